This design comes from an exercise in tuning for small area on the open sky130 flow, not from production work. The RTL was checked by simulation tests, not by an equivalence proof against the original design. Order is by start time. A run may have started before the one above it ended, and the first run may already hold edits. Not every run is shown, and edits may drop behaviour that the tests do not exercise. The clock cells of run 9 come from the design's own scripts or RTL, not from TritonCTS. The clock input has no modelled driver; a real chip could not lean on it and would need a root buffer or a full tree. Power figures rest on the tool's default switching activity, not on a simulated workload.

### flow/design.v
`timescale 1ns / 1ps
module clk_manager(
			input clk_i,
			input rst_i,
			output reg clk_o,
			output tick_o
    );
parameter DIVIDED_BY =200;
	reg [31:0] count;
	assign tick_o = (count > DIVIDED_BY) && !clk_o;
	always@(posedge (clk_i)) begin
		if(!rst_i) begin
			clk_o<=1'b0;
			count<=32'b0;
		end
		else begin
			if(count<=DIVIDED_BY) begin
				count<=count+32'b1;
			end else begin
				clk_o<=!clk_o;
				count<=32'b0;
			end
		end
	end
endmodule
`timescale 1ns / 1ps
module quadenc(
			input clk_in,
			input en_in,
			input rst_in,
			input a_in,
			input b_in,
			input c_in,
			output cw_out,
			output acw_out
    );
	reg [7:0] a_buff,b_buff;
	reg a_valid,b_valid;
	reg [1:0] a_reg,b_reg;
	always@(posedge (clk_in)) begin
		if(!rst_in) begin
			a_buff<=8'd0;
			b_buff<=8'd0;
			a_valid<=1'b0;
			b_valid<=1'b0;
		end
		else if(en_in) begin
			a_buff[7:1]<=a_buff[6:0];
			a_buff[0]<=a_in;
			b_buff[7:1]<=b_buff[6:0];
			b_buff[0]<=b_in;
			if(a_buff==8'b11111111) begin
				a_valid<=1;
			end
			else begin
				if(a_buff==8'b00000000) begin
					a_valid<=0;
				end
			end
			if(b_buff==8'b11111111) begin
				b_valid<=1;
			end
			else begin
				if(b_buff==8'b00000000) begin
					b_valid<=0;
				end
			end
		end
	end
	always@(posedge (clk_in)) begin
		if(!rst_in) begin
			a_reg<=2'd0;
			b_reg<=2'd0;
		end
		else if(en_in) begin
			a_reg[1]<=a_reg[0];
			a_reg[0]<=a_valid;
			b_reg[1]<=b_reg[0];
			b_reg[0]<=b_valid;
		end
	end
	assign  cw_out = (a_reg==2'b00)&&(b_reg==2'b01);
	assign acw_out = (a_reg==2'b01)&&(b_reg==2'b00);
endmodule
`timescale 1ns / 1ps
module game_engine(
		input clk_in,
		input rst_in,
		input cw_in,
		input acw_in,
		output [127:0] line1_out,
		output [127:0] line2_out
    );
	parameter VEL_DIV = 6000000;
	reg clk_vel;
	reg [32:0] count_vel;
	wire vel_tick;
	reg [7:0] line1_buff [15:0];
	reg [7:0] line2_buff [15:0];
	wire [7:0] env1_arr [15:0];
	wire [7:0] env2_arr [15:0];
	reg [1:0] cw_buff,acw_buff;
	reg [4:0]load_count ;
	reg [7:0]car_left;
	reg [7:0] car_right;
	reg [7:0] line1_mix [15:0];
	reg [7:0] line2_mix [15:0];
	reg game_over;
	wire [7:0] msg_game_over[15:0];
	assign msg_game_over[15] = " ";
	assign msg_game_over[14] = " ";
	assign msg_game_over[13] = "G";
	assign msg_game_over[12] = "a";
	assign msg_game_over[11] = "m";
	assign msg_game_over[10] = "e";
	assign msg_game_over[9] =  " ";
	assign msg_game_over[8] = " ";
	assign msg_game_over[7] = "O";
	assign msg_game_over[6] = "v";
	assign msg_game_over[5] = "e";
	assign msg_game_over[4] = "r";
	assign msg_game_over[3] = " ";
	assign msg_game_over[2] = " ";
	assign msg_game_over[1] = " ";
	assign msg_game_over[0] = " ";
	assign env1_arr[15] = " ";
	assign env1_arr[14] = " ";
	assign env1_arr[13] = ">";
	assign env1_arr[12] = " ";
	assign env1_arr[11] = " ";
	assign env1_arr[10] = " ";
	assign env1_arr[9] = " ";
	assign env1_arr[8] = " ";
	assign env1_arr[7] = " ";
	assign env1_arr[6] = " ";
	assign env1_arr[5] = " ";
	assign env1_arr[4] = ">";
	assign env1_arr[3] = " ";
	assign env1_arr[2] = " ";
	assign env1_arr[1] = " ";
	assign env1_arr[0] = " ";
	assign env2_arr[15] = " ";
	assign env2_arr[14] = " ";
	assign env2_arr[13] = " ";
	assign env2_arr[12] = " ";
	assign env2_arr[11] = " ";
	assign env2_arr[10] = " ";
	assign env2_arr[9] = ">";
	assign env2_arr[8] = " ";
	assign env2_arr[7] = " ";
	assign env2_arr[6] = " ";
	assign env2_arr[5] = " ";
	assign env2_arr[4] = " ";
	assign env2_arr[3] = " ";
	assign env2_arr[2] = " ";
	assign env2_arr[1] = ">";
	assign env2_arr[0] = " ";
	always@(posedge clk_in) begin
		if(!rst_in) begin
			cw_buff<=2'b0;
			acw_buff<=2'b0;
			car_left<=8'h20;
			car_right<=8'h60;
		end else begin
			cw_buff[0]<=cw_buff[1];
			cw_buff[1]<=cw_in;
			acw_buff[0]<=acw_buff[1];
			acw_buff[1]<=acw_in;
			if(acw_buff==2'b01) begin
				car_left<=" ";
				car_right<="<";
			end else begin
				if(cw_buff==2'b01) begin
					car_left<="<";
					car_right<=" ";
				end
			end
		end
	end
	always@(posedge clk_in) begin
		if(!rst_in) begin
			game_over<=0;
		end else begin
			if((line2_buff[0]==">" && car_right=="<")|(line1_buff[0]==">" && car_left=="<")) begin
				game_over<=1'b1;
			end
		end
	end
	genvar b;
	generate
	for(b=15;b>0;b=b-1) begin : GameMix
		always@(posedge clk_in) begin
			if(!rst_in) begin
				line1_mix[b]<=0;
				line2_mix[b]<=0;
			end else begin
				if(!game_over) begin
					line1_mix[b]<=line1_buff[b];
					line2_mix[b]<=line2_buff[b];
				end else begin
					line1_mix[b]<=msg_game_over[b];
					line2_mix[b]<=msg_game_over[b];
				end
			end
		end
	end
	endgenerate
		always@(posedge clk_in) begin
			if(!rst_in) begin
				line1_mix[0]<=0;
				line2_mix[0]<=0;
			end else begin
				if(!game_over) begin
					line1_mix[0]<=car_left;
					line2_mix[0]<=car_right;
				end else begin
					line1_mix[0]<=msg_game_over[0];
					line2_mix[0]<=msg_game_over[0];
				end
			end
		end
	always @(posedge clk_in) begin
		if(!rst_in) begin
			clk_vel<=0;
			count_vel<=0;
		end else begin
			if(count_vel<=VEL_DIV) begin
				count_vel<=count_vel+1;
			end
			else begin
				clk_vel<=!clk_vel;
				count_vel<=0;
			end
		end
	end
	assign vel_tick = (count_vel > VEL_DIV) && !clk_vel;
	genvar c;
	generate
	for (c=15;c>0;c=c-1) begin : GameMem
		always @(posedge clk_in) begin
			if(!rst_in) begin
				line1_buff[c-1]<=0;
				line2_buff[c-1]<=0;
			end
			else if(vel_tick) begin
				line1_buff[c-1]<=line1_buff[c];
				line2_buff[c-1]<=line2_buff[c];
			end
		end
	end
	endgenerate
	always@(posedge clk_in) begin
		if(!rst_in) begin
			load_count<=0;
			line1_buff[15]<=0;
			line2_buff[15]<=0;
		end else if(vel_tick) begin		
			if(load_count<5'd16) begin
				line1_buff[15]<=env1_arr[load_count];
				line2_buff[15]<=env2_arr[load_count];
				load_count<=load_count+1;
			end else begin
				line1_buff[15]<=line1_buff[0];
				line2_buff[15]<=line2_buff[0];
			end
		end
	end
		assign line1_out[7:0]=line1_mix[0];
		assign line1_out[15:8]=line1_mix[1];
		assign line1_out[23:16]=line1_mix[2];
		assign line1_out[31:24]=line1_mix[3];
		assign line1_out[39:32]=line1_mix[4];
		assign line1_out[47:40]=line1_mix[5];
		assign line1_out[55:48]=line1_mix[6];
		assign line1_out[63:56]=line1_mix[7];
		assign line1_out[71:64]=line1_mix[8];
		assign line1_out[79:72]=line1_mix[9];
		assign line1_out[87:80]=line1_mix[10];
		assign line1_out[95:88]=line1_mix[11];
		assign line1_out[103:96]=line1_mix[12];
		assign line1_out[111:104]=line1_mix[13];
		assign line1_out[119:112]=line1_mix[14];
		assign line1_out[127:120]=line1_mix[15];
		assign line2_out[7:0]=line2_mix[0];
		assign line2_out[15:8]=line2_mix[1];
		assign line2_out[23:16]=line2_mix[2];
		assign line2_out[31:24]=line2_mix[3];
		assign line2_out[39:32]=line2_mix[4];
		assign line2_out[47:40]=line2_mix[5];
		assign line2_out[55:48]=line2_mix[6];
		assign line2_out[63:56]=line2_mix[7];
		assign line2_out[71:64]=line2_mix[8];
		assign line2_out[79:72]=line2_mix[9];
		assign line2_out[87:80]=line2_mix[10];
		assign line2_out[95:88]=line2_mix[11];
		assign line2_out[103:96]=line2_mix[12];
		assign line2_out[111:104]=line2_mix[13];
		assign line2_out[119:112]=line2_mix[14];
		assign line2_out[127:120]=line2_mix[15];
endmodule
`timescale 1ns / 1ps
module quad_game_top(
			input clk_in,
			input rst_in,
			input a_in,
			input b_in,
			output [127:0] line1_out,
			output [127:0] line2_out
    );
wire rst;
wire enc_tick;
wire cw, acw;
assign rst = !rst_in;
		clk_manager #(.DIVIDED_BY (3)) clkdiv (
				.clk_i(clk_in),
				.rst_i(rst),
				.clk_o(),
				.tick_o(enc_tick)
				);
		quadenc qenc (
				.clk_in(clk_in),
				.en_in(enc_tick),
				.rst_in(rst),
				.a_in(a_in),
				.b_in(b_in),
				.c_in(1'b0),
				.cw_out(cw),
				.acw_out(acw)
		);
game_engine #(.VEL_DIV (250)) gameEngine(
		.clk_in(clk_in),
		.rst_in(rst),
		.cw_in(cw),
		.acw_in(acw),
		.line1_out(line1_out),
		.line2_out(line2_out)
    );
endmodule
### flow/run.sh
#!/bin/bash
# synth_recipe.tcl (not shown) runs the flow's synth.tcl, then flattens the netlist and writes it again
# the make line also repeats each setting of config.mk as NAME=value (left out here)
make -C /OpenROAD-flow-scripts/flow DESIGN_CONFIG=/design/flow/config.mk WORK_HOME=/design/flow/orfs CLKGATE_MAP_FILE= SYNTH_SCRIPT=/design/flow/synth_recipe.tcl finish
### flow/config.mk
export PLATFORM = sky130hd
export DESIGN_NAME = quad_game_top
export DESIGN_NICKNAME = quad_game_top
export VERILOG_FILES = /design/flow/design.v
export SDC_FILE = /design/flow/constraint.sdc
export NUM_CORES = 4
export LEC_CHECK = 0
export CAP_MARGIN = 20
export CORE_MARGIN = 2
export CORE_UTILIZATION = 40
export SLEW_MARGIN = 20
### flow/constraint.sdc
create_clock -name core_clock -period 10.0 [get_ports {clk_in}]
set_input_delay 2.0000 -clock core_clock [delete_from_list [all_inputs] [get_ports {clk_in}]]
set_output_delay 2.0000 -clock core_clock [all_outputs]
set_load 0.01 [all_outputs]
==> impl_metrics.prom, run 1 <==
# TYPE chip_impl_metric gauge
chip_impl_info{name="synth_area_leader_cell",value="sky130_fd_sc_hd__dfxtp_1"} 1
chip_impl_metric{name="globalplace.congestion",unit=""} 0.779
chip_impl_info{name="criticalPathCategory",value="in2reg"} 1
chip_impl_metric{name="timing.final.setup_violations",unit=""} 0
chip_impl_info{name="cp-start-kind",value="input port"} 1
chip_impl_metric{name="syn_inst",unit=""} 2006
chip_impl_metric{name="synthDistinctLibCells",unit=""} 43
chip_impl_metric{name="cts_setup_buffers",unit=""} 0
chip_impl_metric{name="post-synth-top-area-fraction",unit="%"} 64.3
chip_impl_metric{name="p_per_area",unit="nW/um^2"} 204
chip_impl_metric{name="share_of_the_core_filled_with_cells",unit="%"} 51.0
chip_impl_metric{name="cts_htree_levels",unit=""} 2
chip_impl_metric{name="port_buffers",unit=""} 252
chip_impl_metric{name="drc",unit=""} 0
chip_impl_metric{name="grt_max_degree",unit=""} 255
chip_impl_info{name="tritoncts_clock_tree",value="done"} 1
chip_impl_metric{name="post_route_hold_slack",unit="ns"} 0.426
chip_impl_info{name="hold_end",value="clkdiv.count[0]$_SDFF_PP0_"} 1
chip_impl_metric{name="final_cell_area",unit="sq um"} 23700
chip_impl_info{name="worstSetupStartpoint",value="rst_in"} 1
chip_impl_metric{name="setup_tns",unit="ns"} 0
chip_impl_metric{name="syn_avg_cell_area",unit="sq um"} 9.35
chip_impl_metric{name="detailedRoute.firstIterationViolations",unit=""} 923
chip_impl_metric{name="fillers",unit=""} 4329
chip_impl_metric{name="clock_latency_late_sink",unit="ns"} 0.63
chip_impl_metric{name="fraction_of_layout_instances_using_a_drive_strength_above_1",unit="%"} 4.98
chip_impl_metric{name="power_leakage",unit="nW"} 8.57
chip_impl_metric{name="routed_wire_length_per_instance",unit="microns"} 15.1
chip_impl_metric{name="max_cap_violations",unit=""} 0
chip_impl_metric{name="post_drt_via_cell_ratio",unit=""} 4.65
chip_impl_metric{name="wl",unit="microns"} 43800
chip_impl_metric{name="power.switching_fraction",unit="%"} 21.5
chip_impl_metric{name="cts-buffers-inserted",unit=""} 60
chip_impl_metric{name="switchingPower",unit="mW"} 1.04
chip_impl_metric{name="hold_viol_final",unit=""} 0
chip_impl_metric{name="seq_area",unit="sq um"} 12100
chip_impl_metric{name="maxSlewViolCount",unit=""} 0
chip_impl_metric{name="via_count_of_the_first_global_routing_pass",unit=""} 12800
chip_impl_metric{name="reg2regPathDepth",unit=""} 8
chip_impl_metric{name="numPlacedInstances",unit=""} 2791
chip_impl_metric{name="floorplan.core_area",unit="sq um"} 46500
chip_impl_metric{name="cts_repair_resize_count",unit=""} 0
chip_impl_metric{name="count_of_standard_cell_rows",unit=""} 79
chip_impl_info{name="gr-max-usage-layer",value="met2"} 1
chip_impl_metric{name="finalNetCount",unit=""} 2258
chip_impl_metric{name="mappedNetlistArea",unit="sq um"} 18800
chip_impl_metric{name="die_width",unit="microns"} 221
chip_impl_metric{name="cts_clock_pin_slew_for_the_worst_setup_and_hold_paths",unit="ns"} 0.06
chip_impl_metric{name="gr-usage-all-layers",unit="%"} 17.7
chip_impl_metric{name="drt.antenna.violating_nets",unit=""} 0
chip_impl_metric{name="clock-sinks",unit=""} 602
chip_impl_metric{name="min_period",unit="ns"} 3.85
chip_impl_info{name="synth_top_cells_by_area",value="sky130_fd_sc_hd__dfxtp_1 (64%), sky130_fd_sc_hd__nand2_1 (9.9%), sky130_fd_sc_hd__a21oi_1 (6.7%), sky130_fd_sc_hd__and2_1 (5.2%), sky130_fd_sc_hd__nor2_1 (4.1%)"} 1
chip_impl_metric{name="global_route.usage.met1",unit="%"} 25.1
chip_impl_metric{name="number_of_antenna_violations_at_the_first_check_in_global_routing",unit=""} 0
chip_impl_metric{name="final_period_util",unit="%"} 38.5
chip_impl_metric{name="max-clock-path-buffers",unit=""} 3
chip_impl_metric{name="hold_depth",unit=""} 1
chip_impl_metric{name="die_height",unit="microns"} 221
chip_impl_info{name="most_used_flip_flop_cell_after_synthesis",value="sky130_fd_sc_hd__dfxtp_1"} 1
chip_impl_metric{name="layout_skew",unit="ns"} 0.0343
chip_impl_metric{name="critPathMaxFanout",unit=""} 118
chip_impl_metric{name="yosys_warnings",unit=""} 7
chip_impl_metric{name="power.ir.vdd_worst",unit="V"} 0.000114
chip_impl_info{name="worst_hold_startpoint",value="clkdiv.count[0]$_SDFF_PP0_"} 1
chip_impl_metric{name="initial_utilization",unit="%"} 40.4
chip_impl_metric{name="share_of_total_power_in_the_clock_network",unit="%"} 46.2
chip_impl_metric{name="cp_data_required_time",unit="ns"} 10.54
chip_impl_metric{name="comb_power_share",unit="%"} 3.1
chip_impl_metric{name="synth.yosys.seq_area_share",unit="%"} 64.3
chip_impl_metric{name="ys_async_sr_fraction",unit="%"} 0
chip_impl_info{name="grt_setup_unrepaired",value="false"} 1
chip_impl_metric{name="power_frac_seq",unit="%"} 50.7
chip_impl_metric{name="multi_input_comb_area",unit="sq um"} 6190
chip_impl_metric{name="first_pass_grt_wire_length",unit="microns"} 68400
chip_impl_info{name="worst_hold_path_type",value="reg2reg"} 1
chip_impl_metric{name="grt_use_met2",unit="%"} 27.1
chip_impl_metric{name="max-slew-margin-rel",unit="%"} 34.1
chip_impl_metric{name="reg2reg_setup_slack",unit="ns"} 7.06
chip_impl_metric{name="dpl_cell_area",unit="sq um"} 21700
chip_impl_metric{name="p_int",unit="mW"} 3.79
chip_impl_metric{name="ys_seq_elements",unit=""} 602
chip_impl_metric{name="final_cell_count_no_fill",unit=""} 2899
chip_impl_metric{name="worst-slew-pin-transition",unit="ns"} 0.989
chip_impl_metric{name="grt.overflow.total",unit=""} 0
chip_impl_metric{name="worstPathArrival",unit="ns"} 4.39
chip_impl_info{name="crit-reg2reg-capture",value="gameEngine.line2_buff[5][0]$_SDFFE_PP0P_"} 1
chip_impl_metric{name="design.portCount",unit=""} 260
chip_impl_info{name="root_buffer",value="sky130_fd_sc_hd__clkbuf_16"} 1
chip_impl_metric{name="die_outline_area",unit="sq um"} 48600
chip_impl_metric{name="via_count",unit=""} 13500
chip_impl_info{name="rr_startpoint",value="gameEngine.count_vel[0]$_SDFF_PP0_"} 1
chip_impl_info{name="final_cell_mix",value="sky130_fd_sc_hd__dfxtp_1 (601), sky130_fd_sc_hd__nand2_1 (496), sky130_fd_sc_hd__a21oi_1 (252)"} 1
chip_impl_info{name="final_common_cell",value="sky130_fd_sc_hd__dfxtp_1"} 1
chip_impl_metric{name="grt.met3_usage",unit="%"} 3.93
chip_impl_info{name="reg.largest.list",value="gameEngine.line1_buff x128, gameEngine.line2_buff x128"} 1
chip_impl_info{name="status",value="finished clean"} 1
chip_impl_metric{name="synth_edf_count",unit=""} 0
chip_impl_metric{name="area_growth_syn_to_layout",unit="%"} 26.3
chip_impl_info{name="setup.worst_path.end_class",value="register"} 1
chip_impl_metric{name="cts_hold_buffers",unit=""} 0
chip_impl_metric{name="max_freq",unit="MHz"} 260
chip_impl_metric{name="total_iterations_of_the_first_detailed_routing_run",unit=""} 5
chip_impl_metric{name="detailedPlacementHpwl",unit="microns"} 27500
[worst max-delay path: stages]
cell                     delay (ns)
sky130_fd_sc_hd__buf_8         0.23
sky130_fd_sc_hd__nor2_4        0.61
sky130_fd_sc_hd__buf_4         0.46
sky130_fd_sc_hd__buf_4         0.67
sky130_fd_sc_hd__and2_1        0.23
[per-stage QoR]
step | power [mW] | setup WS [ns]
after global placement | 2.65 | 5.65
after CTS | 4.88 | 6.21
after floorplan | 2.61 | 6.99
after detailed placement | 2.65 | 5.56
after global routing | 5.00 | 6.03
final | 4.83 | 6.15
[cell families after synthesis]
group           count (synthesis)  share of synthesized area (%)
simple gates                  932                           21.6
flops                         602                           64.3
fa+ha+maj                       7                          0.467
other cells                     1                         0.0200
xor+xnor                        9                          0.420
compound gates                278                           7.99
mux                            22                           1.17
buf+inv                       155                           4.04
[how the worst max path moves through the flow]
stage                                                         to  slack, ns  depth (start not counted)
final                     gameEngine.line1_mix[13][3]$_SDFF_PP0_       6.15                          5
after global routing      gameEngine.line1_mix[14][3]$_SDFF_PP0_       6.03                          5
after CTS                  gameEngine.line2_mix[9][2]$_SDFF_PP0_       6.21                          5
after detailed placement   gameEngine.line2_mix[9][2]$_SDFF_PP0_       5.56                          5
after global placement     gameEngine.line1_mix[9][0]$_SDFF_PP0_       5.65                          5
after floorplan           gameEngine.line1_mix[15][5]$_SDFF_PP0_       6.99                          4
[cell usage after synthesis (6+ instances only)]
cell                       instances
sky130_fd_sc_hd__nor4_1           18
sky130_fd_sc_hd__a211oi_1          6
sky130_fd_sc_hd__buf_2            36
sky130_fd_sc_hd__ha_1              7
sky130_fd_sc_hd__inv_1            12
sky130_fd_sc_hd__nand3_1          11
sky130_fd_sc_hd__buf_4            13
sky130_fd_sc_hd__buf_1             6
sky130_fd_sc_hd__nor3_1           19
sky130_fd_sc_hd__nand4_1          10
sky130_fd_sc_hd__a21oi_1         252
sky130_fd_sc_hd__buf_6            11
sky130_fd_sc_hd__and2_1          156
sky130_fd_sc_hd__mux2i_1          22
sky130_fd_sc_hd__nor2_1          204
sky130_fd_sc_hd__nand2_1         496
sky130_fd_sc_hd__dfxtp_1         602
sky130_fd_sc_hd__clkbuf_1         77
[power groups by stage]
stage,combinational [mW],clock [mW],sequential (mW)
floorplan,0.112,0,2.50
global placement,0.146,0,2.50
detailed placement,0.148,0,2.50
CTS,0.149,2.28,2.45
global route,0.166,2.39,2.45
finish,0.149,2.23,2.45
[per-layer routing]
metal | share of wire [%] | vias to the layer above
li1 | - | 6817
met1 | 47 | 6278
met2 | 45 | 336
met3 | 6.1 | 63
met4 | 1.8 | 0
met5 | 0 | -
[final cells by class]
cell class | instances | share of cell area, %
clock inverters | 18 | 0.882
multi-input cells | 1309 | 26.1
flip-flops and latches | 602 | 50.9
repair buffers | 262 | 11.2
inverters | 12 | 0.190
diodes | 1 | 0.0106
well taps | 607 | 3.21
clock buffers | 88 | 7.47
==> run 2: changes to the inputs <==
==> flow/design.v (replaced) <==
`timescale 1ns / 1ps
module clk_manager(
			input clk_i,
			input rst_i,           
			output tick_o,         
			output car_o,          
			output step_o,         
			output clr_o           
    );
	reg [2:0] c8;
	reg [2:0] c5;
	reg [5:0] c63;
	always @(posedge clk_i) begin
		if (rst_i) begin
			c8  <= 3'd0;
			c5  <= 3'b000;
			c63 <= 6'b000001;
		end else begin
			c8  <= {c8[2] ^ (c8[1] & c8[0]), c8[1] ^ c8[0], !c8[0]};
			c5  <= {c5[1], c5[0], !(c5[2] & (c5[1] | c5[0]))};
			c63 <= {c63[4:0], c63[5] ^ c63[4]};
		end
	end
	assign tick_o = !c8[0] &&  c5[1] && !c5[0];             
	assign car_o  =  c8[0] && !c5[2] &&  c5[1];             
	assign step_o = c8[2] && !c8[1] && !c8[0] && (c63 == 6'b000001);
	assign clr_o  = !c5[2] && !c5[0];                       
endmodule
`timescale 1ns / 1ps
module quadenc(
			input clk_in,
			input en_in,
			input rst_in,          
			input a_in,
			input b_in,
			output mv_cw_o,
			output mv_acw_o
    );
	reg a_s, b_s;              
	reg [2:0] a_r, b_r;        
	reg a_v, b_v;              
	reg a_u, b_u;              
	reg [1:0] mv;              
	wire a_same = (a_in == a_s);
	wire b_same = (b_in == b_s);
	wire a_sat = &a_r;
	wire b_sat = &b_r;
	wire a_f = a_r[0] ? (a_r[1] | a_r[2]) : !a_r[2];
	wire b_f = b_r[0] ? (b_r[1] | b_r[2]) : !b_r[2];
	wire [2:0] a_rn = a_same ? {a_r[1:0], a_f} : 3'b110;
	wire [2:0] b_rn = b_same ? {b_r[1:0], b_f} : 3'b110;
	always @(posedge clk_in) begin
		if (rst_in) begin
			a_s <= 1'b0; b_s <= 1'b0;
			a_r <= 3'd7; b_r <= 3'd7;
			a_v <= 1'b0; b_v <= 1'b0;
			a_u <= 1'b0; b_u <= 1'b0;
		end else if (en_in) begin
			a_s <= a_in;
			b_s <= b_in;
			a_r <= a_rn;
			b_r <= b_rn;
			if (a_sat) a_v <= a_s;
			if (b_sat) b_v <= b_s;
			a_u <= a_v;
			b_u <= b_v;
		end
	end
	always @(posedge clk_in) begin
		if (en_in) begin
			mv[1] <= !mv[1] && !mv[0] && (a_u ^ b_u);
			mv[0] <= a_u | ((mv[1] | mv[0]) && b_u);
		end
	end
	assign mv_cw_o  = mv[1] & !mv[0];
	assign mv_acw_o = mv[1] &  mv[0];
endmodule
`timescale 1ns / 1ps
module game_engine(
		input clk_in,
		input rst_in,          
		input step_in,         
		input car_in,          
		input mv_cw_in,
		input mv_acw_in,
		input clr_in,          
		output [127:0] line1_out,
		output [127:0] line2_out
    );
	localparam [127:0] MSG  = "  Game  Over    ";
	localparam [15:0] ENV1 = 16'b0010_0000_0001_0000;  
	localparam [15:0] ENV2 = 16'b0000_0010_0000_0010;  
	reg [3:0] q;               
	reg loaded;                
	reg [1:0] st;              
	wire over = st[1] & st[0];
	wire [3:0] dlo = {q[1] & q[0], q[1] & !q[0], !q[1] & q[0], !q[1] & !q[0]};
	wire [3:0] dhi = {4{!over}} & {q[3] & q[2], q[3] & !q[2], !q[3] & q[2], !q[3] & !q[2]};
	wire [3:0] dhl = {4{loaded}} & dhi;
	wire [15:0] m, ml;         
	genvar j;
	generate
	for (j = 0; j < 16; j = j + 1) begin : dec
		assign m[j]  = dlo[j % 4] & dhi[j / 4];
		assign ml[j] = dlo[j % 4] & dhl[j / 4];
	end
	endgenerate
	wire hit1 = ml[4] | ml[13];
	wire hit2 = ml[1] | ml[9];
	always @(posedge clk_in) begin
		if (rst_in) begin
			q <= 4'd0;
			loaded <= 1'b0;
			st <= 2'd0;
		end else begin
			if (step_in) begin
				q <= {q[3] ^ (q[2] & q[1] & q[0]), q[2] ^ (q[1] & q[0]), q[1] ^ q[0], !q[0]};
				loaded <= loaded | (&q);
			end
			if ((st == 2'd1 && hit1) || (st == 2'd2 && hit2)) st <= 2'd3;
			else if (!over && car_in) begin
				if (mv_acw_in) st <= 2'd2;
				else if (mv_cw_in) st <= 2'd1;
			end
		end
	end
	wire [15:1] ge;
	assign ge[8]  = q[3];
	assign ge[4]  = q[3] | q[2];
	assign ge[12] = q[3] & q[2];
	assign ge[2]  = ge[4] | q[1];
	assign ge[6]  = q[3] | (q[2] & q[1]);
	assign ge[10] = q[3] & (q[2] | q[1]);
	assign ge[14] = ge[12] & q[1];
	assign ge[1]  = ge[2] | q[0];
	assign ge[3]  = ge[4] | (q[1] & q[0]);
	assign ge[5]  = q[3] | (q[2] & (q[1] | q[0]));
	assign ge[7]  = q[3] | (q[2] & q[1] & q[0]);
	assign ge[9]  = q[3] & (q[2] | q[1] | q[0]);
	assign ge[11] = q[3] & (q[2] | (q[1] & q[0]));
	assign ge[13] = ge[12] & (q[1] | q[0]);
	assign ge[15] = ge[14] & q[0];
	genvar i;
	generate
	for (i = 1; i < 16; i = i + 1) begin : pos
		wire g1 = (i > 4  ? m[(20 - i) % 16] : ml[(20 - i) % 16]) |
		          (i > 13 ? m[(29 - i) % 16] : ml[(29 - i) % 16]);
		wire g2 = (i > 1  ? m[(17 - i) % 16] : ml[(17 - i) % 16]) |
		          (i > 9  ? m[(25 - i) % 16] : ml[(25 - i) % 16]);
		wire vis = loaded | ge[16 - i];
		wire b5 = MSG[8*i+5] ? (over | vis) : (!over & vis);
		wire [7:0] msg = MSG[8*i+7:8*i];
		assign line1_out[8*i+7:8*i] = {1'b0, msg[6] & over, b5,
		                               msg[4] ? (over | g1) : g1, msg[3] ? (over | g1) : g1,
		                               msg[2] ? (over | g1) : g1, msg[1] ? (over | g1) : g1,
		                               msg[0] & over};
		assign line2_out[8*i+7:8*i] = {1'b0, msg[6] & over, b5,
		                               msg[4] ? (over | g2) : g2, msg[3] ? (over | g2) : g2,
		                               msg[2] ? (over | g2) : g2, msg[1] ? (over | g2) : g2,
		                               msg[0] & over};
	end
	endgenerate
	assign line1_out[7:0] = clr_in ? 8'h00 : (st == 2'd1) ? "<" : " ";
	assign line2_out[7:0] = clr_in ? 8'h00 : (st == 2'd2) ? "<" : (st == 2'd0) ? 8'h60 : " ";
endmodule
`timescale 1ns / 1ps
module quad_game_top(
			input clk_in,
			input rst_in,
			input a_in,
			input b_in,
			output [127:0] line1_out,
			output [127:0] line2_out
    );
wire enc_tick, car_slot, step, clr;
wire mv_cw, mv_acw;
		clk_manager clkdiv (
				.clk_i(clk_in),
				.rst_i(rst_in),
				.tick_o(enc_tick),
				.car_o(car_slot),
				.step_o(step),
				.clr_o(clr)
				);
		quadenc qenc (
				.clk_in(clk_in),
				.en_in(enc_tick),
				.rst_in(rst_in),
				.a_in(a_in),
				.b_in(b_in),
				.mv_cw_o(mv_cw),
				.mv_acw_o(mv_acw)
		);
game_engine gameEngine(
		.clk_in(clk_in),
		.rst_in(rst_in),
		.step_in(step),
		.car_in(car_slot),
		.mv_cw_in(mv_cw),
		.mv_acw_in(mv_acw),
		.clr_in(clr),
		.line1_out(line1_out),
		.line2_out(line2_out)
    );
endmodule
==> flow/flow/run.sh (new file) <==
#!/bin/bash
# Own layout flow: the standard synthesis and layout, except that every
# port buffer is a buf_1 and each output port that carries a constant gets
# a buf_1 of its own too, fed from shared tie cells (see const_ports.tcl).
set -euo pipefail
W=$(pwd)
bash standard.sh synth > "$W/synth.log" 2>&1
bash standard.sh SKIP_REPAIR_TIE_FANOUT=1 \
  "PRE_GLOBAL_PLACE_TCL=$W/flow/const_ports.tcl" \
  "BUFFER_PORTS_ARGS=-buffer_cell sky130_fd_sc_hd__buf_1" \
  finish > "$W/layout.log" 2>&1
==> flow/flow/const_ports.tcl (new file) <==
# PRE_GLOBAL_PLACE hook (tie fanout repair in floorplan is skipped).
# The standard global placement removes synthesis buffers and then gives
# every non-constant port a buffer; ports that carry a constant keep one
# tie cell each there. Here those ports get a buf_1 of their own instead,
# fed from shared tie cells, so that no tie cell is left with only a
# dangling output.
remove_buffers
set db [ord::get_db]
set block [ord::get_db_block]
set buf_master [$db findMaster sky130_fd_sc_hd__buf_1]
set tie_name sky130_fd_sc_hd__conb_1
set n 0
set new_bufs {}
foreach inst [$block getInsts] {
  if { [[$inst getMaster] getName] ne $tie_name } { continue }
  foreach iterm [$inst getITerms] {
    if { ![$iterm isOutputSignal] } { continue }
    set net [$iterm getNet]
    if { $net == "NULL" } { continue }
    foreach bterm [$net getBTerms] {
      if { [$bterm getIoType] ne "OUTPUT" } { continue }
      set buf [odb::dbInst_create $block $buf_master "const_port_buf_$n"]
      set onet [odb::dbNet_create $block "const_port_net_$n"]
      $bterm disconnect
      $bterm connect $onet
      [$buf findITerm A] connect $net
      [$buf findITerm X] connect $onet
      lappend new_bufs $buf
      incr n
    }
  }
}
puts "const_ports: buffered $n constant output ports"
# power and ground pins of the new cells, by the platform's global connection rules
add_global_connection -net {VDD} -inst_pattern {.*} -pin_pattern {^VDD$} -power
add_global_connection -net {VDD} -inst_pattern {.*} -pin_pattern {^VDDPE$}
add_global_connection -net {VDD} -inst_pattern {.*} -pin_pattern {^VDDCE$}
add_global_connection -net {VDD} -inst_pattern {.*} -pin_pattern {VPWR}
add_global_connection -net {VDD} -inst_pattern {.*} -pin_pattern {VPB}
add_global_connection -net {VSS} -inst_pattern {.*} -pin_pattern {^VSS$} -ground
add_global_connection -net {VSS} -inst_pattern {.*} -pin_pattern {^VSSE$}
add_global_connection -net {VSS} -inst_pattern {.*} -pin_pattern {VGND}
add_global_connection -net {VSS} -inst_pattern {.*} -pin_pattern {VNB}
global_connect
# keep them through the buffer removal of global placement
foreach buf $new_bufs { $buf setDoNotTouch 1 }
set lib [get_name [get_property [lindex [get_lib_cell $tie_name] 0] library]]
foreach port {LO HI} {
  repair_tie_fanout -max_fanout 12 $lib/$tie_name/$port
}
==> flow/standard.sh (new file) <==
#!/bin/bash
# synth_recipe.tcl (not shown) runs the flow's synth.tcl, then flattens the netlist and writes it again
# the make line also repeats each setting of config.mk as NAME=value (left out here)
make -C /OpenROAD-flow-scripts/flow DESIGN_CONFIG=/design/flow/config.mk WORK_HOME=/design/flow/orfs CLKGATE_MAP_FILE= SYNTH_SCRIPT=/design/flow/synth_recipe.tcl "${@:-finish}"
removed: flow/run.sh
==> run 2 against run 1 <==
Against the previous run: fmax decreased by 18%; synthesized area decreased by 80%; first-iteration DRC count decreased by 90%; utilization decreased by 17 points.
==> impl_metrics.prom, run 2 <==
# TYPE chip_impl_metric gauge
chip_impl_metric{name="die_height",unit="microns"} 101
chip_impl_metric{name="first_pass_grt_wire_length",unit="microns"} 10700
chip_impl_metric{name="clock-sinks",unit=""} 33
chip_impl_metric{name="final_cell_area",unit="sq um"} 3080
chip_impl_metric{name="syn_inst",unit=""} 498
chip_impl_metric{name="initial_utilization",unit="%"} 40.9
chip_impl_info{name="cp-start-kind",value="register"} 1
chip_impl_metric{name="p_int",unit="mW"} 0.195
chip_impl_metric{name="p_per_area",unit="nW/um^2"} 87.7
chip_impl_metric{name="via_count",unit=""} 2799
chip_impl_metric{name="switchingPower",unit="mW"} 0.0755
chip_impl_metric{name="synth_edf_count",unit=""} 2
chip_impl_metric{name="total_iterations_of_the_first_detailed_routing_run",unit=""} 4
chip_impl_info{name="final_common_cell",value="sky130_fd_sc_hd__buf_1"} 1
chip_impl_metric{name="cts_repair_resize_count",unit=""} 0
chip_impl_info{name="largest_family_of_logic_cells_by_synthesized_area",value="buffers and inverters"} 1
chip_impl_metric{name="layout_skew",unit="ns"} 0.00225
chip_impl_metric{name="max-slew-margin-rel",unit="%"} 36.0
chip_impl_metric{name="multi_input_comb_area",unit="sq um"} 1130
chip_impl_metric{name="max_cap_violations",unit=""} 0
chip_impl_info{name="most_used_flip_flop_cell_after_synthesis",value="sky130_fd_sc_hd__dfxtp_1"} 1
chip_impl_metric{name="grt.overflow.total",unit=""} 0
chip_impl_metric{name="timing.critical_path.slowest_cell_delay",unit="ns"} 0.56
chip_impl_metric{name="power.switching_fraction",unit="%"} 27.9
chip_impl_metric{name="fillers",unit=""} 1014
chip_impl_metric{name="port_buffers",unit=""} 190
chip_impl_metric{name="synth-adder-area-share",unit="%"} 2.67
chip_impl_metric{name="synth.yosys.seq_area_share",unit="%"} 18.2
chip_impl_info{name="reg.largest.list",value="clkdiv.c63 x6, gameEngine.q x4"} 1
chip_impl_metric{name="final_period_util",unit="%"} 47.1
chip_impl_metric{name="yosys_warnings",unit=""} 3
chip_impl_metric{name="largest_register_ffs",unit=""} 6
chip_impl_metric{name="critPathMaxFanout",unit=""} 34
chip_impl_metric{name="cts_clock_pin_slew_for_the_worst_setup_and_hold_paths",unit="ns"} 0.07
chip_impl_metric{name="synth_simple_gate_area_share",unit="%"} 14.8
chip_impl_info{name="setup.worst_path.end_class",value="output pin"} 1
chip_impl_metric{name="cts_setup_buffers",unit=""} 0
chip_impl_metric{name="ys_seq_elements",unit=""} 33
chip_impl_info{name="status",value="finished clean"} 1
chip_impl_metric{name="cts_hold_buffers",unit=""} 0
chip_impl_metric{name="setup_tns",unit="ns"} 0
chip_impl_metric{name="synth_compound_gate_area_share",unit="%"} 10.4
chip_impl_metric{name="die_outline_area",unit="sq um"} 10100
chip_impl_metric{name="cp_data_required_time",unit="ns"} 8.00
chip_impl_metric{name="gr-usage-all-layers",unit="%"} 13.4
chip_impl_metric{name="globalplace.congestion",unit=""} 0.725
chip_impl_metric{name="drt.antenna.violating_nets",unit=""} 0
chip_impl_metric{name="cts-buffers-inserted",unit=""} 5
chip_impl_info{name="root_buffer",value="sky130_fd_sc_hd__clkbuf_8"} 1
chip_impl_metric{name="cts_htree_levels",unit=""} 2
chip_impl_metric{name="area_growth_syn_to_layout",unit="%"} -17.8
chip_impl_metric{name="detailedRoute.firstIterationViolations",unit=""} 95
chip_impl_metric{name="dpl_cell_area",unit="sq um"} 3000
chip_impl_metric{name="maxSlewViolCount",unit=""} 0
chip_impl_info{name="synthMostInstantiatedCell",value="sky130_fd_sc_hd__buf_4"} 1
chip_impl_metric{name="synth_xor_xnor_area_share",unit="%"} 0.936
chip_impl_info{name="worst_hold_path_type",value="reg2reg"} 1
chip_impl_info{name="tritoncts_clock_tree",value="done"} 1
chip_impl_metric{name="syn_avg_cell_area",unit="sq um"} 7.51
chip_impl_metric{name="grt_max_degree",unit=""} 70
chip_impl_info{name="timing.critical_path.slowest_stage_cell",value="sky130_fd_sc_hd__inv_1"} 1
chip_impl_metric{name="worstPathArrival",unit="ns"} 2.71
chip_impl_metric{name="hold_viol_final",unit=""} 0
chip_impl_metric{name="synthDistinctLibCells",unit=""} 46
chip_impl_metric{name="fraction_of_layout_instances_using_a_drive_strength_above_1",unit="%"} 2.35
chip_impl_metric{name="detailedPlacementHpwl",unit="microns"} 5900
chip_impl_metric{name="comb_power_share",unit="%"} 13.2
chip_impl_metric{name="power_frac_seq",unit="%"} 51.6
chip_impl_metric{name="count_of_standard_cell_rows",unit=""} 35
chip_impl_metric{name="share_of_total_power_in_the_clock_network",unit="%"} 35.2
chip_impl_info{name="final_cell_mix",value="sky130_fd_sc_hd__buf_1 (258), sky130_fd_sc_hd__dfxtp_1 (31), sky130_fd_sc_hd__nor2_1 (30)"} 1
chip_impl_metric{name="drc",unit=""} 0
chip_impl_info{name="synth_top_cells_by_count",value="sky130_fd_sc_hd__buf_4 (239), sky130_fd_sc_hd__dfxtp_1 (31), sky130_fd_sc_hd__nor2_1 (30)"} 1
chip_impl_info{name="top_register",value="clkdiv.c63"} 1
chip_impl_metric{name="mappedNetlistArea",unit="sq um"} 3740
chip_impl_metric{name="die_width",unit="microns"} 101
chip_impl_metric{name="antenna_cells",unit=""} 0
chip_impl_info{name="worstPathCellList",value="nand2_1 > inv_1 > nor2_1 > o21ai_0 > buf_1"} 1
chip_impl_metric{name="timing.final.setup_violations",unit=""} 0
chip_impl_metric{name="seq_area",unit="sq um"} 681
chip_impl_metric{name="numPlacedInstances",unit=""} 613
chip_impl_metric{name="number_of_antenna_violations_at_the_first_check_in_global_routing",unit=""} 0
chip_impl_metric{name="power_leakage",unit="nW"} 1.15
chip_impl_metric{name="ys_async_sr_fraction",unit="%"} 0
chip_impl_metric{name="power.ir.vdd_worst",unit="V"} 0.0000690
chip_impl_info{name="synth_area_leader_cell",value="sky130_fd_sc_hd__buf_4"} 1
chip_impl_metric{name="post_drt_via_cell_ratio",unit=""} 4.51
chip_impl_info{name="criticalPathCategory",value="reg2out"} 1
chip_impl_metric{name="design.portCount",unit=""} 260
chip_impl_metric{name="routed_wire_length_per_instance",unit="microns"} 12.5
chip_impl_metric{name="max-clock-path-buffers",unit=""} 2
chip_impl_metric{name="wl",unit="microns"} 7770
chip_impl_metric{name="min_period",unit="ns"} 4.71
chip_impl_metric{name="floorplan.core_area",unit="sq um"} 9150
chip_impl_metric{name="max_freq",unit="MHz"} 212
chip_impl_metric{name="worst-slew-pin-transition",unit="ns"} 0.947
chip_impl_metric{name="clock_latency_late_sink",unit="ns"} 0.29
chip_impl_info{name="synth_top_cells_by_area",value="sky130_fd_sc_hd__buf_4 (48%), sky130_fd_sc_hd__dfxtp_1 (17%), sky130_fd_sc_hd__o21ai_0 (3.5%), sky130_fd_sc_hd__nor2_1 (3.0%), sky130_fd_sc_hd__ha_1 (2.7%)"} 1
chip_impl_metric{name="post-synth-top-area-fraction",unit="%"} 47.9
chip_impl_metric{name="final_cell_count_no_fill",unit=""} 621
chip_impl_metric{name="finalNetCount",unit=""} 521
chip_impl_metric{name="yosys-mux-area-fraction",unit="%"} 1.34
chip_impl_metric{name="via_count_of_the_first_global_routing_pass",unit=""} 2111
chip_impl_info{name="grt_setup_unrepaired",value="false"} 1
run 2: cell count changes after synthesis, sizes merged, moves of 152 or more:
cell,previous run,this run
nor2,204,30
nand2,496,24
dfxtp,602,31
a21oi,252,13
and2,156,4
buf,66,246
run 2: layer usage:
metal  up-vias  track usage (%)  wire length, microns
met2       145             24.5                  3930
li1       1385                -                     -
met1      1259             16.2                  3180
met4         0             4.00                    93
met3        10             2.08                   563
met5         -                0                     0
run 2: stage by stage:
stage          util [%]  hold slack, ns  power [mW]  setup slack (ns)
3_3_place_gp       32.7           0.432       0.176              5.71
2_1_floorplan         -           0.422       0.185              6.31
4_1_cts            33.6           0.450       0.273              5.25
6_report           33.6           0.446       0.270              5.29
5_1_grt            33.6           0.486       0.283              4.97
3_5_place_dp       32.7           0.441       0.177              5.57
run 2: power by group through the flow:
stage | logic (mW) | registers, mW | clock network [mW]
final | 0.0357 | 0.139 | 0.0951
after global routing | 0.0391 | 0.140 | 0.104
after CTS | 0.0351 | 0.139 | 0.0982
after detailed placement | 0.0350 | 0.142 | 0
after global placement | 0.0346 | 0.142 | 0
after floorplan | 0.0439 | 0.141 | 0
run 2: worst max-delay path, delay by kind of cell, from the launching register on:
family	cells	cell delay, ns
simple gates	2	1.02
compound gates	1	0.26
flops	1	0.39
buf+inv	2	0.74
run 2: final cells by class:
| type | count | area share (%) |
|---|---|---|
| Buffer | 69 | 8.41 |
| Multi-Input combinational cell | 192 | 36.8 |
| Clock buffer | 5 | 2.24 |
| Tap cell | 111 | 4.51 |
| Timing Repair Buffer | 191 | 23.5 |
| Clock inverter | 3 | 0.407 |
| Inverter | 17 | 2.07 |
| Sequential cell | 33 | 22.1 |
run 2: worst paths after layout:
| path | start | to | slack, ns | cells after the start |
|---|---|---|---|---|
| max | gameEngine.st[0]$_SDFFE_PP0P_ | line1_out[45] | 5.29 | 5 |
| min | clkdiv.c63[4]$_SDFF_PP0_ | clkdiv.c63[5]$_SDFF_PP0_ | 0.45 | 2 |
| min reg2reg | clkdiv.c63[4]$_SDFF_PP0_ | clkdiv.c63[5]$_SDFF_PP0_ | 0.45 | 2 |
| max reg2reg | clkdiv.c8[0]$_SDFF_PP0_ | qenc.b_r[0]$_SDFFE_PP1P_ | 8.19 | 4 |
run 2: logic make-up after synthesis:
kind of cell,count (synthesis)
xor gates and xnor gates,4
and+or+nand+nor,109
AOI/OAI and AO/OA,65
muxes,5
other,1
adders and majority gates,8
DFF,33
buffers and inverters,273
==> run 3: changes to the inputs <==
==> flow/flow/run.sh (replaced) <==
#!/bin/bash
# Own layout flow.
# Synthesis: the standard synthesis script (synth_recipe.tcl), with two
# changes to the combinational mapping only: no adder extraction
# (ADDER_MAP_FILE empty) and an area-oriented ABC script (abc_area.script).
# Registers, their names and their cells are those of the standard synthesis.
# Layout: the standard layout, except that every port buffer is a buf_1
# and each output port that carries a constant gets a buf_1 of its own too,
# fed from shared tie cells (see const_ports.tcl).
set -euo pipefail
W=$(pwd)
{
  head -n 1 synth_recipe.tcl
  cat <<EOT
set ::env(ADDER_MAP_FILE) ""
proc abc {args} {
  set i [lsearch -exact \$args -script]
  if { \$i >= 0 } { lset args [expr {\$i + 1}] $W/flow/abc_area.script }
  yosys abc {*}\$args
}
EOT
  tail -n +2 synth_recipe.tcl
} > "$W/own_synth.tcl"
bash standard.sh "SYNTH_SCRIPT=$W/own_synth.tcl" synth > "$W/synth.log" 2>&1
bash standard.sh SKIP_REPAIR_TIE_FANOUT=1 \
  "PRE_GLOBAL_PLACE_TCL=$W/flow/const_ports.tcl" \
  "BUFFER_PORTS_ARGS=-buffer_cell sky130_fd_sc_hd__buf_1" \
  finish > "$W/layout.log" 2>&1
==> flow/flow/abc_area.script (new file) <==
strash
dch -f
amap
topo
dnsize
==> run 3 against run 2 <==
Against the previous run: still clean on timing, DRC and antenna; die area down 7.2%; power up 0.84%; non-clock buffer count up 2; synthesized area down 7.5%; synthesized cell count down 7.0%; clock power down 2%; clock skew up 0.0071 ns; via count down 6.1%; cell count down 3.4%; worst hold slack worse by 0.017 ns; utilization up 1.2 points; worst setup slack worse by 0.36 ns; critical path type unchanged; critical endpoint is now line1_out[49].
==> impl_metrics.prom, run 3 <==
# TYPE chip_impl_metric gauge
chip_impl_info{name="status",value="finished clean"} 1
chip_impl_metric{name="first_pass_grt_wire_length",unit="microns"} 10300
chip_impl_metric{name="p_int",unit="mW"} 0.198
chip_impl_metric{name="antenna_cells",unit=""} 0
chip_impl_metric{name="drt.antenna.violating_nets",unit=""} 0
chip_impl_metric{name="worstPathArrival",unit="ns"} 3.06
chip_impl_metric{name="worst-slew-pin-transition",unit="ns"} 0.884
chip_impl_metric{name="cts_hold_buffers",unit=""} 0
chip_impl_metric{name="dpl_cell_area",unit="sq um"} 2810
chip_impl_metric{name="port_buffers",unit=""} 190
chip_impl_info{name="synth_area_leader_cell",value="sky130_fd_sc_hd__buf_4"} 1
chip_impl_info{name="critPathMostFrequentCell",value="sky130_fd_sc_hd__or2_0"} 1
chip_impl_metric{name="finalNetCount",unit=""} 498
chip_impl_metric{name="total_iterations_of_the_first_detailed_routing_run",unit=""} 4
chip_impl_metric{name="cts_repair_resize_count",unit=""} 0
chip_impl_metric{name="largest_register_ffs",unit=""} 6
chip_impl_metric{name="number_of_antenna_violations_at_the_first_check_in_global_routing",unit=""} 0
chip_impl_metric{name="clock-sinks",unit=""} 33
chip_impl_info{name="criticalPathCategory",value="reg2out"} 1
chip_impl_metric{name="timing.final.setup_violations",unit=""} 0
chip_impl_metric{name="die_outline_area",unit="sq um"} 9420
chip_impl_info{name="synthMostInstantiatedCell",value="sky130_fd_sc_hd__buf_4"} 1
chip_impl_metric{name="setup_tns",unit="ns"} 0
chip_impl_info{name="most_used_flip_flop_cell_after_synthesis",value="sky130_fd_sc_hd__dfxtp_1"} 1
chip_impl_info{name="timing.critical_path.slowest_stage_cell",value="sky130_fd_sc_hd__nor2_4"} 1
chip_impl_metric{name="critical_path.n_buffers_inverters",unit=""} 3
chip_impl_metric{name="final_period_util",unit="%"} 50.6
chip_impl_info{name="cp_top_family",value="simple AND/OR/NAND/NOR gates"} 1
chip_impl_metric{name="grt_max_degree",unit=""} 70
chip_impl_metric{name="p_per_area",unit="nW/um^2"} 94.2
chip_impl_metric{name="final_cell_area",unit="sq um"} 2890
chip_impl_info{name="synth_top_cells_by_area",value="sky130_fd_sc_hd__buf_4 (52%), sky130_fd_sc_hd__dfxtp_1 (18%), sky130_fd_sc_hd__o22ai_1 (4.7%), sky130_fd_sc_hd__nor2_1 (4.4%), sky130_fd_sc_hd__clkinv_1 (3.0%)"} 1
chip_impl_metric{name="synthDistinctLibCells",unit=""} 27
chip_impl_metric{name="routed_wire_length_per_instance",unit="microns"} 11.5
chip_impl_metric{name="clock_latency_late_sink",unit="ns"} 0.28
chip_impl_metric{name="synth.yosys.seq_area_share",unit="%"} 19.7
chip_impl_metric{name="gr-usage-all-layers",unit="%"} 13.1
chip_impl_metric{name="ys_seq_elements",unit=""} 33
chip_impl_metric{name="design.portCount",unit=""} 260
chip_impl_info{name="setup.worst_path.end_class",value="output pin"} 1
chip_impl_metric{name="share_of_total_power_in_the_clock_network",unit="%"} 34.4
chip_impl_metric{name="timing.critical_path.slowest_cell_delay",unit="ns"} 0.60
chip_impl_metric{name="cts_setup_buffers",unit=""} 0
chip_impl_metric{name="globalplace.congestion",unit=""} 0.764
chip_impl_metric{name="post-synth-top-area-fraction",unit="%"} 51.6
chip_impl_metric{name="grt.overflow.total",unit=""} 0
chip_impl_metric{name="post_drt_via_cell_ratio",unit=""} 4.38
chip_impl_metric{name="cts_htree_levels",unit=""} 2
chip_impl_info{name="rr_startpoint",value="gameEngine.st[0]$_SDFFE_PP0P_"} 1
chip_impl_metric{name="power_leakage",unit="nW"} 0.927
chip_impl_metric{name="post_route_hold_slack",unit="ns"} 0.428
chip_impl_info{name="tritoncts_clock_tree",value="done"} 1
chip_impl_metric{name="max-clock-path-buffers",unit=""} 2
chip_impl_metric{name="syn_inst",unit=""} 463
chip_impl_metric{name="ys_async_sr_fraction",unit="%"} 0
chip_impl_info{name="worstPathCellList",value="clkinv_1 > nor2_4 > buf_4 > or3_1 > or2_0 > o22ai_1 > or2_0 > buf_1"} 1
chip_impl_metric{name="yosys_warnings",unit=""} 3
chip_impl_info{name="grt_setup_unrepaired",value="false"} 1
chip_impl_metric{name="drc",unit=""} 0
chip_impl_metric{name="synth_edf_count",unit=""} 2
chip_impl_info{name="cp-start-kind",value="register"} 1
chip_impl_info{name="final_common_cell",value="sky130_fd_sc_hd__buf_1"} 1
chip_impl_metric{name="max_cap_violations",unit=""} 0
chip_impl_metric{name="cp_data_required_time",unit="ns"} 8.00
chip_impl_metric{name="syn_avg_cell_area",unit="sq um"} 7.48
chip_impl_metric{name="detailedPlacementHpwl",unit="microns"} 5460
chip_impl_metric{name="hold_viol_final",unit=""} 0
chip_impl_metric{name="die_width",unit="microns"} 97.0
chip_impl_metric{name="critPathMaxFanout",unit=""} 40
chip_impl_metric{name="initial_utilization",unit="%"} 41.7
chip_impl_metric{name="layout_skew",unit="ns"} 0.00934
chip_impl_metric{name="via_count_of_the_first_global_routing_pass",unit=""} 2014
chip_impl_metric{name="finalPower",unit="mW"} 0.272
chip_impl_metric{name="max_freq",unit="MHz"} 197
chip_impl_info{name="worstSetupStartpoint",value="gameEngine.st[0]$_SDFFE_PP0P_"} 1
chip_impl_info{name="top_register",value="clkdiv.c63"} 1
chip_impl_metric{name="cts_clock_pin_slew_for_the_worst_setup_and_hold_paths",unit="ns"} 0.06
chip_impl_info{name="root_buffer",value="sky130_fd_sc_hd__clkbuf_8"} 1
chip_impl_metric{name="power.switching_fraction",unit="%"} 27.2
chip_impl_metric{name="maxSlewViolCount",unit=""} 0
chip_impl_metric{name="wl",unit="microns"} 6900
chip_impl_metric{name="mappedNetlistArea",unit="sq um"} 3460
chip_impl_metric{name="detailedRoute.firstIterationViolations",unit=""} 66
chip_impl_info{name="synth_top_cells_by_count",value="sky130_fd_sc_hd__buf_4 (238), sky130_fd_sc_hd__nor2_1 (41), sky130_fd_sc_hd__dfxtp_1 (31)"} 1
chip_impl_metric{name="switchingPower",unit="mW"} 0.0740
chip_impl_metric{name="floorplan.core_area",unit="sq um"} 8300
chip_impl_info{name="final_cell_mix",value="sky130_fd_sc_hd__buf_1 (259), sky130_fd_sc_hd__nor2_1 (40), sky130_fd_sc_hd__dfxtp_1 (31)"} 1
chip_impl_info{name="reg.largest.list",value="clkdiv.c63 x6, gameEngine.q x4"} 1
chip_impl_info{name="worst_hold_startpoint",value="clkdiv.c63[0]$_SDFF_PP1_"} 1
chip_impl_metric{name="count_of_standard_cell_rows",unit=""} 33
chip_impl_metric{name="max-slew-margin-rel",unit="%"} 41.1
chip_impl_metric{name="cts-buffers-inserted",unit=""} 5
chip_impl_metric{name="via_count",unit=""} 2627
chip_impl_metric{name="comb_power_share",unit="%"} 13.9
chip_impl_metric{name="area_growth_syn_to_layout",unit="%"} -16.5
chip_impl_metric{name="die_height",unit="microns"} 97.0
chip_impl_info{name="worst_hold_path_type",value="reg2reg"} 1
chip_impl_metric{name="power.ir.vdd_worst",unit="V"} 0.0000870
chip_impl_metric{name="power_frac_seq",unit="%"} 51.8
chip_impl_metric{name="min_period",unit="ns"} 5.06
chip_impl_metric{name="fraction_of_layout_instances_using_a_drive_strength_above_1",unit="%"} 2.02
==> run 3: changes by cell type after synthesis, moves of 7 or more <==
cell                       change
sky130_fd_sc_hd__inv_1        -17
sky130_fd_sc_hd__ha_1          -8
sky130_fd_sc_hd__clkbuf_1     -10
sky130_fd_sc_hd__clkinv_1     +28
sky130_fd_sc_hd__nand3_1       -7
sky130_fd_sc_hd__o22ai_1      +24
sky130_fd_sc_hd__or2_0        +16
sky130_fd_sc_hd__nor2_1       +11
sky130_fd_sc_hd__o21ai_0      -10
sky130_fd_sc_hd__nand2_1      -15
==> run 3: path summary, 6_finish.rpt <==
path	endpoint	slack, ns	cells after the start
min	clkdiv.c63[1]$_SDFF_PP0_	0.43	2
min reg2reg	clkdiv.c63[1]$_SDFF_PP0_	0.43	2
max	line1_out[49]	4.94	8
max reg2reg	gameEngine.st[0]$_SDFFE_PP0P_	7.05	10
==> run 3: cell type report <==
| type | instances | area (sq um) |
|---|---|---|
| buffer | 69 | 259 |
| clock buffer | 7 | 76.3 |
| clock inverter | 1 | 5.00 |
| fill | 919 | 5410 |
| inverter | 28 | 105 |
| multi-input combinational | 164 | 897 |
| sequential | 33 | 681 |
| tap | 105 | 131 |
| timing repair buffer | 193 | 736 |
==> run 3: worst register-to-register path: cells and delay by family (launching register included) <==
| kind | cells | cell delay, ns |
|---|---|---|
| simple gates | 6 | 1.66 |
| flops | 1 | 0.39 |
| buf+inv | 2 | 0.51 |
| compound gates | 2 | 0.25 |
==> run 3: cells by family (layout without fill, tap and decap cells) <==
| kind of cell | count (synthesis) | count (layout) | synth area share, % |
|---|---|---|---|
| AO/OA/AOI/OAI | 70 | 70 | 13.0 |
| buffers and inverters | 266 | 298 | 54.6 |
| flip-flops | 33 | 33 | 19.7 |
| other | 1 | 1 | 0.108 |
| AND/OR/NAND/NOR | 93 | 93 | 12.6 |
==> run 3: per-layer routing <==
metal | vias to the layer above | routed length [microns] | GRT usage (%) | part of all wire, %
met4 | 0 | 48 | 3.36 | 0.70
li1 | 1362 | - | - | -
met1 | 1147 | 2730 | 15.4 | 40
met2 | 112 | 3660 | 24.5 | 53
met5 | - | 0 | 0 | 0
met3 | 6 | 463 | 2.17 | 6.7
==> run 3: metrics by stage <==
step                setup slack, ns  util, %  cells
floorplan                      4.60        -    463
CTS                            4.89     34.8    600
global placement               5.35     33.8    592
detailed placement             5.19     33.8    592
global route                   4.62     34.8    600
finish                         4.94     34.8    600
==> run 3: power groups by stage <==
stage	registers, mW	logic (mW)	clock network, mW
6_report	0.141	0.0377	0.0936
5_1_grt	0.142	0.0422	0.104
4_1_cts	0.141	0.0371	0.0965
3_5_place_dp	0.144	0.0370	0
3_3_place_gp	0.144	0.0366	0
2_1_floorplan	0.143	0.0441	0
==> run 4: changes to the inputs <==
--- a/flow/flow/run.sh
+++ b/flow/flow/run.sh
@@ -27,2 +27,3 @@
   "BUFFER_PORTS_ARGS=-buffer_cell sky130_fd_sc_hd__buf_1" \
+  "CTS_ARGS=-sink_clustering_enable -buf_list sky130_fd_sc_hd__clkbuf_4 -root_buf sky130_fd_sc_hd__clkbuf_4 -dont_use_dummy_load -repair_clock_nets" \
   finish > "$W/layout.log" 2>&1
==> run 4 against run 3 <==
Against the previous run: worst hold slack improved by 0.0019 ns; largest cell class unchanged; largest power group unchanged; sequential power about the same; worst setup slack got worse by 0.013 ns; combinational power about the same; first-iteration DRC count up 4.5%; flip-flop and latch count did not move; critical path type unchanged; wire length up 0.13%; critical path depth did not move; clock-buffer cell count down 2; fmax decreased by 0.25%; critical endpoint unchanged; register-to-register slack gained 0.02 ns; still clean.
==> impl_metrics.prom, run 4 <==
# TYPE chip_impl_metric gauge
chip_impl_info{name="status",value="finished clean"} 1
chip_impl_metric{name="cts_clock_pin_slew_for_the_worst_setup_and_hold_paths",unit="ns"} 0.09
chip_impl_info{name="final_cell_mix",value="sky130_fd_sc_hd__buf_1 (259), sky130_fd_sc_hd__nor2_1 (40), sky130_fd_sc_hd__dfxtp_1 (31)"} 1
chip_impl_metric{name="final_cell_count_no_fill",unit=""} 597
chip_impl_info{name="tritoncts_clock_tree",value="done"} 1
chip_impl_metric{name="drc",unit=""} 0
chip_impl_info{name="cp-start-kind",value="register"} 1
chip_impl_info{name="timing.critical_path.slowest_stage_cell",value="sky130_fd_sc_hd__nor2_4"} 1
chip_impl_metric{name="mappedNetlistArea",unit="sq um"} 3460
chip_impl_info{name="setup.worst_path.end_class",value="output pin"} 1
chip_impl_metric{name="critical_path.n_buffers_inverters",unit=""} 3
chip_impl_metric{name="max-clock-path-buffers",unit=""} 2
chip_impl_metric{name="clock_latency_late_sink",unit="ns"} 0.33
chip_impl_metric{name="via_count",unit=""} 2635
chip_impl_metric{name="total_iterations_of_the_first_detailed_routing_run",unit=""} 4
chip_impl_metric{name="syn_inst",unit=""} 463
chip_impl_metric{name="die_width",unit="microns"} 97.0
chip_impl_metric{name="critPathMaxFanout",unit=""} 40
chip_impl_metric{name="post_drt_via_cell_ratio",unit=""} 4.41
chip_impl_metric{name="initial_utilization",unit="%"} 41.7
chip_impl_metric{name="floorplan.core_area",unit="sq um"} 8300
chip_impl_metric{name="cts_repair_resize_count",unit=""} 0
chip_impl_metric{name="numPlacedInstances",unit=""} 592
chip_impl_metric{name="first_pass_grt_wire_length",unit="microns"} 10200
chip_impl_metric{name="yosys_warnings",unit=""} 3
chip_impl_metric{name="cp_data_required_time",unit="ns"} 8.00
chip_impl_metric{name="maxSlewViolCount",unit=""} 0
chip_impl_info{name="most_used_flip_flop_cell_after_synthesis",value="sky130_fd_sc_hd__dfxtp_1"} 1
chip_impl_metric{name="ys_seq_elements",unit=""} 33
chip_impl_metric{name="synthDistinctLibCells",unit=""} 27
chip_impl_metric{name="p_per_area",unit="nW/um^2"} 84.6
chip_impl_metric{name="final_period_util",unit="%"} 50.8
chip_impl_metric{name="max-slew-margin-rel",unit="%"} 42.5
chip_impl_info{name="synth_top_cells_by_area",value="sky130_fd_sc_hd__buf_4 (52%), sky130_fd_sc_hd__dfxtp_1 (18%), sky130_fd_sc_hd__o22ai_1 (4.7%), sky130_fd_sc_hd__nor2_1 (4.4%), sky130_fd_sc_hd__clkinv_1 (3.0%)"} 1
chip_impl_metric{name="area_growth_syn_to_layout",unit="%"} -17.8
chip_impl_metric{name="syn_avg_cell_area",unit="sq um"} 7.48
chip_impl_metric{name="clock-sinks",unit=""} 33
chip_impl_metric{name="synth.yosys.seq_area_share",unit="%"} 19.7
chip_impl_info{name="synth_top_cells_by_count",value="sky130_fd_sc_hd__buf_4 (238), sky130_fd_sc_hd__nor2_1 (41), sky130_fd_sc_hd__dfxtp_1 (31)"} 1
chip_impl_metric{name="fraction_of_layout_instances_using_a_drive_strength_above_1",unit="%"} 1.83
chip_impl_metric{name="max_freq",unit="MHz"} 197
chip_impl_metric{name="worstPathArrival",unit="ns"} 3.08
chip_impl_info{name="criticalPathCategory",value="reg2out"} 1
chip_impl_metric{name="post-synth-top-area-fraction",unit="%"} 51.6
chip_impl_metric{name="timing.final.setup_violations",unit=""} 0
chip_impl_info{name="root_buffer",value="sky130_fd_sc_hd__clkbuf_4"} 1
chip_impl_metric{name="port_buffers",unit=""} 190
chip_impl_info{name="grt_setup_unrepaired",value="false"} 1
chip_impl_metric{name="synth_edf_count",unit=""} 2
chip_impl_info{name="cp_top_family",value="simple AND/OR/NAND/NOR gates"} 1
chip_impl_metric{name="gr-usage-all-layers",unit="%"} 13.0
chip_impl_info{name="final_common_cell",value="sky130_fd_sc_hd__buf_1"} 1
chip_impl_metric{name="count_of_standard_cell_rows",unit=""} 33
chip_impl_metric{name="power.ir.vdd_worst",unit="V"} 0.0000710
chip_impl_metric{name="worst_slack_setup_final",unit="ns"} 4.92
chip_impl_info{name="synth_area_leader_cell",value="sky130_fd_sc_hd__buf_4"} 1
chip_impl_metric{name="routed_wire_length_per_instance",unit="microns"} 11.6
chip_impl_metric{name="number_of_antenna_violations_at_the_first_check_in_global_routing",unit=""} 0
chip_impl_metric{name="globalplace.congestion",unit=""} 0.764
chip_impl_metric{name="cts-buffers-inserted",unit=""} 5
chip_impl_metric{name="cts_setup_buffers",unit=""} 0
chip_impl_metric{name="min_period",unit="ns"} 5.08
chip_impl_metric{name="worst-slew-pin-transition",unit="ns"} 0.863
chip_impl_metric{name="wl",unit="microns"} 6910
chip_impl_info{name="synthMostInstantiatedCell",value="sky130_fd_sc_hd__buf_4"} 1
chip_impl_metric{name="power_leakage",unit="nW"} 0.907
chip_impl_metric{name="timing.critical_path.slowest_cell_delay",unit="ns"} 0.60
chip_impl_metric{name="setup_tns",unit="ns"} 0
chip_impl_metric{name="detailedPlacementHpwl",unit="microns"} 5460
chip_impl_info{name="top_register",value="clkdiv.c63"} 1
chip_impl_metric{name="grt_max_degree",unit=""} 70
chip_impl_metric{name="drt.antenna.violating_nets",unit=""} 0
chip_impl_info{name="reg.largest.list",value="clkdiv.c63 x6, gameEngine.q x4"} 1
chip_impl_metric{name="finalPower",unit="mW"} 0.241
chip_impl_metric{name="finalNetCount",unit=""} 498
chip_impl_metric{name="grt.overflow.total",unit=""} 0
chip_impl_info{name="worst_hold_path_type",value="reg2reg"} 1
chip_impl_metric{name="cts_htree_levels",unit=""} 2
chip_impl_metric{name="antenna_cells",unit=""} 0
chip_impl_info{name="gr-max-usage-layer",value="met2"} 1
chip_impl_metric{name="design.portCount",unit=""} 260
chip_impl_metric{name="grt_use_met2",unit="%"} 24.7
chip_impl_metric{name="max_cap_violations",unit=""} 0
chip_impl_metric{name="via_count_of_the_first_global_routing_pass",unit=""} 2030
chip_impl_metric{name="cts_hold_buffers",unit=""} 0
chip_impl_metric{name="die_outline_area",unit="sq um"} 9420
chip_impl_metric{name="hold_viol_final",unit=""} 0
chip_impl_info{name="worstPathCellList",value="clkinv_1 > nor2_4 > buf_4 > or3_1 > or2_0 > o22ai_1 > or2_0 > buf_1"} 1
chip_impl_metric{name="die_height",unit="microns"} 97.0
chip_impl_metric{name="place_worst_setup_slack",unit="ns"} 5.19
chip_impl_metric{name="grt.met3_usage",unit="%"} 2.60
chip_impl_metric{name="ys_async_sr_fraction",unit="%"} 0
chip_impl_info{name="critPathMostFrequentCell",value="sky130_fd_sc_hd__or2_0"} 1
chip_impl_metric{name="global_route.usage.met1",unit="%"} 15.2
chip_impl_metric{name="largest_register_ffs",unit=""} 6
chip_impl_metric{name="detailedRoute.firstIterationViolations",unit=""} 69
chip_impl_metric{name="layout_skew",unit="ns"} 0.0252
-- run 4: changes by cell type in the layout (fill, tap and decap cells not counted) --
cell	previous run	this run
sky130_fd_sc_hd__clkbuf_1	2	0
sky130_fd_sc_hd__clkbuf_8	5	0
sky130_fd_sc_hd__clkbuf_4	0	5
sky130_fd_sc_hd__clkinv_2	1	0
-- run 4: final cells by class --
type,instances,area [sq um]
buffer,69,259
clock buffer,5,37.5
fill,924,5450
inverter,28,105
multi-input combinational,164,897
sequential,33,681
tap,105,131
timing repair buffer,193,736
-- run 4: cells by family (layout without fill, tap and decap cells) --
logic type,count (synthesis),count (layout),synth area share (%)
AO/OA/AOI/OAI,70,70,13.0
other,1,1,0.108
AND/OR/NAND/NOR,93,93,12.6
buffers and inverters,266,295,54.6
flip-flops,33,33,19.7
-- run 4: path summary, 6_finish.rpt --
path,start,end,slack [ns],cells past startpoint
max reg2reg,gameEngine.st[0]$_SDFFE_PP0P_,gameEngine.st[0]$_SDFFE_PP0P_,7.07,10
min,clkdiv.c63[0]$_SDFF_PP1_,clkdiv.c63[1]$_SDFF_PP0_,0.43,2
max,gameEngine.st[0]$_SDFFE_PP0P_,line1_out[49],4.92,8
min reg2reg,clkdiv.c63[0]$_SDFF_PP1_,clkdiv.c63[1]$_SDFF_PP0_,0.43,2
-- run 4: tightest hold or removal path, delay by kind of cell (launching register included) --
family / cells / cell delay, ns
buffers and inverters: 1 / 0.05
DFF: 1 / 0.31
and+or+nand+nor: 1 / 0.04
-- run 4: report_power, final --
group          internal [mW]  switching, mW
clock                 0.0234         0.0389
combinational         0.0117         0.0260
sequential             0.138        0.00311
total                  0.173         0.0680
-- run 4: through the flow --
stage	hold slack [ns]	instance area [sq um]	util [%]
2_1_floorplan	0.402	3460	-
3_3_place_gp	0.420	2810	33.8
3_5_place_dp	0.422	2810	33.8
4_1_cts	0.437	2850	34.3
5_1_grt	0.464	2850	34.3
6_report	0.430	2850	34.3
-- run 4: per-layer routing --
layer,vias up,part of all wire [%]
met5,-,0
met4,0,0.72
met3,6,7.1
met2,121,53
met1,1150,39
li1,1358,-
==> run 5: changes to the inputs <==
--- a/flow/design.v
+++ b/flow/design.v
@@ -97,3 +97,3 @@
 	wire [3:0] dlo = {q[1] & q[0], q[1] & !q[0], !q[1] & q[0], !q[1] & !q[0]};
-	wire [3:0] dhi = {4{!over}} & {q[3] & q[2], q[3] & !q[2], !q[3] & q[2], !q[3] & !q[2]};
+	wire [3:0] dhi = {q[3] & q[2], q[3] & !q[2], !q[3] & q[2], !q[3] & !q[2]};
 	wire [3:0] dhl = {4{loaded}} & dhi;
@@ -109,13 +109,17 @@
 	wire hit2 = ml[1] | ml[9];
-	always @(posedge clk_in) begin
-		if (rst_in) begin
+	wire hit = (st == 2'd1 && hit1) || (st == 2'd2 && hit2);
+	always @(posedge clk_in) begin
+		if (rst_in || hit) begin
 			q <= 4'd0;
 			loaded <= 1'b0;
+		end else if (step_in && !over) begin
+			q <= {q[3] ^ (q[2] & q[1] & q[0]), q[2] ^ (q[1] & q[0]), q[1] ^ q[0], !q[0]};
+			loaded <= loaded | (&q);
+		end
+	end
+	always @(posedge clk_in) begin
+		if (rst_in) begin
 			st <= 2'd0;
 		end else begin
-			if (step_in) begin
-				q <= {q[3] ^ (q[2] & q[1] & q[0]), q[2] ^ (q[1] & q[0]), q[1] ^ q[0], !q[0]};
-				loaded <= loaded | (&q);
-			end
-			if ((st == 2'd1 && hit1) || (st == 2'd2 && hit2)) st <= 2'd3;
+			if (hit) st <= 2'd3;
 			else if (!over && car_in) begin
@@ -150,3 +154,3 @@
 		wire vis = loaded | ge[16 - i];
-		wire b5 = MSG[8*i+5] ? (over | vis) : (!over & vis);
+		wire b5 = MSG[8*i+5] ? (over | vis) : vis;
 		wire [7:0] msg = MSG[8*i+7:8*i];
==> run 5 against run 4 <==
Against the previous run: still clean on timing, DRC and antenna; synthesized area shrank 0.69%; sequential power is essentially flat; utilization shrank 0.27 points; cell area shrank 1.3%; largest power group unchanged.
==> impl_metrics.prom, run 5 <==
# TYPE chip_impl_metric gauge
chip_impl_metric{name="design.portCount",unit=""} 260
chip_impl_metric{name="total_iterations_of_the_first_detailed_routing_run",unit=""} 4
chip_impl_metric{name="post_drt_via_cell_ratio",unit=""} 4.52
chip_impl_info{name="worst_hold_path_type",value="reg2reg"} 1
chip_impl_metric{name="number_of_antenna_violations_at_the_first_check_in_global_routing",unit=""} 0
chip_impl_metric{name="post-synth-top-area-fraction",unit="%"} 52.0
chip_impl_metric{name="detailedRoute.firstIterationViolations",unit=""} 69
chip_impl_metric{name="routed_wire_length_per_instance",unit="microns"} 12.4
chip_impl_metric{name="die_width",unit="microns"} 96.7
chip_impl_metric{name="final_cell_count_no_fill",unit=""} 602
chip_impl_metric{name="finalNetCount",unit=""} 503
chip_impl_metric{name="cts_clock_pin_slew_for_the_worst_setup_and_hold_paths",unit="ns"} 0.08
chip_impl_info{name="critPathMostFrequentCell",value="sky130_fd_sc_hd__clkinv_1"} 1
chip_impl_info{name="final_common_cell",value="sky130_fd_sc_hd__buf_1"} 1
chip_impl_metric{name="final_period_util",unit="%"} 46.8
chip_impl_metric{name="ys_async_sr_fraction",unit="%"} 0
chip_impl_metric{name="port_buffers",unit=""} 190
chip_impl_info{name="synthMostInstantiatedCell",value="sky130_fd_sc_hd__buf_4"} 1
chip_impl_metric{name="fraction_of_layout_instances_using_a_drive_strength_above_1",unit="%"} 1.61
chip_impl_info{name="timing.critical_path.slowest_stage_cell",value="sky130_fd_sc_hd__o22ai_1"} 1
chip_impl_info{name="cp-start-kind",value="register"} 1
chip_impl_metric{name="mappedNetlistArea",unit="sq um"} 3440
chip_impl_info{name="synth_top_cells_by_count",value="sky130_fd_sc_hd__buf_4 (238), sky130_fd_sc_hd__nor2_1 (55), sky130_fd_sc_hd__clkinv_1 (37)"} 1
chip_impl_metric{name="synthDistinctLibCells",unit=""} 26
chip_impl_metric{name="drc",unit=""} 0
chip_impl_metric{name="cts_hold_buffers",unit=""} 0
chip_impl_metric{name="place_worst_setup_slack",unit="ns"} 5.59
chip_impl_info{name="reg.largest.list",value="clkdiv.c63 x6, gameEngine.q x4"} 1
chip_impl_metric{name="cts-buffers-inserted",unit=""} 5
chip_impl_metric{name="timing.final.setup_violations",unit=""} 0
chip_impl_metric{name="wl",unit="microns"} 7470
chip_impl_metric{name="initial_utilization",unit="%"} 41.6
chip_impl_metric{name="grt.overflow.total",unit=""} 0
chip_impl_metric{name="timing.critical_path.slowest_cell_delay",unit="ns"} 0.49
chip_impl_metric{name="hold_viol_final",unit=""} 0
chip_impl_metric{name="antenna_cells",unit=""} 0
chip_impl_metric{name="die_height",unit="microns"} 96.7
chip_impl_metric{name="power_leakage",unit="nW"} 0.894
chip_impl_metric{name="clock-sinks",unit=""} 33
chip_impl_metric{name="area_growth_syn_to_layout",unit="%"} -18.3
chip_impl_metric{name="worst-slew-pin-transition",unit="ns"} 0.804
chip_impl_metric{name="critPathMaxFanout",unit=""} 7
chip_impl_metric{name="grt_max_degree",unit=""} 70
chip_impl_metric{name="fillers",unit=""} 954
chip_impl_metric{name="power.ir.vdd_worst",unit="V"} 0.0000524
chip_impl_metric{name="p_per_area",unit="nW/um^2"} 86.0
chip_impl_metric{name="cp_data_required_time",unit="ns"} 8.00
chip_impl_metric{name="cts_setup_buffers",unit=""} 0
chip_impl_info{name="setup.worst_path.end_class",value="output pin"} 1
chip_impl_metric{name="max_freq",unit="MHz"} 214
chip_impl_metric{name="gr-usage-all-layers",unit="%"} 14.5
chip_impl_metric{name="layout_skew",unit="ns"} 0.0358
chip_impl_metric{name="drt.antenna.violating_nets",unit=""} 0
chip_impl_metric{name="numPlacedInstances",unit=""} 597
chip_impl_metric{name="first_pass_grt_wire_length",unit="microns"} 11100
chip_impl_info{name="root_buffer",value="sky130_fd_sc_hd__clkbuf_4"} 1
chip_impl_info{name="criticalPathCategory",value="reg2out"} 1
chip_impl_metric{name="count_of_standard_cell_rows",unit=""} 33
chip_impl_metric{name="cts_htree_levels",unit=""} 2
chip_impl_metric{name="yosys_warnings",unit=""} 3
chip_impl_metric{name="max_cap_violations",unit=""} 0
chip_impl_metric{name="max-clock-path-buffers",unit=""} 2
chip_impl_metric{name="die_outline_area",unit="sq um"} 9350
chip_impl_info{name="status",value="finished clean"} 1
chip_impl_metric{name="share_of_the_core_filled_with_cells",unit="%"} 34.0
chip_impl_metric{name="cts_repair_resize_count",unit=""} 0
chip_impl_metric{name="synth_edf_count",unit=""} 2
chip_impl_metric{name="synth.yosys.seq_area_share",unit="%"} 19.8
chip_impl_info{name="synth_area_leader_cell",value="sky130_fd_sc_hd__buf_4"} 1
chip_impl_metric{name="setup_tns",unit="ns"} 0
chip_impl_metric{name="clock_latency_late_sink",unit="ns"} 0.35
chip_impl_metric{name="max-slew-margin-rel",unit="%"} 46.2
chip_impl_metric{name="multi_input_comb_area",unit="sq um"} 835
chip_impl_metric{name="detailedPlacementHpwl",unit="microns"} 6110
chip_impl_metric{name="ys_seq_elements",unit=""} 33
chip_impl_metric{name="largest_register_ffs",unit=""} 6
chip_impl_metric{name="seq_area",unit="sq um"} 681
chip_impl_metric{name="syn_avg_cell_area",unit="sq um"} 7.33
chip_impl_info{name="synth_top_cells_by_area",value="sky130_fd_sc_hd__buf_4 (52%), sky130_fd_sc_hd__dfxtp_1 (18%), sky130_fd_sc_hd__nor2_1 (6.0%), sky130_fd_sc_hd__clkinv_1 (4.0%), sky130_fd_sc_hd__o22ai_1 (3.3%)"} 1
chip_impl_metric{name="worstPathArrival",unit="ns"} 2.68
chip_impl_metric{name="worst_slack_setup_final",unit="ns"} 5.32
chip_impl_info{name="final_cell_mix",value="sky130_fd_sc_hd__buf_1 (259), sky130_fd_sc_hd__nor2_1 (54), sky130_fd_sc_hd__clkinv_1 (37)"} 1
chip_impl_metric{name="globalplace.congestion",unit=""} 0.837
chip_impl_info{name="worstPathCellList",value="clkinv_1 > nor2_1 > clkinv_1 > nor2_1 > clkinv_1 > o22ai_1 > buf_1"} 1
chip_impl_metric{name="via_count",unit=""} 2719
chip_impl_metric{name="syn_inst",unit=""} 469
chip_impl_info{name="grt_setup_unrepaired",value="false"} 1
chip_impl_info{name="most_used_flip_flop_cell_after_synthesis",value="sky130_fd_sc_hd__dfxtp_1"} 1
chip_impl_metric{name="maxSlewViolCount",unit=""} 0
chip_impl_metric{name="via_count_of_the_first_global_routing_pass",unit=""} 2060
chip_impl_metric{name="min_period",unit="ns"} 4.68
chip_impl_info{name="tritoncts_clock_tree",value="done"} 1
chip_impl_info{name="top_register",value="clkdiv.c63"} 1
chip_impl_metric{name="floorplan.core_area",unit="sq um"} 8260
## run 5: final cells by class
type / count / share of cell area, %
inverters: 37 / 4.94
plain buffers: 69 / 9.22
well taps: 105 / 4.67
clock buffers: 5 / 1.34
flip-flops and latches: 33 / 24.2
multi-input cells: 161 / 29.7
repair buffers: 192 / 25.9
## run 5: final timing paths
| kind | startpoint | to | slack [ns] | depth (start not counted) |
|---|---|---|---|---|
| max | gameEngine.q[1]$_SDFFE_PP0P_ | line1_out[74] | 5.32 | 7 |
| max reg2reg | gameEngine.q[3]$_SDFFE_PP0P_ | gameEngine.q[0]$_SDFFE_PP0P_ | 7.44 | 8 |
| min | clkdiv.c63[3]$_SDFF_PP0_ | clkdiv.c63[4]$_SDFF_PP0_ | 0.42 | 2 |
| min reg2reg | clkdiv.c63[3]$_SDFF_PP0_ | clkdiv.c63[4]$_SDFF_PP0_ | 0.42 | 2 |
## run 5: through the flow
step,cell area (sq um),total power [mW],hold slack [ns]
2_1_floorplan,3440,0.187,0.401
3_5_place_dp,2770,0.180,0.414
5_1_grt,2810,0.255,0.452
6_report,2810,0.242,0.421
4_1_cts,2810,0.244,0.426
3_3_place_gp,2770,0.180,0.415
## run 5: logic make-up (layout without fill, tap and decap cells)
family | after synthesis | after routing | share of synthesized area (%)
buffers and inverters | 275 | 303 | 56.0
AO/OA/AOI/OAI | 60 | 60 | 11.2
flip-flops | 33 | 33 | 19.8
AND/OR/NAND/NOR | 100 | 100 | 12.9
other | 1 | 1 | 0.109
## run 5: routing by layer
layer  routed length, microns  share of wire, %  up-vias  track usage [%]
li1                         -                 -     1348                -
met3                      632               8.5        5             2.67
met2                     3790                51      160             26.5
met5                        0                 0        -                0
met1                     3000                40     1206             17.7
met4                       48              0.64        0             2.71
## run 5: report_power, final
| group | internal, mW | total, mW | switching, mW |
|---|---|---|---|
| sequential | 0.138 | 0.141 | 0.00321 |
| combinational | 0.0116 | 0.0372 | 0.0256 |
| clock | 0.0235 | 0.0637 | 0.0402 |
## run 5: critical path, delay by kind of cell, from the launching register on
family	cells	cell delay, ns
flops	1	0.39
compound gates	1	0.49
buf+inv	4	0.83
simple gates	2	0.63
==> run 6: changes to the inputs <==
--- a/flow/design.v
+++ b/flow/design.v
@@ -92,6 +92,9 @@
 	localparam [15:0] ENV2 = 16'b0000_0010_0000_0010;  
-	reg [3:0] q;               
+	reg [3:0] qs;              
+	localparam [3:0] QPOL = 4'd6;
+	wire [3:0] q = qs ^ QPOL;
 	reg loaded;                
 	reg [1:0] st;              
-	wire over = st[1] & st[0];
+	localparam [1:0] S_INIT = 2'd1, S_L1 = 2'd3, S_L2 = 2'd2, S_OVER = 2'd0;
+	wire over = (st == S_OVER);
 	wire [3:0] dlo = {q[1] & q[0], q[1] & !q[0], !q[1] & q[0], !q[1] & !q[0]};
@@ -109,9 +112,9 @@
 	wire hit2 = ml[1] | ml[9];
-	wire hit = (st == 2'd1 && hit1) || (st == 2'd2 && hit2);
+	wire hit = (st == S_L1 && hit1) || (st == S_L2 && hit2);
 	always @(posedge clk_in) begin
 		if (rst_in || hit) begin
-			q <= 4'd0;
+			qs <= QPOL;
 			loaded <= 1'b0;
 		end else if (step_in && !over) begin
-			q <= {q[3] ^ (q[2] & q[1] & q[0]), q[2] ^ (q[1] & q[0]), q[1] ^ q[0], !q[0]};
+			qs <= {q[3] ^ (q[2] & q[1] & q[0]), q[2] ^ (q[1] & q[0]), q[1] ^ q[0], !q[0]} ^ QPOL;
 			loaded <= loaded | (&q);
@@ -121,8 +124,8 @@
 		if (rst_in) begin
-			st <= 2'd0;
+			st <= S_INIT;
 		end else begin
-			if (hit) st <= 2'd3;
+			if (hit) st <= S_OVER;
 			else if (!over && car_in) begin
-				if (mv_acw_in) st <= 2'd2;
-				else if (mv_cw_in) st <= 2'd1;
+				if (mv_acw_in) st <= S_L2;
+				else if (mv_cw_in) st <= S_L1;
 			end
@@ -166,4 +169,4 @@
 	endgenerate
-	assign line1_out[7:0] = clr_in ? 8'h00 : (st == 2'd1) ? "<" : " ";
-	assign line2_out[7:0] = clr_in ? 8'h00 : (st == 2'd2) ? "<" : (st == 2'd0) ? 8'h60 : " ";
+	assign line1_out[7:0] = clr_in ? 8'h00 : (st == S_L1) ? "<" : " ";
+	assign line2_out[7:0] = clr_in ? 8'h00 : (st == S_L2) ? "<" : (st == S_INIT) ? 8'h60 : " ";
 endmodule
==> run 6 against run 5 <==
Against the previous run: still clean; critical path depth is the same; die area shrank 0.73%; clock-buffer cell count is the same; non-clock buffer count is the same; largest cell class unchanged.
==> impl_metrics.prom, run 6 <==
# TYPE chip_impl_metric gauge
chip_impl_info{name="status",value="finished clean"} 1
chip_impl_metric{name="drc",unit=""} 0
chip_impl_metric{name="cts_hold_buffers",unit=""} 0
chip_impl_metric{name="worstPathArrival",unit="ns"} 2.68
chip_impl_metric{name="max-clock-path-buffers",unit=""} 2
chip_impl_metric{name="cts_htree_levels",unit=""} 2
chip_impl_metric{name="final_cell_area",unit="sq um"} 2780
chip_impl_info{name="grt_setup_unrepaired",value="false"} 1
chip_impl_metric{name="cts_setup_buffers",unit=""} 0
chip_impl_metric{name="die_width",unit="microns"} 96.4
chip_impl_metric{name="synth.yosys.seq_area_share",unit="%"} 19.9
chip_impl_metric{name="gr-usage-all-layers",unit="%"} 15.1
chip_impl_metric{name="maxSlewViolCount",unit=""} 0
chip_impl_metric{name="max_cap_violations",unit=""} 0
chip_impl_metric{name="detailedPlacementHpwl",unit="microns"} 6140
chip_impl_metric{name="timing.critical_path.slowest_cell_delay",unit="ns"} 0.44
chip_impl_info{name="synth_top_cells_by_count",value="sky130_fd_sc_hd__buf_4 (238), sky130_fd_sc_hd__nor2_1 (41), sky130_fd_sc_hd__clkinv_1 (34)"} 1
chip_impl_metric{name="synthDistinctLibCells",unit=""} 25
chip_impl_metric{name="via_count",unit=""} 2685
chip_impl_metric{name="routed_wire_length_per_instance",unit="microns"} 12.8
chip_impl_metric{name="largest_register_ffs",unit=""} 6
chip_impl_metric{name="mappedNetlistArea",unit="sq um"} 3410
chip_impl_metric{name="finalPower",unit="mW"} 0.286
chip_impl_metric{name="detailedRoute.firstIterationViolations",unit=""} 78
chip_impl_metric{name="count_of_standard_cell_rows",unit=""} 33
chip_impl_metric{name="yosys_warnings",unit=""} 3
chip_impl_metric{name="wl",unit="microns"} 7590
chip_impl_info{name="final_cell_mix",value="sky130_fd_sc_hd__buf_1 (259), sky130_fd_sc_hd__nor2_1 (40), sky130_fd_sc_hd__clkinv_1 (34)"} 1
chip_impl_info{name="synth_area_leader_cell",value="sky130_fd_sc_hd__buf_4"} 1
chip_impl_info{name="reg.largest.list",value="clkdiv.c63 x6, gameEngine.qs x4"} 1
chip_impl_metric{name="cts_repair_resize_count",unit=""} 0
chip_impl_metric{name="cp_data_required_time",unit="ns"} 8.00
chip_impl_metric{name="dpl_cell_area",unit="sq um"} 2750
chip_impl_metric{name="max_freq",unit="MHz"} 214
chip_impl_info{name="tritoncts_clock_tree",value="done"} 1
chip_impl_metric{name="setup_tns",unit="ns"} 0
chip_impl_metric{name="floorplan.core_area",unit="sq um"} 8260
chip_impl_info{name="final_common_cell",value="sky130_fd_sc_hd__buf_1"} 1
chip_impl_info{name="crit_end",value="line1_out[67]"} 1
chip_impl_metric{name="area_growth_syn_to_layout",unit="%"} -18.4
chip_impl_metric{name="clock_latency_late_sink",unit="ns"} 0.33
chip_impl_info{name="rr_startpoint",value="gameEngine.qs[3]$_SDFFE_PP0P_"} 1
chip_impl_metric{name="worst-slew-pin-transition",unit="ns"} 0.821
chip_impl_metric{name="die_height",unit="microns"} 96.4
chip_impl_metric{name="ys_async_sr_fraction",unit="%"} 0
chip_impl_metric{name="max-slew-margin-rel",unit="%"} 45.1
chip_impl_info{name="most_used_flip_flop_cell_after_synthesis",value="sky130_fd_sc_hd__dfxtp_1"} 1
chip_impl_metric{name="synth_edf_count",unit=""} 2
chip_impl_info{name="top_register",value="clkdiv.c63"} 1
chip_impl_metric{name="design.portCount",unit=""} 260
chip_impl_metric{name="hold_viol_final",unit=""} 0
chip_impl_metric{name="cts-buffers-inserted",unit=""} 5
chip_impl_info{name="critPathMostFrequentCell",value="sky130_fd_sc_hd__clkinv_1"} 1
chip_impl_metric{name="syn_avg_cell_area",unit="sq um"} 7.39
chip_impl_metric{name="die_outline_area",unit="sq um"} 9290
chip_impl_info{name="cp-start-kind",value="register"} 1
chip_impl_metric{name="post_drt_via_cell_ratio",unit=""} 4.51
chip_impl_metric{name="post-synth-top-area-fraction",unit="%"} 52.4
chip_impl_metric{name="power.ir.vdd_worst",unit="V"} 0.0000737
chip_impl_metric{name="power_leakage",unit="nW"} 0.898
chip_impl_metric{name="grt_max_degree",unit=""} 70
chip_impl_metric{name="reg2reg_setup_slack",unit="ns"} 7.32
chip_impl_metric{name="clock-sinks",unit=""} 33
chip_impl_metric{name="reg2regPathDepth",unit=""} 7
chip_impl_metric{name="layout_skew",unit="ns"} 0.0235
chip_impl_metric{name="port_buffers",unit=""} 190
chip_impl_info{name="worstSetupStartpoint",value="gameEngine.qs[1]$_SDFFE_PP1P_"} 1
chip_impl_info{name="criticalPathCategory",value="reg2out"} 1
chip_impl_metric{name="share_of_the_core_filled_with_cells",unit="%"} 33.7
chip_impl_metric{name="critPathMaxFanout",unit=""} 9
chip_impl_metric{name="first_pass_grt_wire_length",unit="microns"} 10700
chip_impl_metric{name="timing.final.setup_violations",unit=""} 0
chip_impl_info{name="setup.worst_path.end_class",value="output pin"} 1
chip_impl_metric{name="finalNetCount",unit=""} 496
chip_impl_info{name="timing.critical_path.slowest_stage_cell",value="sky130_fd_sc_hd__dfxtp_1"} 1
chip_impl_metric{name="final_period_util",unit="%"} 46.8
chip_impl_metric{name="via_count_of_the_first_global_routing_pass",unit=""} 2051
chip_impl_info{name="synth_top_cells_by_area",value="sky130_fd_sc_hd__buf_4 (52%), sky130_fd_sc_hd__dfxtp_1 (18%), sky130_fd_sc_hd__nor2_1 (4.5%), sky130_fd_sc_hd__clkinv_1 (3.7%), sky130_fd_sc_hd__o21ai_0 (3.1%)"} 1
chip_impl_info{name="synthMostInstantiatedCell",value="sky130_fd_sc_hd__buf_4"} 1
chip_impl_metric{name="p_per_area",unit="nW/um^2"} 103
chip_impl_metric{name="min_period",unit="ns"} 4.68
chip_impl_metric{name="globalplace.congestion",unit=""} 0.865
chip_impl_info{name="worst_hold_path_type",value="reg2reg"} 1
chip_impl_metric{name="grt.overflow.total",unit=""} 0
chip_impl_metric{name="cts_clock_pin_slew_for_the_worst_setup_and_hold_paths",unit="ns"} 0.10
chip_impl_info{name="root_buffer",value="sky130_fd_sc_hd__clkbuf_4"} 1
chip_impl_metric{name="total_iterations_of_the_first_detailed_routing_run",unit=""} 4
chip_impl_metric{name="antenna_cells",unit=""} 0
chip_impl_metric{name="ys_seq_elements",unit=""} 33
chip_impl_metric{name="drt.antenna.violating_nets",unit=""} 0
chip_impl_metric{name="number_of_antenna_violations_at_the_first_check_in_global_routing",unit=""} 0
chip_impl_metric{name="initial_utilization",unit="%"} 41.3
chip_impl_info{name="crit-reg2reg-capture",value="gameEngine.qs[0]$_SDFFE_PP0P_"} 1
chip_impl_metric{name="syn_inst",unit=""} 462
chip_impl_metric{name="fraction_of_layout_instances_using_a_drive_strength_above_1",unit="%"} 1.63
chip_impl_info{name="worstPathCellList",value="clkinv_1 > nor2_1 > clkinv_1 > nor2_1 > clkinv_1 > o22ai_1 > buf_1"} 1
-- run 6: cell types whose count changed in the layout (fill, tap and decap cells not counted), moves of 2 or more --
| cell | before | now |
|---|---|---|
| sky130_fd_sc_hd__nor2_1 | 54 | 40 |
| sky130_fd_sc_hd__nand2_1 | 9 | 19 |
| sky130_fd_sc_hd__o21ai_0 | 16 | 21 |
| sky130_fd_sc_hd__o22ai_1 | 18 | 13 |
| sky130_fd_sc_hd__a21oi_1 | 8 | 11 |
| sky130_fd_sc_hd__clkinv_1 | 37 | 34 |
| sky130_fd_sc_hd__nor2b_1 | 3 | 5 |
| sky130_fd_sc_hd__nor3_1 | 12 | 10 |
| sky130_fd_sc_hd__nor4_1 | 2 | 0 |
| sky130_fd_sc_hd__o32ai_1 | 2 | 0 |
-- run 6: layer usage --
metal	up-vias	wire [microns]	GRT usage, %
met1	1207	3010	18.1
li1	1322	-	-
met2	149	3910	27.9
met4	0	55	3.52
met3	7	617	2.43
met5	-	0	0
-- run 6: cell type report --
cell class | count | area [sq um]
Fill cell | 939 | 5470
Inverter | 34 | 128
Buffer | 69 | 259
Timing Repair Buffer | 192 | 728
Clock buffer | 5 | 37.5
Sequential cell | 33 | 681
Tap cell | 105 | 131
Multi-Input combinational cell | 157 | 820
-- run 6: worst min-delay path by stage --
stage          slack (ns)  cells after the start                       end                     start
2_1_floorplan        0.40                      2  clkdiv.c63[1]$_SDFF_PP0_  clkdiv.c63[0]$_SDFF_PP1_
3_3_place_gp         0.42                      2  clkdiv.c63[1]$_SDFF_PP0_  clkdiv.c63[0]$_SDFF_PP1_
3_5_place_dp         0.42                      2  clkdiv.c63[1]$_SDFF_PP0_  clkdiv.c63[0]$_SDFF_PP1_
4_1_cts              0.43                      2  clkdiv.c63[1]$_SDFF_PP0_  clkdiv.c63[0]$_SDFF_PP1_
5_1_grt              0.45                      2  clkdiv.c63[1]$_SDFF_PP0_  clkdiv.c63[0]$_SDFF_PP1_
6_report             0.43                      2  clkdiv.c63[1]$_SDFF_PP0_  clkdiv.c63[0]$_SDFF_PP1_
-- run 6: metrics by stage --
step	worst slack [ns]	instances	hold slack [ns]
after floorplan	5.40	462	0.399
final	5.32	595	0.430
after CTS	5.25	595	0.434
after detailed placement	5.66	590	0.422
after global placement	5.72	590	0.421
after global routing	4.96	595	0.450
-- run 6: report_power, final --
group / switching (mW) / leakage (nW) / internal [mW]
registers: 0.00375 / 0.273 / 0.138
logic: 0.0575 / 0.602 / 0.0241
clock network: 0.0395 / 0.0230 / 0.0235
-- run 6: logic make-up (layout without fill, tap and decap cells) --
group / Yosys count / in the layout / share of synthesized area (%)
flops: 33 / 33 / 19.9
buf+inv: 272 / 300 / 56.1
other cells: 1 / 1 / 0.110
compound gates: 64 / 64 / 11.9
simple gates: 92 / 92 / 12.0
-- run 6: critical path: cells and delay by family (launching register included) --
kind,cells,cell delay [ns]
buffers and inverters,4,0.93
and+or+nand+nor,2,0.68
DFF,1,0.44
AOI/OAI and AO/OA,1,0.30
==> run 7: changes to the inputs <==
--- a/flow/design.v
+++ b/flow/design.v
@@ -9,14 +9,19 @@
     );
-	reg [2:0] c8;
-	reg [2:0] c5;
-	reg [5:0] c63;
+	localparam [2:0] P8 = 3'd0, P5 = 3'd0;
+	localparam [5:0] P63 = 6'd54;
+	reg [2:0] c8s;
+	reg [2:0] c5s;
+	reg [5:0] c63s;
+	wire [2:0] c8 = c8s ^ P8;
+	wire [2:0] c5 = c5s ^ P5;
+	wire [5:0] c63 = c63s ^ P63;
 	always @(posedge clk_i) begin
 		if (rst_i) begin
-			c8  <= 3'd0;
-			c5  <= 3'b000;
-			c63 <= 6'b000001;
+			c8s  <= 3'd0 ^ P8;
+			c5s  <= 3'b000 ^ P5;
+			c63s <= 6'b000001 ^ P63;
 		end else begin
-			c8  <= {c8[2] ^ (c8[1] & c8[0]), c8[1] ^ c8[0], !c8[0]};
-			c5  <= {c5[1], c5[0], !(c5[2] & (c5[1] | c5[0]))};
-			c63 <= {c63[4:0], c63[5] ^ c63[4]};
+			c8s  <= {c8[2] ^ (c8[1] & c8[0]), c8[1] ^ c8[0], !c8[0]} ^ P8;
+			c5s  <= {c5[1], c5[0], !(c5[2] & (c5[1] | c5[0]))} ^ P5;
+			c63s <= {c63[4:0], c63[5] ^ c63[4]} ^ P63;
 		end
==> run 7 against run 6 <==
Against the previous run: clock-buffer cell count unchanged; worst setup slack gained 0.21 ns; critical endpoint is now line1_out[105]; largest cell class unchanged; power down 0.97%.
==> impl_metrics.prom, run 7 <==
# TYPE chip_impl_metric gauge
chip_impl_metric{name="cts_hold_buffers",unit=""} 0
chip_impl_info{name="setup.worst_path.end_class",value="output pin"} 1
chip_impl_metric{name="comb_power_share",unit="%"} 28.3
chip_impl_info{name="synth_area_leader_cell",value="sky130_fd_sc_hd__buf_4"} 1
chip_impl_metric{name="switchingPower",unit="mW"} 0.0982
chip_impl_metric{name="max-slew-margin-rel",unit="%"} 50.3
chip_impl_metric{name="fraction_of_layout_instances_using_a_drive_strength_above_1",unit="%"} 1.64
chip_impl_metric{name="cts_repair_resize_count",unit=""} 0
chip_impl_metric{name="mappedNetlistArea",unit="sq um"} 3400
chip_impl_metric{name="die_height",unit="microns"} 96.2
chip_impl_metric{name="floorplan.core_area",unit="sq um"} 8220
chip_impl_metric{name="synth_edf_count",unit=""} 2
chip_impl_info{name="timing.critical_path.slowest_stage_cell",value="sky130_fd_sc_hd__dfxtp_1"} 1
chip_impl_metric{name="total_iterations_of_the_first_detailed_routing_run",unit=""} 4
chip_impl_info{name="root_buffer",value="sky130_fd_sc_hd__clkbuf_4"} 1
chip_impl_metric{name="grt.overflow.total",unit=""} 0
chip_impl_info{name="criticalPathCategory",value="reg2out"} 1
chip_impl_metric{name="share_of_total_power_in_the_clock_network",unit="%"} 21.8
chip_impl_metric{name="cts_clock_pin_slew_for_the_worst_setup_and_hold_paths",unit="ns"} 0.09
chip_impl_metric{name="detailedPlacementHpwl",unit="microns"} 5880
chip_impl_metric{name="post-synth-top-area-fraction",unit="%"} 52.6
chip_impl_info{name="top_register",value="clkdiv.c63s"} 1
chip_impl_metric{name="clock_latency_late_sink",unit="ns"} 0.32
chip_impl_metric{name="routed_wire_length_per_instance",unit="microns"} 12.0
chip_impl_metric{name="cts-buffers-inserted",unit=""} 5
chip_impl_metric{name="die_width",unit="microns"} 96.2
chip_impl_metric{name="yosys_warnings",unit=""} 3
chip_impl_metric{name="initial_utilization",unit="%"} 41.4
chip_impl_metric{name="setup_tns",unit="ns"} 0
chip_impl_info{name="synth_top_cells_by_area",value="sky130_fd_sc_hd__buf_4 (53%), sky130_fd_sc_hd__dfxtp_1 (18%), sky130_fd_sc_hd__nor2_1 (4.4%), sky130_fd_sc_hd__clkinv_1 (3.5%), sky130_fd_sc_hd__o21ai_0 (3.2%)"} 1
chip_impl_metric{name="max-clock-path-buffers",unit=""} 2
chip_impl_metric{name="cts_setup_buffers",unit=""} 0
chip_impl_info{name="worst_hold_path_type",value="reg2reg"} 1
chip_impl_info{name="cp-start-kind",value="register"} 1
chip_impl_metric{name="first_pass_grt_wire_length",unit="microns"} 9430
chip_impl_metric{name="grt_max_degree",unit=""} 70
chip_impl_metric{name="critPathMaxFanout",unit=""} 8
chip_impl_metric{name="syn_avg_cell_area",unit="sq um"} 7.39
chip_impl_info{name="most_used_flip_flop_cell_after_synthesis",value="sky130_fd_sc_hd__dfxtp_1"} 1
chip_impl_metric{name="power_frac_seq",unit="%"} 49.9
chip_impl_metric{name="synthDistinctLibCells",unit=""} 26
chip_impl_metric{name="hold_viol_final",unit=""} 0
chip_impl_metric{name="clock-sinks",unit=""} 33
chip_impl_metric{name="layout_skew",unit="ns"} 0.0150
chip_impl_metric{name="post_drt_via_cell_ratio",unit=""} 4.38
chip_impl_metric{name="p_int",unit="mW"} 0.185
chip_impl_metric{name="number_of_antenna_violations_at_the_first_check_in_global_routing",unit=""} 0
chip_impl_metric{name="final_cell_area",unit="sq um"} 2770
chip_impl_info{name="final_common_cell",value="sky130_fd_sc_hd__buf_1"} 1
chip_impl_metric{name="port_buffers",unit=""} 190
chip_impl_metric{name="via_count",unit=""} 2595
chip_impl_metric{name="finalNetCount",unit=""} 494
chip_impl_metric{name="via_count_of_the_first_global_routing_pass",unit=""} 1850
chip_impl_metric{name="max_cap_violations",unit=""} 0
chip_impl_metric{name="syn_inst",unit=""} 460
chip_impl_metric{name="power.ir.vdd_worst",unit="V"} 0.0000657
chip_impl_metric{name="min_period",unit="ns"} 4.46
chip_impl_info{name="worstPathCellList",value="clkinv_1 > nor2_1 > clkinv_1 > nor2_1 > clkinv_1 > o22ai_1 > or2_0 > buf_1"} 1
chip_impl_metric{name="cts_htree_levels",unit=""} 2
chip_impl_info{name="critPathMostFrequentCell",value="sky130_fd_sc_hd__clkinv_1"} 1
chip_impl_metric{name="cp_data_required_time",unit="ns"} 8.00
chip_impl_metric{name="dpl_cell_area",unit="sq um"} 2730
chip_impl_metric{name="ys_async_sr_fraction",unit="%"} 0
chip_impl_metric{name="drt.antenna.violating_nets",unit=""} 0
chip_impl_metric{name="power_leakage",unit="nW"} 0.889
chip_impl_metric{name="drc",unit=""} 0
chip_impl_metric{name="finalPower",unit="mW"} 0.283
chip_impl_metric{name="fillers",unit=""} 907
chip_impl_info{name="reg.largest.list",value="clkdiv.c63s x6, gameEngine.qs x4"} 1
chip_impl_metric{name="maxSlewViolCount",unit=""} 0
chip_impl_metric{name="power.switching_fraction",unit="%"} 34.7
chip_impl_metric{name="timing.critical_path.slowest_cell_delay",unit="ns"} 0.39
chip_impl_metric{name="ys_seq_elements",unit=""} 33
chip_impl_metric{name="wl",unit="microns"} 7100
chip_impl_metric{name="p_per_area",unit="nW/um^2"} 102
chip_impl_metric{name="worst-slew-pin-transition",unit="ns"} 0.742
chip_impl_metric{name="largest_register_ffs",unit=""} 6
chip_impl_metric{name="detailedRoute.firstIterationViolations",unit=""} 71
chip_impl_info{name="grt_setup_unrepaired",value="false"} 1
chip_impl_metric{name="die_outline_area",unit="sq um"} 9250
chip_impl_metric{name="antenna_cells",unit=""} 0
chip_impl_info{name="synthMostInstantiatedCell",value="sky130_fd_sc_hd__buf_4"} 1
chip_impl_metric{name="area_growth_syn_to_layout",unit="%"} -18.5
chip_impl_metric{name="globalplace.congestion",unit=""} 0.929
chip_impl_metric{name="timing.final.setup_violations",unit=""} 0
chip_impl_metric{name="design.portCount",unit=""} 260
chip_impl_info{name="synth_top_cells_by_count",value="sky130_fd_sc_hd__buf_4 (238), sky130_fd_sc_hd__nor2_1 (40), sky130_fd_sc_hd__clkinv_1 (32)"} 1
chip_impl_info{name="tritoncts_clock_tree",value="done"} 1
chip_impl_metric{name="max_freq",unit="MHz"} 224
chip_impl_metric{name="count_of_standard_cell_rows",unit=""} 33
chip_impl_metric{name="synth.yosys.seq_area_share",unit="%"} 20.0
chip_impl_metric{name="gr-usage-all-layers",unit="%"} 13.2
chip_impl_metric{name="post_route_hold_slack",unit="ns"} 0.376
chip_impl_metric{name="final_period_util",unit="%"} 44.6
chip_impl_info{name="status",value="finished clean"} 1
chip_impl_info{name="final_cell_mix",value="sky130_fd_sc_hd__buf_1 (259), sky130_fd_sc_hd__nor2_1 (39), sky130_fd_sc_hd__clkinv_1 (32)"} 1
chip_impl_metric{name="worstPathArrival",unit="ns"} 2.46
==> run 7: layer usage <==
metal	wire [microns]	track usage, %
met3	498	2.11
met5	0	0
met1	2760	15.6
met4	14	2.14
met2	3830	25.0
==> run 7: area by class of cell <==
class	instances	area, sq um	area share (%)
clock buffers	5	37.5	1.36
flip-flops and latches	33	681	24.6
inverters	32	120	4.34
well taps	105	131	4.74
repair buffers	192	728	26.3
multi-input cells	157	813	29.4
plain buffers	69	259	9.35
==> run 7: path summary, 6_finish.rpt <==
path                                 startpoint                            end  slack [ns]  depth (start not counted)
setup / recovery  gameEngine.qs[0]$_SDFFE_PP0P_                 line1_out[105]        5.54                          8
setup reg to reg  gameEngine.qs[3]$_SDFFE_PP0P_  gameEngine.qs[3]$_SDFFE_PP0P_        7.34                          7
hold reg to reg       clkdiv.c63s[3]$_SDFF_PP0_      clkdiv.c63s[4]$_SDFF_PP1_        0.38                          1
hold / removal        clkdiv.c63s[3]$_SDFF_PP0_      clkdiv.c63s[4]$_SDFF_PP1_        0.38                          1
==> run 7: cells by family (layout without fill, tap and decap cells) <==
kind of cell / after synthesis / after routing / synth area share, %
compound gates: 65 / 65 / 12.0
other cells: 1 / 1 / 0.110
simple gates: 91 / 91 / 11.7
buf+inv: 270 / 298 / 56.1
flops: 33 / 33 / 20.0
==> run 7: per-stage QoR <==
step | worst slack (ns) | instances | utilization (%)
floorplan | 5.40 | 460 | -
CTS | 5.57 | 593 | 33.7
finish | 5.54 | 593 | 33.7
detailed placement | 5.94 | 588 | 33.3
global placement | 6.05 | 588 | 33.3
global route | 5.21 | 593 | 33.7
==> run 7: power by group through the flow <==
| stage | Sequential, mW | Combinational [mW] | Clock, mW |
|---|---|---|---|
| floorplan | 0.144 | 0.0962 | 0 |
| global route | 0.142 | 0.0908 | 0.0706 |
| global placement | 0.144 | 0.0797 | 0 |
| CTS | 0.142 | 0.0800 | 0.0647 |
| detailed placement | 0.145 | 0.0799 | 0 |
| finish | 0.142 | 0.0801 | 0.0618 |
==> run 7: critical path, delay by kind of cell (launching register included) <==
kind,cells,cell delay (ns)
AOI/OAI and AO/OA,1,0.27
buffers and inverters,4,0.84
DFF,1,0.39
and+or+nand+nor,3,0.66
==> run 8: changes to the inputs <==
--- a/flow/design.v
+++ b/flow/design.v
@@ -45,4 +45,6 @@
 	reg [2:0] a_r, b_r;        
-	reg a_v, b_v;              
-	reg a_u, b_u;              
+	reg a_vn, b_vn;            
+	reg a_un, b_un;            
+	wire a_v = !a_vn, b_v = !b_vn;
+	wire a_u = !a_un, b_u = !b_un;
 	reg [1:0] mv;              
@@ -60,4 +62,4 @@
 			a_r <= 3'd7; b_r <= 3'd7;
-			a_v <= 1'b0; b_v <= 1'b0;
-			a_u <= 1'b0; b_u <= 1'b0;
+			a_vn <= 1'b1; b_vn <= 1'b1;
+			a_un <= 1'b1; b_un <= 1'b1;
 		end else if (en_in) begin
@@ -67,6 +69,6 @@
 			b_r <= b_rn;
-			if (a_sat) a_v <= a_s;
-			if (b_sat) b_v <= b_s;
-			a_u <= a_v;
-			b_u <= b_v;
+			if (a_sat) a_vn <= !a_s;
+			if (b_sat) b_vn <= !b_s;
+			a_un <= a_vn;
+			b_un <= b_vn;
 		end
==> run 8 against run 7 <==
Against the previous run: still clean on timing, DRC and antenna; power hardly changed; synthesized area is 0.29% lower; sequential power about the same; critical path type unchanged; largest cell class unchanged; largest power group unchanged; highest routed layer unchanged.
==> impl_metrics.prom, run 8 <==
# TYPE chip_impl_metric gauge
chip_impl_info{name="status",value="finished clean"} 1
chip_impl_metric{name="fraction_of_layout_instances_using_a_drive_strength_above_1",unit="%"} 1.65
chip_impl_info{name="worstSetupStartpoint",value="gameEngine.qs[2]$_SDFFE_PP1P_"} 1
chip_impl_metric{name="power_frac_seq",unit="%"} 50.1
chip_impl_info{name="criticalPathCategory",value="reg2out"} 1
chip_impl_info{name="synth_top_cells_by_area",value="sky130_fd_sc_hd__buf_4 (53%), sky130_fd_sc_hd__dfxtp_1 (18%), sky130_fd_sc_hd__nor2_1 (4.7%), sky130_fd_sc_hd__o21ai_0 (3.2%), sky130_fd_sc_hd__clkinv_1 (3.0%)"} 1
chip_impl_metric{name="worst_slack_setup_final",unit="ns"} 5.50
chip_impl_metric{name="wl",unit="microns"} 7130
chip_impl_metric{name="cts_setup_buffers",unit=""} 0
chip_impl_metric{name="power.ir.vdd_worst",unit="V"} 0.0000442
chip_impl_metric{name="maxSlewViolCount",unit=""} 0
chip_impl_info{name="root_buffer",value="sky130_fd_sc_hd__clkbuf_4"} 1
chip_impl_metric{name="gr-usage-all-layers",unit="%"} 13.4
chip_impl_info{name="rr_startpoint",value="gameEngine.qs[3]$_SDFFE_PP0P_"} 1
chip_impl_metric{name="synth.yosys.seq_area_share",unit="%"} 20.1
chip_impl_metric{name="drc",unit=""} 0
chip_impl_metric{name="clock-sinks",unit=""} 33
chip_impl_metric{name="via_count_of_the_first_global_routing_pass",unit=""} 1885
chip_impl_metric{name="cts_hold_buffers",unit=""} 0
chip_impl_metric{name="syn_avg_cell_area",unit="sq um"} 7.43
chip_impl_info{name="tritoncts_clock_tree",value="done"} 1
chip_impl_metric{name="area_growth_syn_to_layout",unit="%"} -18.5
chip_impl_metric{name="setup_tns",unit="ns"} 0
chip_impl_metric{name="port_buffers",unit=""} 190
chip_impl_info{name="final_common_cell",value="sky130_fd_sc_hd__buf_1"} 1
chip_impl_metric{name="worst-slew-pin-transition",unit="ns"} 0.730
chip_impl_metric{name="timing.final.setup_violations",unit=""} 0
chip_impl_metric{name="total_iterations_of_the_first_detailed_routing_run",unit=""} 4
chip_impl_metric{name="place_worst_setup_slack",unit="ns"} 5.86
chip_impl_metric{name="max-slew-margin-rel",unit="%"} 51.2
chip_impl_metric{name="grt.overflow.total",unit=""} 0
chip_impl_metric{name="comb_power_share",unit="%"} 27.9
chip_impl_metric{name="cp_data_required_time",unit="ns"} 8.00
chip_impl_info{name="final_cell_mix",value="sky130_fd_sc_hd__buf_1 (259), sky130_fd_sc_hd__nor2_1 (41), sky130_fd_sc_hd__dfxtp_1 (31)"} 1
chip_impl_metric{name="globalplace.congestion",unit=""} 0.902
chip_impl_info{name="cp-start-kind",value="register"} 1
chip_impl_metric{name="routed_wire_length_per_instance",unit="microns"} 12.1
chip_impl_metric{name="initial_utilization",unit="%"} 41.2
chip_impl_metric{name="ys_async_sr_fraction",unit="%"} 0
chip_impl_metric{name="via_count",unit=""} 2566
chip_impl_metric{name="post_drt_via_cell_ratio",unit=""} 4.36
chip_impl_metric{name="drt.antenna.violating_nets",unit=""} 0
chip_impl_metric{name="antenna_cells",unit=""} 0
chip_impl_metric{name="synthDistinctLibCells",unit=""} 27
chip_impl_metric{name="cts_clock_pin_slew_for_the_worst_setup_and_hold_paths",unit="ns"} 0.09
chip_impl_info{name="worst_hold_startpoint",value="clkdiv.c63s[0]$_SDFF_PP1_"} 1
chip_impl_metric{name="syn_inst",unit=""} 456
chip_impl_metric{name="min_period",unit="ns"} 4.50
chip_impl_metric{name="cts-buffers-inserted",unit=""} 5
chip_impl_metric{name="die_height",unit="microns"} 96.0
chip_impl_metric{name="critPathMaxFanout",unit=""} 12
chip_impl_metric{name="largest_register_ffs",unit=""} 6
chip_impl_metric{name="clock_latency_late_sink",unit="ns"} 0.33
chip_impl_info{name="top_register",value="clkdiv.c63s"} 1
chip_impl_metric{name="max_freq",unit="MHz"} 222
chip_impl_info{name="worst_hold_path_type",value="reg2reg"} 1
chip_impl_metric{name="share_of_total_power_in_the_clock_network",unit="%"} 22.0
chip_impl_metric{name="post-synth-top-area-fraction",unit="%"} 52.7
chip_impl_metric{name="mappedNetlistArea",unit="sq um"} 3390
chip_impl_info{name="setup.worst_path.end_class",value="output pin"} 1
chip_impl_metric{name="final_period_util",unit="%"} 45.0
chip_impl_metric{name="max_cap_violations",unit=""} 0
chip_impl_metric{name="detailedPlacementHpwl",unit="microns"} 5800
chip_impl_info{name="synth_area_leader_cell",value="sky130_fd_sc_hd__buf_4"} 1
chip_impl_metric{name="worstPathArrival",unit="ns"} 2.50
chip_impl_metric{name="grt_max_degree",unit=""} 70
chip_impl_metric{name="synth_edf_count",unit=""} 2
chip_impl_metric{name="number_of_antenna_violations_at_the_first_check_in_global_routing",unit=""} 0
chip_impl_info{name="synthMostInstantiatedCell",value="sky130_fd_sc_hd__buf_4"} 1
chip_impl_metric{name="first_pass_grt_wire_length",unit="microns"} 9590
chip_impl_metric{name="p_per_area",unit="nW/um^2"} 103
chip_impl_metric{name="finalNetCount",unit=""} 490
chip_impl_metric{name="power_leakage",unit="nW"} 0.884
chip_impl_info{name="grt_setup_unrepaired",value="false"} 1
chip_impl_metric{name="detailedRoute.firstIterationViolations",unit=""} 49
chip_impl_metric{name="count_of_standard_cell_rows",unit=""} 33
chip_impl_metric{name="cts_repair_resize_count",unit=""} 0
chip_impl_metric{name="hold_viol_final",unit=""} 0
chip_impl_metric{name="power.switching_fraction",unit="%"} 34.7
chip_impl_info{name="synth_top_cells_by_count",value="sky130_fd_sc_hd__buf_4 (238), sky130_fd_sc_hd__nor2_1 (42), sky130_fd_sc_hd__dfxtp_1 (31)"} 1
chip_impl_metric{name="max-clock-path-buffers",unit=""} 2
chip_impl_metric{name="layout_skew",unit="ns"} 0.0186
chip_impl_metric{name="p_int",unit="mW"} 0.185
chip_impl_info{name="most_used_flip_flop_cell_after_synthesis",value="sky130_fd_sc_hd__dfxtp_1"} 1
chip_impl_metric{name="design.portCount",unit=""} 260
chip_impl_metric{name="die_outline_area",unit="sq um"} 9220
chip_impl_info{name="reg.largest.list",value="clkdiv.c63s x6, gameEngine.qs x4"} 1
chip_impl_metric{name="cts_htree_levels",unit=""} 2
chip_impl_metric{name="yosys_warnings",unit=""} 3
chip_impl_metric{name="die_width",unit="microns"} 96.0
chip_impl_metric{name="ys_seq_elements",unit=""} 33
chip_impl_metric{name="fillers",unit=""} 942
chip_impl_metric{name="floorplan.core_area",unit="sq um"} 8220
chip_impl_metric{name="switchingPower",unit="mW"} 0.0982
==> run 8: cell count changes after synthesis, moves of 2 or more <==
cell                       delta
sky130_fd_sc_hd__a221o_1      +2
sky130_fd_sc_hd__a221oi_1     -2
sky130_fd_sc_hd__clkinv_1     -5
sky130_fd_sc_hd__nand2_1      -2
sky130_fd_sc_hd__nor2_1       +2
==> run 8: logic make-up (layout without fill, tap and decap cells) <==
kind of cell           after synthesis  in the layout  synth area share (%)
and+or+nand+nor                     93             93                  12.1
DFF                                 33             33                  20.1
buffers and inverters              265            293                  55.7
AOI/OAI and AO/OA                   64             64                  12.0
other                                1              1                 0.111
==> run 8: per-stage QoR <==
step / area, sq um / utilization, % / hold slack (ns) / std cells / power (mW)
finish: 2760 / 33.6 / 0.389 / 589 / 0.283
global route: 2760 / 33.6 / 0.417 / 589 / 0.305
CTS: 2760 / 33.6 / 0.394 / 589 / 0.287
detailed placement: 2720 / 33.1 / 0.370 / 584 / 0.224
global placement: 2720 / 33.1 / 0.365 / 584 / 0.223
floorplan: 3390 / - / 0.358 / 456 / 0.240
==> run 8: layer usage <==
layer	up-vias	part of all wire [%]	global-route usage [%]
met1	1117	38	15.2
met2	128	54	25.5
met4	0	0.73	3.45
met3	7	7.1	2.51
li1	1314	-	-
met5	-	0	0
==> run 8: layout make-up <==
type	count	area (sq um)	share of cell area, %
Sequential cell	33	681	24.7
Timing Repair Buffer	192	728	26.4
Clock buffer	5	37.5	1.36
Multi-Input combinational cell	158	822	29.8
Inverter	27	101	3.67
Buffer	69	259	9.38
Tap cell	105	131	4.76
==> run 8: path summary, 6_finish.rpt <==
kind	cells after the start	slack, ns	end
setup / recovery	6	5.50	line1_out[82]
hold / removal	1	0.39	clkdiv.c63s[1]$_SDFF_PP1_
setup reg to reg	7	7.49	gameEngine.qs[0]$_SDFFE_PP0P_
hold reg to reg	1	0.39	clkdiv.c63s[1]$_SDFF_PP1_
==> run 8: critical path: stages, from the launching register on <==
cell	delay [ns]
sky130_fd_sc_hd__dfxtp_1	0.60
sky130_fd_sc_hd__clkinv_1	0.35
sky130_fd_sc_hd__nor2_1	0.43
sky130_fd_sc_hd__clkinv_1	0.22
sky130_fd_sc_hd__o22ai_1	0.30
sky130_fd_sc_hd__or2_0	0.15
sky130_fd_sc_hd__buf_1	0.15
==> run 8: power groups by stage <==
stage          Sequential (mW)  Clock (mW)  Combinational [mW]
6_report                 0.142      0.0624              0.0790
3_5_place_dp             0.145           0              0.0791
2_1_floorplan            0.144           0              0.0957
5_1_grt                  0.143      0.0724              0.0897
4_1_cts                  0.142      0.0657              0.0792
3_3_place_gp             0.145           0              0.0787
==> run 9: changes to the inputs <==
--- a/flow/flow/run.sh
+++ b/flow/flow/run.sh
@@ -6,5 +6,8 @@
 # Registers, their names and their cells are those of the standard synthesis.
-# Layout: the standard layout, except that every port buffer is a buf_1
-# and each output port that carries a constant gets a buf_1 of its own too,
-# fed from shared tie cells (see const_ports.tcl).
+# Layout: the standard layout, except that
+# - every port buffer is a buf_1, and each output port that carries a
+#   constant gets a buf_1 of its own too, fed from shared tie cells
+#   (const_ports.tcl);
+# - the clock tree is one level of four clkbuf_4, one per quadrant of the
+#   registers, driven by the clock port (clock_buffers.tcl).
 set -euo pipefail
@@ -27,3 +30,3 @@
   "BUFFER_PORTS_ARGS=-buffer_cell sky130_fd_sc_hd__buf_1" \
-  "CTS_ARGS=-sink_clustering_enable -buf_list sky130_fd_sc_hd__clkbuf_4 -root_buf sky130_fd_sc_hd__clkbuf_4 -dont_use_dummy_load -repair_clock_nets" \
+  "PRE_CTS_TCL=$W/flow/clock_buffers.tcl" CLOCK_BUFFER_CELL=sky130_fd_sc_hd__clkbuf_4 \
   finish > "$W/layout.log" 2>&1
==> flow/flow/clock_buffers.tcl (new file) <==
# PRE_CTS hook. The design has few registers, so its clock tree is one
# level: the clock port drives four clock buffers of type CLOCK_BUFFER_CELL,
# each driving the clock pins of one group of registers (the registers split
# into quadrants: halves by x, each half split by y) and placed at its
# group's centre. Every register is one buffer away from the port, and the
# port feeds exactly four cell pins. Clock tree synthesis itself is then
# skipped; the rest of the CTS step (placement legalisation, timing repair)
# runs as usual.
set db [ord::get_db]
set block [ord::get_db_block]
set clk_net [[$block findBTerm clk_in] getNet]
set master [$db findMaster $::env(CLOCK_BUFFER_CELL)]
set sinks {}
foreach it [$clk_net getITerms] {
  set loc [[$it getInst] getLocation]
  lappend sinks [list [lindex $loc 0] [lindex $loc 1] $it]
}
set sinks [lsort -integer -index 0 $sinks]
set n [llength $sinks]
set half [expr { $n / 2 }]
set groups {}
foreach part [list [lrange $sinks 0 [expr { $half - 1 }]] [lrange $sinks $half end]] {
  set part [lsort -integer -index 1 $part]
  set m [llength $part]
  set mh [expr { $m / 2 }]
  lappend groups [lrange $part 0 [expr { $mh - 1 }]] [lrange $part $mh end]
}
set g 0
foreach group $groups {
  set buf [odb::dbInst_create $block $master "clkbuf_regs_$g"]
  set net [odb::dbNet_create $block "clknet_regs_$g"]
  $net setSigType CLOCK
  set sx 0
  set sy 0
  foreach s $group {
    set sx [expr { $sx + [lindex $s 0] }]
    set sy [expr { $sy + [lindex $s 1] }]
    set it [lindex $s 2]
    $it disconnect
    $it connect $net
  }
  set m [llength $group]
  [$buf findITerm A] connect $clk_net
  [$buf findITerm X] connect $net
  $buf setLocation [expr { $sx / $m }] [expr { $sy / $m }]
  $buf setPlacementStatus PLACED
  puts "clock_buffers: clkbuf_regs_$g drives $m clock pins"
  incr g
}
add_global_connection -net {VDD} -inst_pattern {.*} -pin_pattern {VPWR}
add_global_connection -net {VDD} -inst_pattern {.*} -pin_pattern {VPB}
add_global_connection -net {VSS} -inst_pattern {.*} -pin_pattern {VGND}
add_global_connection -net {VSS} -inst_pattern {.*} -pin_pattern {VNB}
global_connect
proc clock_tree_synthesis { args } { puts "clock tree synthesis skipped: one level of clock buffers" }
==> run 9 against run 8 <==
Against the previous run: still clean; worst hold slack better by 0.0024 ns; wire length decreased by 0.79%; register-to-register slack about the same; utilization fell by 0.091 points; fmax is 3.8% higher; via count increased by 0.12%; worst setup slack better by 0.16 ns; cell area is 0.27% lower; critical path depth stayed put; clock power is 17% lower; sequential share of layout area increased by 0.067 points; flip-flop and latch count unchanged.
==> impl_metrics.prom, run 9 <==
# TYPE chip_impl_metric gauge
chip_impl_info{name="status",value="finished clean"} 1
chip_impl_info{name="rr_startpoint",value="gameEngine.qs[3]$_SDFFE_PP0P_"} 1
chip_impl_metric{name="final_period_util",unit="%"} 43.4
chip_impl_metric{name="largest_register_ffs",unit=""} 6
chip_impl_metric{name="power.switching_fraction",unit="%"} 33.6
chip_impl_info{name="worstPathCellList",value="clkinv_1 > nor2_1 > clkinv_1 > o22ai_1 > or2_0 > buf_1"} 1
chip_impl_metric{name="critical_path_cell_count",unit=""} 6
chip_impl_metric{name="maxSlewViolCount",unit=""} 0
chip_impl_metric{name="setup_tns",unit="ns"} 0
chip_impl_metric{name="syn_inst",unit=""} 456
chip_impl_metric{name="hold_viol_final",unit=""} 0
chip_impl_metric{name="max_cap_violations",unit=""} 0
chip_impl_info{name="cp-start-kind",value="register"} 1
chip_impl_info{name="critPathMostFrequentCell",value="sky130_fd_sc_hd__clkinv_1"} 1
chip_impl_info{name="worst_hold_path_type",value="reg2reg"} 1
chip_impl_metric{name="count_of_standard_cell_rows",unit=""} 33
chip_impl_metric{name="cts_setup_buffers",unit=""} 0
chip_impl_metric{name="area_growth_syn_to_layout",unit="%"} -18.8
chip_impl_info{name="grt_setup_unrepaired",value="false"} 1
chip_impl_metric{name="detailedPlacementHpwl",unit="microns"} 5800
chip_impl_metric{name="antenna_cells",unit=""} 0
chip_impl_metric{name="share_of_total_power_in_the_clock_network",unit="%"} 18.9
chip_impl_metric{name="cp_data_required_time",unit="ns"} 8.00
chip_impl_metric{name="fillers",unit=""} 949
chip_impl_metric{name="p_int",unit="mW"} 0.181
chip_impl_metric{name="post_drt_via_cell_ratio",unit=""} 4.37
chip_impl_metric{name="finalPower",unit="mW"} 0.272
chip_impl_info{name="top_register",value="clkdiv.c63s"} 1
chip_impl_metric{name="reg2reg_setup_slack",unit="ns"} 7.50
chip_impl_info{name="synth_area_leader_cell",value="sky130_fd_sc_hd__buf_4"} 1
chip_impl_metric{name="reg2regPathDepth",unit=""} 7
chip_impl_metric{name="die_width",unit="microns"} 96.0
chip_impl_metric{name="layout_skew",unit="ns"} 0.00742
chip_impl_metric{name="comb_power_share",unit="%"} 29.0
chip_impl_metric{name="yosys_warnings",unit=""} 3
chip_impl_metric{name="switchingPower",unit="mW"} 0.0916
chip_impl_info{name="synthMostInstantiatedCell",value="sky130_fd_sc_hd__buf_4"} 1
chip_impl_info{name="final_common_cell",value="sky130_fd_sc_hd__buf_1"} 1
chip_impl_metric{name="die_outline_area",unit="sq um"} 9220
chip_impl_info{name="final_cell_mix",value="sky130_fd_sc_hd__buf_1 (259), sky130_fd_sc_hd__nor2_1 (41), sky130_fd_sc_hd__dfxtp_1 (31)"} 1
chip_impl_metric{name="synthDistinctLibCells",unit=""} 27
chip_impl_metric{name="floorplan.core_area",unit="sq um"} 8220
chip_impl_metric{name="ys_async_sr_fraction",unit="%"} 0
chip_impl_info{name="crit-reg2reg-capture",value="gameEngine.qs[0]$_SDFFE_PP0P_"} 1
chip_impl_metric{name="globalplace.congestion",unit=""} 0.902
chip_impl_metric{name="max-slew-margin-rel",unit="%"} 50.9
chip_impl_metric{name="design.portCount",unit=""} 260
chip_impl_metric{name="grt_max_degree",unit=""} 70
chip_impl_metric{name="via_count",unit=""} 2569
chip_impl_metric{name="fraction_of_layout_instances_using_a_drive_strength_above_1",unit="%"} 1.45
chip_impl_info{name="timing.critical_path.slowest_stage_cell",value="sky130_fd_sc_hd__dfxtp_1"} 1
chip_impl_info{name="criticalPathCategory",value="reg2out"} 1
chip_impl_metric{name="min_period",unit="ns"} 4.34
chip_impl_metric{name="drc",unit=""} 0
chip_impl_metric{name="wl",unit="microns"} 7070
chip_impl_metric{name="cts_clock_pin_slew_for_the_worst_setup_and_hold_paths",unit="ns"} 0.09
chip_impl_metric{name="max_freq",unit="MHz"} 230
chip_impl_metric{name="drt.antenna.violating_nets",unit=""} 0
chip_impl_metric{name="syn_avg_cell_area",unit="sq um"} 7.43
chip_impl_metric{name="number_of_antenna_violations_at_the_first_check_in_global_routing",unit=""} 0
chip_impl_info{name="setup.worst_path.end_class",value="output pin"} 1
chip_impl_metric{name="routed_wire_length_per_instance",unit="microns"} 12.0
chip_impl_metric{name="p_per_area",unit="nW/um^2"} 98.9
chip_impl_metric{name="via_count_of_the_first_global_routing_pass",unit=""} 1870
chip_impl_metric{name="detailedRoute.firstIterationViolations",unit=""} 44
chip_impl_info{name="synth_top_cells_by_count",value="sky130_fd_sc_hd__buf_4 (238), sky130_fd_sc_hd__nor2_1 (42), sky130_fd_sc_hd__dfxtp_1 (31)"} 1
chip_impl_metric{name="synth_edf_count",unit=""} 2
chip_impl_metric{name="gr-usage-all-layers",unit="%"} 12.7
chip_impl_metric{name="post-synth-top-area-fraction",unit="%"} 52.7
chip_impl_info{name="worstSetupStartpoint",value="gameEngine.qs[2]$_SDFFE_PP1P_"} 1
chip_impl_metric{name="cts_repair_resize_count",unit=""} 0
chip_impl_metric{name="port_buffers",unit=""} 190
chip_impl_metric{name="cts_hold_buffers",unit=""} 0
chip_impl_info{name="synth_top_cells_by_area",value="sky130_fd_sc_hd__buf_4 (53%), sky130_fd_sc_hd__dfxtp_1 (18%), sky130_fd_sc_hd__nor2_1 (4.7%), sky130_fd_sc_hd__o21ai_0 (3.2%), sky130_fd_sc_hd__clkinv_1 (3.0%)"} 1
chip_impl_info{name="most_used_flip_flop_cell_after_synthesis",value="sky130_fd_sc_hd__dfxtp_1"} 1
chip_impl_metric{name="timing.critical_path.slowest_cell_delay",unit="ns"} 0.60
chip_impl_metric{name="grt.overflow.total",unit=""} 0
chip_impl_metric{name="ys_seq_elements",unit=""} 33
chip_impl_metric{name="synth.yosys.seq_area_share",unit="%"} 20.1
chip_impl_metric{name="worst-slew-pin-transition",unit="ns"} 0.733
chip_impl_metric{name="total_iterations_of_the_first_detailed_routing_run",unit=""} 4
chip_impl_info{name="reg.largest.list",value="clkdiv.c63s x6, gameEngine.qs x4"} 1
chip_impl_metric{name="critical_path.n_buffers_inverters",unit=""} 3
chip_impl_metric{name="timing.final.setup_violations",unit=""} 0
chip_impl_metric{name="first_pass_grt_wire_length",unit="microns"} 9480
chip_impl_metric{name="mappedNetlistArea",unit="sq um"} 3390
chip_impl_info{name="crit_end",value="line1_out[82]"} 1
chip_impl_metric{name="power.ir.vdd_worst",unit="V"} 0.0000377
chip_impl_metric{name="power_leakage",unit="nW"} 0.880
chip_impl_metric{name="clock_latency_late_sink",unit="ns"} 0.15
chip_impl_metric{name="power_frac_seq",unit="%"} 52.1
chip_impl_metric{name="worstPathArrival",unit="ns"} 2.34
chip_impl_metric{name="share_of_the_core_filled_with_cells",unit="%"} 33.5
chip_impl_metric{name="initial_utilization",unit="%"} 41.2
chip_impl_metric{name="finalNetCount",unit=""} 489
chip_impl_info{name="cp_top_family",value="buffers and inverters"} 1
chip_impl_metric{name="die_height",unit="microns"} 96.0
chip_impl_metric{name="critPathMaxFanout",unit=""} 12
-- run 9: changes by cell type in the layout (fill, tap and decap cells not counted) --
| cell | delta |
|---|---|
| sky130_fd_sc_hd__clkbuf_4 | -1 |
-- run 9: cell families (layout without fill, tap and decap cells) --
logic type	after synthesis	in the layout	share of synthesized area [%]
buf+inv	265	292	55.7
simple gates	93	93	12.1
compound gates	64	64	12.0
flops	33	33	20.1
other cells	1	1	0.111
-- run 9: worst min path at each step --
stage | startpoint | endpoint | slack [ns] | cells past startpoint
6_report | clkdiv.c63s[0]$_SDFF_PP1_ | clkdiv.c63s[1]$_SDFF_PP1_ | 0.39 | 1
3_3_place_gp | clkdiv.c63s[0]$_SDFF_PP1_ | clkdiv.c63s[1]$_SDFF_PP1_ | 0.37 | 1
2_1_floorplan | clkdiv.c63s[3]$_SDFF_PP0_ | clkdiv.c63s[4]$_SDFF_PP1_ | 0.36 | 1
5_1_grt | clkdiv.c63s[0]$_SDFF_PP1_ | clkdiv.c63s[1]$_SDFF_PP1_ | 0.42 | 1
3_5_place_dp | clkdiv.c63s[0]$_SDFF_PP1_ | clkdiv.c63s[1]$_SDFF_PP1_ | 0.37 | 1
4_1_cts | clkdiv.c63s[0]$_SDFF_PP1_ | clkdiv.c63s[1]$_SDFF_PP1_ | 0.37 | 1
-- run 9: per-stage QoR --
stage | instance area [sq um] | cells | setup slack, ns | hold slack (ns)
after global routing | 2750 | 588 | 5.36 | 0.417
after CTS | 2750 | 588 | 5.85 | 0.372
after global placement | 2720 | 584 | 5.89 | 0.365
after floorplan | 3390 | 456 | 5.40 | 0.358
after detailed placement | 2720 | 584 | 5.86 | 0.370
final | 2750 | 588 | 5.66 | 0.392
-- run 9: power groups by stage --
| stage | sequential, mW | combinational, mW | clock, mW |
|---|---|---|---|
| floorplan | 0.144 | 0.0957 | 0 |
| global placement | 0.145 | 0.0787 | 0 |
| detailed placement | 0.145 | 0.0791 | 0 |
| global route | 0.143 | 0.0896 | 0.0594 |
| CTS | 0.145 | 0.0792 | 0.0390 |
| finish | 0.142 | 0.0789 | 0.0516 |
-- run 9: metal layers --
layer	wire (microns)	global-route usage, %	up-vias
met5	0	0	-
li1	-	-	1311
met3	500	0.783	9
met1	2720	15.1	1117
met2	3760	25.2	132
met4	89	1.79	0
-- run 9: area by class of cell --
| type | instances | area, sq um | share of cell area [%] |
|---|---|---|---|
| Tap cell | 105 | 131 | 4.77 |
| Sequential cell | 33 | 681 | 24.7 |
| Buffer | 73 | 289 | 10.5 |
| Timing Repair Buffer | 192 | 728 | 26.5 |
| Inverter | 27 | 101 | 3.68 |
| Multi-Input combinational cell | 158 | 822 | 29.9 |
-- run 9: worst reg2reg max path, delay by kind of cell (launching register included) --
kind	cells	cell delay [ns]
and+or+nand+nor	3	0.84
buffers and inverters	2	0.62
DFF	1	0.49
AOI/OAI and AO/OA	2	0.48

==> port drivers added, routing unchanged <==
No port has a modelled driver above. Below, the same layouts with a new extraction and two added sets of constraints.
Step 1: set_driving_cell puts a clkbuf_16 on clk_in and a buf_2 on each other input, an assumption about the parent block.
Step 2 also shifts input and output timing later by t, the mid clock arrival at the registers, as if the neighbouring blocks saw the same clock.
a / b / c = ideal ports / drivers / drivers and shift; a / b = the first two.
| run | shift t [ns] | setup WS [ns] | worst setup path at the end | slew at the worst register clock pin (ns) | worst data-port slew with drivers (ns) |
|---|---|---|---|---|---|
| run 1 | 0.661 | 6.150 / 6.161 / 5.499 | input to register | 0.06 / 0.06 | 0.05 |
| run 2 | 0.309 | 5.292 / 5.267 / 5.576 | register to output | 0.07 / 0.07 | 0.03 |
| run 3 | 0.299 | 4.936 / 4.912 / 5.212 | register to output | 0.07 / 0.07 | 0.04 |
| run 4 | 0.340 | 4.923 / 4.901 / 5.241 | register to output | 0.10 / 0.10 | 0.04 |
| run 5 | 0.356 | 5.323 / 5.296 / 5.652 | register to output | 0.12 / 0.12 | 0.03 |
| run 6 | 0.343 | 5.323 / 5.298 / 5.641 | register to output | 0.10 / 0.10 | 0.03 |
| run 7 | 0.330 | 5.537 / 5.517 / 5.847 | register to output | 0.10 / 0.10 | 0.03 |
| run 8 | 0.341 | 5.496 / 5.472 / 5.813 | register to output | 0.10 / 0.10 | 0.03 |
| run 9 | 0.194 | 5.659 / 5.615 / 5.809 | register to output | 0.09 / 0.09 | 0.03 |
After both steps setup and hold are still met in every run listed. The setup slack of run 1, which loses most, moves by +0.011 ns with the drivers and by -0.651 ns with both steps.
